This design comes from an exercise in tuning for a short achievable clock period and few clock cycles on the open sky130 flow, not from production work. At most, simulation tests tie the RTL to the original design; equivalence was not proved. Order is by start time. A run may have started before the one above it ended, and the first run may already hold edits. Some runs may be left out. An edit can pass the tests and still lose a function that they never use. Function not checked in run 1: the RTL went through the layout flow alone.

==> flow/design.v <==
module MUX(input [31:0]a,input [31:0]b, input crl,output [31:0]c);
reg [31:0]temp;
always @(*)
begin 
 if(crl==0)
 temp=a;
 else
 temp=b;
end
assign c=temp;
endmodule
module MUXfour(input [31:0]a,input [31:0]b, input crl,output [4:0]c);
reg  [4:0] temp1;
reg  [4:0] temp2;
reg  [4:0] temp;
always @(*)
begin 
 temp1 [4:0] =a[20:16];
 temp2 [4:0] =b[15:11];
 if(crl==0)
 temp=temp1;
 else
 temp=temp2;
end
assign c=temp;
endmodule
module SHL2(input [31:0] a,input [31:0] pcn, output[31:0]b); 
reg [31:0] an;
always@(*)
begin
 an[25:0]=a[25:0];
 an[31:26]=pcn[31:26];
end
 assign b=an;
endmodule
module sixteentodou(input [31:0]a,output [31:0]b);
reg [31:0]ac;
integer i;
always @(a)
begin
ac[15:0]=a[15:0];
if (a[15]==0)
 for (i=16;i<=31;i=i+1)
  ac[i]=0;
else
 for (i=16;i<=31;i=i+1)
  ac[i]=1;
end
assign b=ac;
endmodule
module alu(
        input [31:0] a,         
        input [31:0] b,         
        input [5:0] aluc,     
        output [31:0] r,     
        output zero,
        output carry,
        output negative,
        output overflow);
    parameter Addu    =    4'b0000;     
    parameter Add    =    4'b0010;     
    parameter Subu    =    4'b0001;     
    parameter Sub    =    4'b0011;     
    parameter And    =    4'b0100;     
    parameter Or    =    4'b0101;     
    parameter Xor    =    4'b0110;     
    parameter Nor    =    4'b0111;     
    parameter Lui1    =    4'b1000;     
    parameter Lui2    =    4'b1001;     
    parameter Slt    =    4'b1011;     
    parameter Sltu    =    4'b1010;     
    parameter Sra    =    4'b1100;     
    parameter Sll    =    4'b1110;     
    parameter Srl    =    4'b1101;     
    parameter Divu   = 6'b010000;     
    parameter Multu   = 6'b010001;     
    parameter bits=31;
    parameter ENABLE=1,DISABLE=0;
    reg [32:0] result;
    wire signed [31:0] sa=a,sb=b;
    always@(*)begin
        case(aluc)
            Addu: begin
                result=a+b;
            end
            Subu: begin
                result=a-b;
            end
            Add: begin
                result=sa+sb;
            end
            Sub: begin
                result=sa-sb;
            end
            Sra: begin
                if(a==0) {result[31:0],result[32]}={b,1'b0};
                else {result[31:0],result[32]}=sb>>>(a-1);
            end
            Srl: begin
                if(a==0) {result[31:0],result[32]}={b,1'b0};
                else {result[31:0],result[32]}=b>>(a-1);
            end
            Sll: begin
                result=b<<a;
            end
            And: begin
                result=a&b;
            end
            Or: begin
                result=a|b;
            end
            Xor: begin
                result=a^b;
            end
            Nor: begin
                result=~(a|b);
            end
            Sltu: begin
                result=a<b?1:0;
            end
            Slt: begin
                result=sa<sb?1:0;
            end
            Lui1,Lui2: result = {b[15:0], 16'b0};
            Divu:begin 
                 result=(b==0)?33'h0ffffffff:a/b;
            end 
            Multu:begin 
                 result=a*b;   
            end
            default:
                result=a+b;
        endcase
    end
    assign r=result[31:0];
    assign carry = result[32]; 
    assign zero=(a==b)?1:0;
    assign negative=result[31];
    assign overflow=result[32];
endmodule
module RF(
        input clk,
        input we,
        input [4:0] raddr1,
        input [4:0] raddr2,
        input [4:0] waddr,
        input [31:0] wdata,
        output [31:0] rdata1,
        output [31:0] rdata2
        );
    reg [31:0] data [0:31];
    reg [31:0] a1,a2;
    always@(posedge clk) 
    begin
            if(we) data[waddr]<=wdata;
    end
    always@(*)
    begin
    a1=data[raddr1];
    a2=data[raddr2];
    end
    assign rdata1=a1;
    assign rdata2=a2;
endmodule
module CU(input [31:0] c,output regdst,output jump,output regwr,output bne,output branch,output memtoreg,output [5:0]aluop,output memwr,output memrd,output alusrc);
    parameter    
                ADDU    =   6'b100001, 
                SUBU    =   6'b100011,
                ADD     =   6'b100000,
                SUB     =   6'b100010,
                AND     =   6'b100100,
                OR      =   6'b100101,
                XOR     =   6'b100110,
                NOR     =   6'b100111,
                SLT     =   6'b101010,
                SLTU    =   6'b101011,
                SRL     =   6'b000010,
                SRA     =   6'b000011,
                SLL     =   6'b000000,
                SLLV    =   6'b000100,
                SRLV    =   6'b000110,
                SRAV    =   6'b000111,
                JR      =   6'b001000,
                JALR    =   6'b001001,
                MULT    =    6'b011000,
                MULTU   =   6'b011001,
                DIV     =   6'b011010,
                DIVU    =   6'b011011,
                MFHI    =   6'b010000,
                MFLO    =   6'b010010,
                MTHI    =   6'b010001,
                MTLO    =   6'b010011,
                BREAK   =   6'b001101,
                SYSCALL =   6'b001100,
                TEQ     =   6'b110100,
                CLZ        =   6'b100000,
                MUL        =   6'b000010,
                BLTZ    =   5'b00000,
                BGEZ    =   5'b00001,
                ERET    =   6'b011000,   
                MFC0    =   5'b00000,    
                MTC0    =   5'b00100,
                ADDI    =   6'b001000,
                ADDIU   =   6'b001001,
                ANDI    =   6'b001100,
                ORI     =   6'b001101,
                XORI    =   6'b001110,
                LW      =   6'b100011,
                SW      =   6'b101011,
                BEQ     =   6'b000100,
                BNE     =   6'b000101,
                BLEZ    =   6'b000110,
                BGTZ    =   6'b000111,
                SLTI    =   6'b001010,
                SLTIU   =   6'b001011,
                LUI     =   6'b001111,
                J       =   6'b000010,
                JAL     =   6'b000011,
                LB      =   6'b100000, 
                LBU     =   6'b100100, 
                LH      =   6'b100001, 
                LHU     =   6'b100101, 
                SB      =   6'b101000, 
                SH      =   6'b101001, 
                SPECIAL =   6'b000000,
                SPECIAL2=    6'b011100,
                REGIMM  =   6'b000001,
                COP0    =   6'b010000; 
    parameter   _ADDU   =   4'b0000;     
    parameter   _ADD    =   4'b0010;     
    parameter   _SUBU   =   4'b0001;     
    parameter   _SUB    =   4'b0011;     
    parameter   _AND    =   4'b0100;     
    parameter   _OR     =   4'b0101;     
    parameter   _XOR    =   4'b0110;     
    parameter   _NOR    =   4'b0111;     
    parameter   _LUI    =   4'b1000;     
    parameter   _SLT    =   4'b1011;     
    parameter   _SLTU   =   4'b1010;     
    parameter   _SRA    =   4'b1100;     
    parameter   _SLL    =   4'b1110;     
    parameter   _SRL    =   4'b1101;     
    parameter   _DIVU   = 6'b010000;
    parameter   _MULTU   = 6'b010001;
    parameter    _SYSCALL=   4'b1000,
                _BREAK    =   4'b1001,
                _TEQ    =   4'b1101;
reg c1,c2,c3,c4,c5,c6,c8,c9,c14;
reg[5:0]c7;
reg [5:0]o;
reg [5:0]mo,suanshu;
   always @(*)
   begin
   suanshu=0;
   o[5:0]=c[31:26];
   mo[5:0]=c[5:0];
   if(o==0)
   begin
      o=mo;
      suanshu=1;
   end
   c14=0;
   c1=0;c2=0;c3=0;c4=0;c5=0;c6=0;c7=0;c8=0;c9=0;
if(suanshu==0)
begin
c14=0;
   case(o)
LW:begin c1=0; c3=1;c4=1;c5=1;c6=0;c8=1;c9=0;c2=0;c7=_ADD;end 
SW,SB,SH:begin c1=1; c3=0;c4=1;c5=0;c6=1;c8=1;c9=0;c2=0;c7=_ADD;end 
BEQ:begin c1=0; c3=0;c4=0;c5=0;c6=0;c8=1;c9=1;c2=0;c7=_SUB;end
BNE:begin c1=0; c3=0;c4=0;c5=0;c6=0;c8=1;c9=0;c2=0;c7=_SUB;c14=1;end
J:begin c1=0; c3=0;c4=1;c5=0;c6=0;c8=1;c9=0;c2=1;c7=_ADD;end
ADDI:begin c1=0; c3=1;c4=1;c5=0;c6=0;c8=0;c9=0;c2=0;c7=_ADD;end
ANDI:begin c1=0; c3=1;c4=1;c5=0;c6=0;c8=0;c9=0;c2=0;c7=_AND;end
ORI:begin c1=0; c3=1;c4=1;c5=0;c6=0;c8=0;c9=0;c2=0;c7=_OR;end
XORI:begin c1=0; c3=1;c4=1;c5=0;c6=0;c8=0;c9=0;c2=0;c7=_XOR;end
SLTI:begin c1=0; c3=1;c4=1;c5=0;c6=0;c8=0;c9=0;c2=0;c7=_SLT;end
SLTIU:begin c1=0; c3=1;c4=1;c5=0;c6=0;c8=0;c9=0;c2=0;c7=_SLTU;end
ADDIU:begin c1=0; c3=1;c4=1;c5=0;c6=0;c8=0;c9=0;c2=0;c7=_ADDU;end
   endcase
end
else
begin
c14=0;
   case(o)
ADD:begin c1=1; c3=1;c4=0;c5=0;c6=0;c8=0;c9=0;c2=0;c7=_ADD;end
ADDU:begin c1=1; c3=1;c4=0;c5=0;c6=0;c8=0;c9=0;c2=0;c7=_ADDU;end
SUB:begin c1=1; c3=1;c4=0;c5=0;c6=0;c8=0;c9=0;c2=0;c7=_SUB;end
AND:begin c1=1; c3=1;c4=0;c5=0;c6=0;c8=0;c9=0;c2=0;c7=_AND;end
OR:begin c1=1; c3=1;c4=0;c5=0;c6=0;c8=0;c9=0;c2=0;c7=_OR;end
SLT:begin c1=1; c3=1;c4=0;c5=0;c6=0;c8=0;c9=0;c2=0;c7=_SLT;end
XOR:begin c1=1; c3=1;c4=0;c5=0;c6=0;c8=0;c9=0;c2=0;c7=_XOR;end 
NOR:begin c1=1; c3=1;c4=0;c5=0;c6=0;c8=0;c9=0;c2=0;c7=_NOR;end
SLTU:begin c1=1; c3=1;c4=0;c5=0;c6=0;c8=0;c9=0;c2=0;c7=_SLTU;end
SUBU:begin c1=1; c3=1;c4=0;c5=0;c6=0;c8=0;c9=0;c2=0;c7=_SUBU;end
SRAV:begin c1=1; c3=1;c4=0;c5=0;c6=0;c8=0;c9=0;c2=0;c7=_SRA;end
SLLV:begin c1=1; c3=1;c4=0;c5=0;c6=0;c8=0;c9=0;c2=0;c7=_SLL;end
SRLV:begin c1=1; c3=1;c4=0;c5=0;c6=0;c8=0;c9=0;c2=0;c7=_SRL;end
DIVU:begin c1=1; c3=1;c4=0;c5=0;c6=0;c8=0;c9=0;c2=0;c7=_DIVU;end
MULTU:begin c1=1; c3=1;c4=0;c5=0;c6=0;c8=0;c9=0;c2=0;c7=_MULTU;end
   endcase
end
   end
assign regdst=c1;
assign jump=c2;
assign regwr=c3;
assign alusrc=c4;
assign memrd=c5;
assign memwr=c6;
assign aluop=c7;
assign memtoreg=c8;
assign branch=c9;
assign bne=c14;
endmodule
module pca(
    input clk, 
    input rst, 
    input [31:0] data_in,
    output [31:0] data_out
    );
    reg [31:0] data;
    always @(posedge clk) begin
        if(rst) data<=32'h00000000;         
        else begin
             data<=data_in;         
        end
    end
    assign data_out    =   data;
endmodule
module sc_cpu(
    input         clk,
    input         rst,
    output [31:0] imem_addr,
    input  [31:0] imem_rdata,
    output [31:0] dmem_addr,
    output [31:0] dmem_wdata,
    output        dmem_we,
    output [3:0]  dmem_be,
    input  [31:0] dmem_rdata
    );
wire [31:0] s1,s2,s3,s4,s5,s7,s9,s10,s11,s12,s13,s14,s15,s16;
wire [4:0] s6;
wire [5:0] c7;
wire c1,c2,c3,c4,c5,c6,c8,c9,c10,c11,c12,c13,c14,c15;
assign c11=c9&c10;
assign c12=~c10;
assign c13=c14&c12;
assign c15=c11|c13;
assign imem_addr=s1;
assign s4=imem_rdata;
assign dmem_addr=s14;
assign dmem_wdata=s10;
assign dmem_we=c6;
assign dmem_be=(s4[31:26]==6'b101000)?4'b0001:
               (s4[31:26]==6'b101001)?4'b0011:4'b1111;
assign s15=dmem_rdata;
pca pc1(.clk(clk),.rst(rst),.data_in(s2),.data_out(s1));
alu alu1(.a(32'd1),.b(s1),.r(s3),.aluc(6'd0));
alu alu2(.a(s3),.b(s5),.r(s9),.aluc(6'd0));
alu alu3(.a(s11),.b(s13),.aluc(c7),.r(s14),.zero(c10));
sixteentodou se1(.a(s4),.b(s5));
MUXfour mux1(.a(s4),.b(s4),.crl(c1),.c(s6));
MUX     mux2(.a(s10),.b(s5),.crl(c4),.c(s13));
MUX     mux3(.a(s14),.b(s15),.crl(c8),.c(s12));
MUX     mux4(.a(s3),.b(s9),.crl(c15),.c(s16));
MUX     mux5(.a(s16),.b(s7),.crl(c2),.c(s2));
SHL2    shl(.a(s4),.b(s7),.pcn(s3));
RF   rf(.we(c3),.raddr1(s4[25:21]),.raddr2(s4[20:16]),.waddr(s6),.wdata(s12),.rdata1(s11),.rdata2(s10),.clk(clk));
CU   cu(.c(s4),.regdst(c1),.jump(c2),.regwr(c3),.alusrc(c4),.memrd(c5),.memwr(c6),.aluop(c7),.memtoreg(c8),.branch(c9),.bne(c14));
endmodule
==> flow/run.sh <==
#!/bin/bash
# synth_recipe.tcl (not shown) runs the flow's synth.tcl, then flattens the netlist and writes it again
# the make line also repeats each setting of config.mk as NAME=value (left out here)
make -C /OpenROAD-flow-scripts/flow DESIGN_CONFIG=/design/flow/config.mk WORK_HOME=/design/flow/orfs CLKGATE_MAP_FILE= SYNTH_SCRIPT=/design/flow/synth_recipe.tcl finish
==> flow/config.mk <==
export PLATFORM = sky130hd
export DESIGN_NAME = sc_cpu
export DESIGN_NICKNAME = sc_cpu
export VERILOG_FILES = /design/flow/design.v
export SDC_FILE = /design/flow/constraint.sdc
export NUM_CORES = 4
export LEC_CHECK = 0
export CAP_MARGIN = 20
export CORE_MARGIN = 2
export CORE_UTILIZATION = 40
export SLEW_MARGIN = 20
==> flow/constraint.sdc <==
create_clock -name core_clock -period 135.0 [get_ports {clk}]
set_input_delay 27.0000 -clock core_clock [delete_from_list [all_inputs] [get_ports {clk}]]
set_output_delay 27.0000 -clock core_clock [all_outputs]
set_load 0.01 [all_outputs]
==> results of run 1 <==
[cells by family (layout without fill, tap and decap cells)]
family,count (synthesis),in the layout,share of synthesized area
AND/OR/NAND/NOR,3681,3681,0.1506
AO/OA/AOI/OAI,2694,2694,0.1606
buffers and inverters,1410,2346,0.05325
adder cells (fa/ha/maj),1257,1257,0.1669
multiplexers,1130,1130,0.1455
flip-flops,1056,1056,0.2783
XOR/XNOR,576,576,0.04473
other,1,27,0.00003325
[synth_stat cells, types with 90 or more instances]
cell      instances  area [µm²]
nand2_1        1137        4268
nor2_1         1049        3938
edfxtp_1       1024       30750
ha_1            845       10570
inv_1           782        2935
a21oi_1         582        2913
mux2i_1         551        5515
o21ai_0         539        2698
fa_1            412        8248
xnor2_1         405        3547
nor3_1          386        1932
mux4_2          346        7792
clkbuf_1        312        1171
nand3_1         307        1536
o21a_1          220        1652
mux2_2          195        2196
a21o_1          177        1329
xor2_1          171        1498
a22oi_1         146        1096
a31oi_1         130       813.3
buf_2           117       585.6
nor2b_1         110       688.2
o211ai_1        108       810.8
nand4_1          97       606.8
and3_1           95       594.3
nand2b_1         93       581.8
and2_1           92       575.6
buf_1            90       337.8
[how the worst max path moves through the flow]
stage | from | endpoint | slack (ns) | depth (start not counted)
floorplan | imem_rdata[16] | dmem_addr[0] | 0.07 | 415
global placement | imem_rdata[24] | dmem_addr[0] | 0.33 | 388
detailed placement | imem_rdata[22] | dmem_addr[0] | -1.13 | 382
CTS | imem_rdata[26] | dmem_addr[0] | 0.004 | 398
global route | imem_rdata[28] | dmem_addr[0] | -0.53 | 402
finish | imem_rdata[17] | dmem_addr[0] | 3.58 | 380
[critical path: cells and delay by family]
kind	cells	cell delay [ns]
buffers and inverters	39	6.60
AO/OA/AOI/OAI	210	42.62
adder cells (fa/ha/maj)	32	9.49
AND/OR/NAND/NOR	90	15.68
multiplexers	9	2.83
[final cells by class]
type	instances	area [µm²]	area share
clock buffers	100	2354	0.01799
repair buffers	1375	11120	0.08504
diodes	26	65.06	0.0004974
well taps	3724	4659	0.03562
inverters	799	3000	0.02294
flip-flops and latches	1056	31390	0.2400
multi-input cells	9339	77380	0.5916
clock inverters	72	832.0	0.006361
[state kept, by name, summed over array words and instances, names as in the netlist]
signal,flops
rf.data,1024
pc1.data,32
[what timing repair did]
item                                    CTS  global route
endpoints found under the setup margin    1             3
hold buffers                              0             0
cloned                                    0             2
pin swaps                                 3           102
resized for setup                        26           275
buffers inserted                          7            53
[stage by stage]
step | setup TNS [ns] | utilization | hold WS, ns | area, µm²
after CTS | 0 | 0.4615 | 0.6827 | 129200
after detailed placement | -1.131 | 0.4496 | 0.6735 | 125800
after global placement | 0 | 0.4495 | 0.6667 | 125800
after floorplan | 0 | - | 0.6573 | 112900
after global routing | -0.5303 | 0.4672 | 0.7439 | 130700
final | 0 | 0.4674 | 0.6886 | 130800
[layer usage]
metal / track usage / up-vias
li1: - / 45339
met3: 0.07877 / 1993
met1: 0.4635 / 53584
met5: 0 / -
met2: 0.6201 / 6955
met4: 0.3156 / 36
==> results.json, run 1 <==
{
  "clock_latency_ns": 0.74,
  "routed.top_layer": "met5",
  "final_common_cell": "buf_4",
  "first_global_vias": 105557,
  "core_area_mm2": 0.2799,
  "required_ns": 108.00,
  "critPathKind": "input pin to output port",
  "critical_path_peak_fanout": 36,
  "drt_iter0_drc": 12713,
  "tightestPinTransition_ns": 1.327,
  "most-common-layout-cells": "1,174 x buf_4, 1,131 x nand2_1, 1,024 x edfxtp_1, 991 x nor2_1, 841 x ha_1",
  "slowest_stage": "nand3_1",
  "num_vias": 107907,
  "ioPinCount": 167,
  "portBuffers": 165,
  "min-delay-start": "pc1.data[0]$_SDFF_PP0_",
  "die_x_um": 535.0,
  "reg2reg_to": "rf.data[30][0]$_DFFE_PP_",
  "holdPathStages": 3,
  "routedWlPerCell_um": 34.96,
  "ys_warn_count": 8,
  "syn_area_mm2": 0.1128,
  "cts_made_buffers": 92,
  "timing.reg2reg.setup_slack_ns": 56.75,
  "cts_sinks": 1056,
  "gp_congestion": 1.080,
  "cts_tree": "yes",
  "hold_path.class": "register to register",
  "rows": 194,
  "post-route-period-util": 0.9735,
  "dr.pass1.iters": 8,
  "maxSlewHeadroom": 0.1074,
  "synth_cell_types": 130,
  "syn_inst": 11805,
  "hold_viol": 0,
  "layout_min_cycle_time_ns": 131.42,
  "root_buffer": "clkbuf_16",
  "max_freq_mhz": 7.609,
  "n_fill_cell": 26281,
  "syn_avg_cell_area_um2": 9.553,
  "ys_seq_area_frac": 0.2783,
  "dp.cells": 16230,
  "cp_common_cell": "ha_1",
  "ctsLongestPathBuffers": 3,
  "ys.flop_type": "edfxtp_1",
  "die_y_um": 535.0,
  "antenna_left": 0,
  "drt-met1-wl_um": 207000,
  "reg2reg_depth": 383,
  "wl_met2_um": 257800,
  "slowest_delay_ns": 0.76,
  "grt_max_degree": 80,
  "instances_no_fill": 16491,
  "htree_levels": 3,
  "fin_nets": 13986,
  "r2r_start": "rf.data[27][0]$_DFFE_PP_",
  "synth-seq-cells": 1056,
  "crit_path_end_kind": "output port",
  "worst_slack_ns": 3.580,
  "synthArstFlopShare": 0,
  "startpoint_type": "input pin",
  "drv_cap": 0,
  "syn_to_final_growth_pct": 15.99,
  "wl_met3_um": 55330,
  "wirelength_um": 576600,
  "clock-skew-final_ns": 0.04306,
  "synth_edf_count": 1024,
  "arrival_ns": 104.42,
  "hpwl_um": 429200,
  "path_clk_slew_ns": 0.07,
  "slew_violations": 0,
  "gr-total-overflow": 0,
  "start_util": 0.4030,
  "antenna_found_initial": 50,
  "grt_pass1_wl_um": 800200,
  "hold_end": "pc1.data[0]$_SDFF_PP0_",
  "grt_usage": 0.3918,
  "dieArea_mm2": 0.2862,
  "drt-vias-per-instance": 6.543,
  "setup_viol": 0,
  "dp_worst_setup_slack_ns": -1.131,
  "drc": 0,
  "drive_gt1_frac": 0.1915,
  "outcome": "timing/DRC/antenna clean"
}
Power of run 1 is not shown: default switching activity piles up to over one toggle a cycle in this logic, so the estimate is an artifact.
==> run 2: changes to the inputs <==
--- a/flow/design.v
+++ b/flow/design.v
@@ -338,33 +338,161 @@
     output [3:0]  dmem_be,
     input  [31:0] dmem_rdata
     );
-wire [31:0] s1,s2,s3,s4,s5,s7,s9,s10,s11,s12,s13,s14,s15,s16;
-wire [4:0] s6;
-wire [5:0] c7;
-wire c1,c2,c3,c4,c5,c6,c8,c9,c10,c11,c12,c13,c14,c15;
-assign c11=c9&c10;
-assign c12=~c10;
-assign c13=c14&c12;
-assign c15=c11|c13;
-assign imem_addr=s1;
-assign s4=imem_rdata;
-assign dmem_addr=s14;
-assign dmem_wdata=s10;
-assign dmem_we=c6;
-assign dmem_be=(s4[31:26]==6'b101000)?4'b0001:
-               (s4[31:26]==6'b101001)?4'b0011:4'b1111;
-assign s15=dmem_rdata;
-pca pc1(.clk(clk),.rst(rst),.data_in(s2),.data_out(s1));
-alu alu1(.a(32'd1),.b(s1),.r(s3),.aluc(6'd0));
-alu alu2(.a(s3),.b(s5),.r(s9),.aluc(6'd0));
-alu alu3(.a(s11),.b(s13),.aluc(c7),.r(s14),.zero(c10));
-sixteentodou se1(.a(s4),.b(s5));
-MUXfour mux1(.a(s4),.b(s4),.crl(c1),.c(s6));
-MUX     mux2(.a(s10),.b(s5),.crl(c4),.c(s13));
-MUX     mux3(.a(s14),.b(s15),.crl(c8),.c(s12));
-MUX     mux4(.a(s3),.b(s9),.crl(c15),.c(s16));
-MUX     mux5(.a(s16),.b(s7),.crl(c2),.c(s2));
-SHL2    shl(.a(s4),.b(s7),.pcn(s3));
-RF   rf(.we(c3),.raddr1(s4[25:21]),.raddr2(s4[20:16]),.waddr(s6),.wdata(s12),.rdata1(s11),.rdata2(s10),.clk(clk));
-CU   cu(.c(s4),.regdst(c1),.jump(c2),.regwr(c3),.alusrc(c4),.memrd(c5),.memwr(c6),.aluop(c7),.memtoreg(c8),.branch(c9),.bne(c14));
+localparam K   = 8;              
+localparam NCH = (32 + K - 1) / K;
+reg        valid;                
+reg [31:0] ir;                   
+reg [31:0] pc1;                  
+reg [31:0] opa, opb;             
+reg [31:0] rf [0:31];
+wire [5:0]  op  = ir[31:26];
+wire [5:0]  fn  = ir[5:0];
+wire [31:0] imm = {{16{ir[15]}}, ir[15:0]};
+wire        rty = (op == 6'b000000);
+wire f_add  = rty & (fn == 6'b100000 | fn == 6'b100001);
+wire f_sub  = rty & (fn == 6'b100010 | fn == 6'b100011);
+wire f_and  = rty & (fn == 6'b100100);
+wire f_or   = rty & (fn == 6'b100101);
+wire f_xor  = rty & (fn == 6'b100110);
+wire f_nor  = rty & (fn == 6'b100111);
+wire f_slt  = rty & (fn == 6'b101010);
+wire f_sltu = rty & (fn == 6'b101011);
+wire f_sllv = rty & (fn == 6'b000100);
+wire f_srlv = rty & (fn == 6'b000110);
+wire f_srav = rty & (fn == 6'b000111);
+wire f_mul  = rty & (fn == 6'b011001);
+wire f_div  = rty & (fn == 6'b011011);
+wire i_add  = (op == 6'b001000 | op == 6'b001001);
+wire i_and  = (op == 6'b001100);
+wire i_or   = (op == 6'b001101);
+wire i_xor  = (op == 6'b001110);
+wire i_slt  = (op == 6'b001010);
+wire i_sltu = (op == 6'b001011);
+wire i_lw   = (op == 6'b100011);
+wire i_sw   = (op == 6'b101011);
+wire i_sb   = (op == 6'b101000);
+wire i_sh   = (op == 6'b101001);
+wire i_beq  = (op == 6'b000100);
+wire i_bne  = (op == 6'b000101);
+wire i_j    = (op == 6'b000010);
+wire r_wr = f_add | f_sub | f_and | f_or | f_xor | f_nor | f_slt | f_sltu |
+            f_sllv | f_srlv | f_srav | f_mul | f_div;
+wire i_wr = i_add | i_and | i_or | i_xor | i_slt | i_sltu | i_lw;
+wire [31:0] bsel = rty ? opb : imm;
+wire [31:0] sum  = opa + bsel;
+wire [31:0] dif  = opa - opb;
+wire        lt_s = {~opa[31], opa[30:0]} < {~bsel[31], bsel[30:0]};
+wire        lt_u = opa < bsel;
+wire        big  = |opa[31:5];
+wire [31:0] shl  = big ? 32'd0 : (opb << opa[4:0]);
+wire [31:0] shr  = big ? 32'd0 : (opb >> opa[4:0]);
+wire signed [31:0] sopb = opb;
+wire [31:0] sra0 = sopb >>> opa[4:0];
+wire [31:0] sra  = big ? {32{opb[31]}} : sra0;
+wire [31:0] prod = opa * opb;
+wire [31:0] quo;
+wire [31:0] alu =
+      ({32{f_add | i_add}}   & sum)
+    | ({32{f_sub}}           & dif)
+    | ({32{f_and | i_and}}   & (opa & bsel))
+    | ({32{f_or  | i_or}}    & (opa | bsel))
+    | ({32{f_xor | i_xor}}   & (opa ^ bsel))
+    | ({32{f_nor}}           & ~(opa | bsel))
+    | ({32{f_slt | i_slt}}   & {31'd0, lt_s})
+    | ({32{f_sltu | i_sltu}} & {31'd0, lt_u})
+    | ({32{f_sllv}}          & shl)
+    | ({32{f_srlv}}          & shr)
+    | ({32{f_srav}}          & sra)
+    | ({32{f_mul}}           & prod)
+    | ({32{f_div}}           & quo);
+reg           dbusy;             
+reg [31:0]    drem;              
+reg [31:0]    dq;                
+reg [31:0]    dnum;              
+reg [2:0]     dch;               
+reg [31:0]    opb_d_r;           
+wire [31:0]   opb_d = dbusy ? opb_d_r : opb;
+reg [NCH-1:0] dz;                
+reg [2:0]     dtop;              
+reg [31:0]    d_rem0;            
+reg [K-1:0]   d_bits;            
+reg [2:0]     d_c;               
+reg [31:0]    d_rem;             
+reg [K-1:0]   d_qb;              
+reg [32:0]    d_t, d_s;
+integer       c, i;
+always @* begin
+    for (c = 0; c < NCH; c = c + 1)
+        dz[c] = ({32'd0, opa} >> (c * K)) < {32'd0, opb};
+    dtop = 3'd0;
+    for (c = 0; c < NCH; c = c + 1)
+        if (!dz[c]) dtop = c;
+    if (dbusy) begin
+        d_c    = dch;
+        d_rem0 = drem;
+        d_bits = {64'd0, dnum} >> (dch * K);
+    end else begin
+        d_c    = dtop;
+        d_rem0 = {32'd0, opa} >> ((dtop + 1) * K);
+        d_bits = {64'd0, opa} >> (dtop * K);
+    end
+    d_rem = d_rem0;
+    for (i = K - 1; i >= 0; i = i - 1) begin
+        d_t = {d_rem, d_bits[i]};
+        d_s = d_t - {1'b0, opb_d};
+        d_qb[i] = ~d_s[32];
+        d_rem = d_s[32] ? d_t[31:0] : d_s[31:0];
+    end
+end
+wire [31:0] d_q    = ((dbusy ? dq : 32'd0) << K) | d_qb;
+wire        d_zero = (opb == 32'd0);
+wire        d_done = dbusy ? (dch == 3'd0) : (d_zero | dz[0] | (dtop == 3'd0));
+assign quo = dbusy ? d_q : d_zero ? 32'hFFFFFFFF : dz[0] ? 32'd0 : d_q;
+wire stall = valid & f_div & ~d_done;
+always @(posedge clk) begin
+    if (rst) begin
+        dbusy <= 1'b0;
+    end else if (stall) begin
+        dbusy   <= 1'b1;
+        drem    <= d_rem;
+        dq      <= d_q;
+        dch     <= d_c - 3'd1;
+        if (!dbusy) begin
+            dnum    <= opa;
+            opb_d_r <= opb;
+        end
+    end else begin
+        dbusy <= 1'b0;
+    end
+end
+wire        eq    = (opa == opb);
+wire        take  = valid & ((i_beq & eq) | (i_bne & ~eq));
+wire        jump  = valid & i_j;
+wire [31:0] npc   = jump ? {pc1[31:26], ir[25:0]} : take ? (pc1 + imm) : pc1;
+assign imem_addr = npc;
+assign dmem_addr  = opa + imm;
+assign dmem_wdata = opb;
+assign dmem_we    = valid & (i_sw | i_sb | i_sh);
+assign dmem_be    = i_sb ? 4'b0001 : i_sh ? 4'b0011 : 4'b1111;
+wire        wen   = valid & (r_wr | i_wr) & ~stall;
+wire [4:0]  wa    = rty ? ir[15:11] : ir[20:16];
+wire [31:0] wdata = i_lw ? dmem_rdata : alu;
+always @(posedge clk)
+    if (wen) rf[wa] <= wdata;
+wire [4:0] nrs = imem_rdata[25:21];
+wire [4:0] nrt = imem_rdata[20:16];
+always @(posedge clk) begin
+    if (rst) begin
+        valid <= 1'b0;
+        pc1   <= 32'd0;
+    end else if (!stall) begin
+        valid <= 1'b1;
+        pc1   <= npc + 32'd1;
+    end
+    if (!stall) begin
+        ir  <= imem_rdata;
+        opa <= (wen && wa == nrs) ? wdata : rf[nrs];
+        opb <= (wen && wa == nrt) ? wdata : rf[nrt];
+    end
+end
 endmodule
==> results.json, run 2 <==
{
  "outcome": "timing/DRC/antenna clean",
  "synth_edf_count": 1243,
  "final_common_cell": "edfxtp_1",
  "ys.flop_type": "edfxtp_1",
  "slowest_delay_ns": 0.86,
  "antenna_found_initial": 36,
  "synth_top_family_by_area": "multiplexers",
  "die_x_um": 512.6,
  "drt_iter0_drc": 9741,
  "ys_seq_area_frac": 0.3674,
  "cts_sinks": 1277,
  "first_global_vias": 78472,
  "gr-total-overflow": 0,
  "max_freq_mhz": 26.46,
  "tns_ns": 0,
  "wirelength_um": 403300,
  "clock_latency_ns": 0.83,
  "critical_path_peak_fanout": 40,
  "min-delay-start": "pc1[28]$_SDFFE_PP0N_",
  "gp_congestion": 1.034,
  "layout_min_cycle_time_ns": 37.79,
  "synth-simple-area-share": 0.09082,
  "drt-vias-per-instance": 6.251,
  "dieArea_mm2": 0.2627,
  "crit_path_end_kind": "register",
  "hpwl_um": 283500,
  "synthArstFlopShare": 0,
  "ioPinCount": 167,
  "synth-seq-cells": 1277,
  "largest_reg_flops": 1024,
  "synthAdderAreaFrac": 0.1604,
  "tightestPinTransition_ns": 1.332,
  "fin_nets": 10260,
  "ys_top_cells_by_area": "edfxtp_1 36%, mux4_2 14%, fa_1 8.1%",
  "cp-startpoint": "opb[2]$_DFFE_PN_",
  "cp_common_cell": "a21oi_1",
  "rsz0062_at_grt": "no",
  "rows": 186,
  "synthTopCellsByCount": "1,243 x edfxtp_1, 847 x inv_1, 815 x nand2_1",
  "top_register": "rf",
  "slew_violations": 0,
  "hold_viol": 0,
  "grt_max_degree": 122,
  "yosysMostFrequentCell": "edfxtp_1",
  "core_area_mm2": 0.2569,
  "num_vias": 78860,
  "syn_inst": 9028,
  "syn_avg_cell_area_um2": 11.46,
  "n_fill_cell": 23475,
  "htree_levels": 4,
  "arrival_ns": 38.29,
  "hold_buffers": 0,
  "post-route-period-util": 0.2799,
  "cts_tree": "yes",
  "antenna_left": 0,
  "cts_made_buffers": 137,
  "slowest_stage": "nor2b_2",
  "die_y_um": 512.6,
  "maxSlewHeadroom": 0.1028,
  "startpoint_type": "register",
  "synth_top_area_cell": "edfxtp_1",
  "path_clk_slew_ns": 0.07,
  "most-common-layout-cells": "1,243 x edfxtp_1, 845 x inv_1, 814 x nand2_1, 662 x mux4_2, 654 x ha_1",
  "cts_resized": 0,
  "hold_path.class": "register to register",
  "start_util": 0.4027,
  "clock-skew-final_ns": 0.05890,
  "syn_area_mm2": 0.1035,
  "synth_top_area_share": 0.3608,
  "root_buffer": "clkbuf_16",
  "required_ns": 135.50,
  "routedWlPerCell_um": 31.97,
  "synth_compound_area_frac": 0.1100,
  "synth_cell_types": 104,
  "grt_usage": 0.3023,
  "synthXorXnorAreaFrac": 0.03515,
  "portBuffers": 165,
  "r2r_start": "opb[2]$_DFFE_PN_",
  "dr.pass1.iters": 9,
  "ys_warn_count": 1,
  "syn_to_final_growth_pct": 10.54,
  "cts_setup_buffers": 0,
  "synth_mux_area_frac": 0.1871,
  "drc": 0,
  "setup_viol": 0,
  "critPathKind": "register to register",
  "drv_cap": 0,
  "ctsLongestPathBuffers": 3,
  "grt_pass1_wl_um": 572000,
  "drive_gt1_frac": 0.1635
}
## run 2: cell count changes in the layout (fill, tap and decap cells not counted), sizes merged, moves of 271 or more
cell   previous run  this run
nor3            391       120
nor2           1051       659
buf            1219       279
mux2i           554       141
nand2          1140       815
mux4            376       662
## run 2: logic make-up after synthesis
group	count (synthesis)
simple gates	2121
compound gates	1748
buf+inv	1339
flops	1277
fa+ha+maj	1074
mux	1058
xor+xnor	410
other cells	1
## run 2: path summary, 6_finish.rpt
kind | slack, ns | cells past startpoint | end
max | 97.21 | 139 | rf[11][0]$_DFFE_PP_
min reg2reg | 0.49 | 2 | pc1[28]$_SDFFE_PP0N_
min | 0.49 | 2 | pc1[28]$_SDFFE_PP0N_
max reg2reg | 97.21 | 139 | rf[11][0]$_DFFE_PP_
## run 2: final cells by class
class	count	area, µm²	share of cell area
repair buffers	433	3699	0.03234
well taps	3384	4234	0.03703
diodes	8	20.02	0.0001751
clock inverters	76	793.3	0.006937
multi-input cells	6412	60790	0.5316
clock buffers	166	3578	0.03129
flip-flops and latches	1277	38010	0.3324
inverters	859	3227	0.02822
## run 2: layer usage
layer	vias to the layer above	track usage	part of all wire
met2	4149	0.4718	0.45
met1	40353	0.4020	0.40
met4	10	0.1635	0.062
li1	33452	-	-
met3	896	0.05111	0.087
met5	-	0	0.00016
## run 2: worst max-delay path: cells and delay by family (launching register included)
| kind | cells | cell delay (ns) |
|---|---|---|
| buffers and inverters | 14 | 4.73 |
| and+or+nand+nor | 24 | 5.67 |
| muxes | 7 | 2.90 |
| xor gates and xnor gates | 2 | 0.65 |
| DFF | 1 | 0.32 |
| adders and majority gates | 10 | 3.48 |
| AOI/OAI and AO/OA | 82 | 19.49 |
## run 2: per-stage QoR
step	setup slack [ns]	cell area [µm²]	hold slack [ns]	util	instances
floorplan	102.28	103500	0.4494	-	9028
global placement	98.30	109900	0.4656	0.4278	12363
detailed placement	97.91	109900	0.4776	0.4279	12364
CTS	97.70	114300	0.4866	0.4449	12606
global route	94.19	114300	0.5124	0.4450	12611
finish	97.21	114400	0.4862	0.4451	12615
Testbench counts for the RTL of run 2, summed over its fixed seeds: cycles 17,415.
Power of run 2 is left out for the same reason.
==> run 3: changes to the inputs <==
--- a/flow/design.v
+++ b/flow/design.v
@@ -338,13 +338,210 @@
     output [3:0]  dmem_be,
     input  [31:0] dmem_rdata
     );
-localparam K   = 8;              
-localparam NCH = (32 + K - 1) / K;
-reg        valid;                
-reg [31:0] ir;                   
-reg [31:0] pc1;                  
-reg [31:0] opa, opb;             
-reg [31:0] rf [0:31];
+localparam K = 7;                
+reg          valid;              
+reg [31:0]   ir;                 
+reg [31:0]   opa, opb;           
+reg [31:0]   aeq, ane;           
+reg [1023:0] rf;                 
+reg          mwe;                
+reg          mld;                
+reg [4:0]    mrt;                
+reg [31:0]   ma;                 
+reg [31:0]   mwd;                
+reg [3:0]    mbe;                
+reg        dpend;                
+reg [4:0]  pd;                   
+reg [31:0] drem;                 
+reg [31:0] dq;                   
+reg [31:0] dnum;                 
+reg [31:0] dden;                 
+reg [2:0]  dch;                  
+genvar g;
+generate for (g = 0; g < 4; g = g + 1) begin : g_npc
+    cpu_npc u_npc(.a(opa), .b(opb), .aeq(aeq[g*8 +: 8]), .ane(ane[g*8 +: 8]),
+        .npc(imem_addr[g*8 +: 8]));
+end endgenerate
+assign dmem_addr  = ma;
+assign dmem_wdata = mwd;
+assign dmem_we    = mwe;
+assign dmem_be    = mbe;
+wire [5:0]  op  = ir[31:26];
+wire [5:0]  fn  = ir[5:0];
+wire        rty = (op == 6'b000000);
+wire f_div  = rty & (fn == 6'b011011);
+wire i_lw   = (op == 6'b100011);
+wire i_sw   = (op == 6'b101011);
+wire i_sb   = (op == 6'b101000);
+wire i_sh   = (op == 6'b101001);
+wire        regwr;
+wire [31:0] alu;
+wire        d_zero, d_small;
+wire [2:0]  d_top;
+wire [31:0] d_rem0;
+cpu_divstart #(.K(K)) u_dst(.a(opa), .b(opb), .zero(d_zero), .lt(d_small),
+    .top(d_top), .rem0(d_rem0));
+cpu_alu u_alu(.ir(ir), .opa(opa), .opb(opb), .quo({32{d_zero}}), .regwr(regwr), .r(alu));
+wire        ddisp = valid & f_div & ~d_zero & ~d_small;    
+wire [4:0]  wa    = rty ? ir[15:11] : ir[20:16];
+wire        wen   = valid & regwr & ~i_lw & ~ddisp;
+wire [31:0] addr;
+cpu_agen u_agen(.a(opa), .imm(ir[15:0]), .addr(addr));
+always @(posedge clk) begin
+    if (rst) begin
+        mwe <= 1'b0;
+        mld <= 1'b0;
+    end else begin
+        mwe <= valid & (i_sw | i_sb | i_sh);
+        mld <= valid & i_lw;
+    end
+    mrt <= ir[20:16];
+    ma  <= addr;
+    mwd <= opb;
+    mbe <= i_sb ? 4'b0001 : i_sh ? 4'b0011 : 4'b1111;
+end
+wire [63:0]  dbits = {32'd0, dnum} >> (dch * K);
+wire [31:0]  e_rem;
+wire [K-1:0] e_qb;
+cpu_divsteps #(.K(K)) u_steps(.rem0(drem), .bits(dbits[K-1:0]), .den(dden), .rem(e_rem), .qb(e_qb));
+wire [63:0]  e_qs  = {32'd0, dq} << K;
+wire [31:0]  e_q   = e_qs[31:0] | {{(32-K){1'b0}}, e_qb};
+wire         dwr   = dpend & (dch == 3'd0);
+always @(posedge clk) begin
+    if (rst)
+        dpend <= 1'b0;
+    else if (ddisp)
+        dpend <= 1'b1;
+    else if (dwr)
+        dpend <= 1'b0;
+    if (ddisp) begin
+        dnum <= opa;
+        dden <= opb;
+        drem <= d_rem0;
+        dq   <= 32'd0;
+        dch  <= d_top;
+        pd   <= wa;
+    end else begin
+        drem <= e_rem;
+        dq   <= e_q;
+        dch  <= dch - 3'd1;
+    end
+end
+reg [1023:0] rfx;                
+integer      j;
+always @* begin
+    for (j = 0; j < 32; j = j + 1)
+        if (mld && mrt == j && !(wen && wa == j))
+            rfx[j*32 +: 32] = dmem_rdata;
+        else if (wen && wa == j)
+            rfx[j*32 +: 32] = alu;
+        else if (dwr && pd == j)
+            rfx[j*32 +: 32] = e_q;
+        else
+            rfx[j*32 +: 32] = rf[j*32 +: 32];
+end
+always @(posedge clk)
+    rf <= rfx;
+wire [31:0] opa_n, opb_n, aeq_n, ane_n;
+cpu_rfread u_rda(.sel(imem_rdata[25:21]), .rfv(rfx), .q(opa_n));
+cpu_rfread u_rdb(.sel(imem_rdata[20:16]), .rfv(rfx), .q(opb_n));
+cpu_pre u_pre(.ins(imem_rdata), .pc1(imem_addr + 32'd1), .aeq(aeq_n), .ane(ane_n));
+wire [4:0]  nrs    = imem_rdata[25:21];
+wire [4:0]  nrt    = imem_rdata[20:16];
+wire        dbusy  = (dpend & ~dwr) | ddisp;
+wire [4:0]  dreg   = ddisp ? wa : pd;
+wire        dwait  = dbusy & ((nrs == dreg) | (nrt == dreg) | (imem_rdata[15:11] == dreg) |
+                              (imem_rdata[31:26] == 6'b000000 & imem_rdata[5:0] == 6'b011011));
+wire [5:0]  nop    = imem_rdata[31:26];
+wire        nrdt   = (nop == 6'b000000) | (nop == 6'b000100) | (nop == 6'b000101) |
+                     (nop == 6'b101011) | (nop == 6'b101000) | (nop == 6'b101001);
+wire        lwait  = valid & i_lw & ((nrs == ir[20:16]) | (nrdt & nrt == ir[20:16]));
+wire        replay = dwait | lwait;
+always @(posedge clk) begin
+    if (rst) begin
+        valid <= 1'b0;
+        aeq   <= 32'd0;
+        ane   <= 32'd0;
+    end else if (replay) begin
+        valid <= 1'b0;
+        aeq   <= imem_addr;
+        ane   <= imem_addr;
+    end else begin
+        valid <= 1'b1;
+        aeq   <= aeq_n;
+        ane   <= ane_n;
+    end
+    ir  <= imem_rdata;
+    opa <= opa_n;
+    opb <= opb_n;
+end
+endmodule
+module cpu_npc(
+    input  [31:0] a,
+    input  [31:0] b,
+    input  [7:0]  aeq,
+    input  [7:0]  ane,
+    output [7:0]  npc
+    );
+assign npc = (a == b) ? aeq : ane;
+endmodule
+module cpu_agen(
+    input  [31:0] a,
+    input  [15:0] imm,
+    output [31:0] addr
+    );
+assign addr = a + {{16{imm[15]}}, imm};
+endmodule
+module cpu_pre(
+    input  [31:0] ins,
+    input  [31:0] pc1,
+    output [31:0] aeq,
+    output [31:0] ane
+    );
+wire [5:0]  op   = ins[31:26];
+wire [31:0] imm  = {{16{ins[15]}}, ins[15:0]};
+wire [31:0] nt   = (op == 6'b000010) ? {pc1[31:26], ins[25:0]} : pc1;
+wire [31:0] bt   = pc1 + imm;
+assign aeq  = (op == 6'b000100) ? bt : nt;
+assign ane  = (op == 6'b000101) ? bt : nt;
+endmodule
+module cpu_rfread(
+    input  [4:0]    sel,
+    input  [1023:0] rfv,
+    output [31:0]   q
+    );
+wire [31:0] hot;
+cpu_dec5 u_dec(.sel(sel), .hot(hot));
+genvar b, x;
+generate for (b = 0; b < 32; b = b + 1) begin : g_bit
+    wire [31:0] col;
+    for (x = 0; x < 32; x = x + 1) begin : g_reg
+        assign col[x] = rfv[x*32 + b];
+    end
+    cpu_andor32 u_ao(.en(hot), .d(col), .q(q[b]));
+end endgenerate
+endmodule
+module cpu_dec5(
+    input  [4:0]  sel,
+    output [31:0] hot
+    );
+assign hot = 32'd1 << sel;
+endmodule
+module cpu_andor32(
+    input  [31:0] en,
+    input  [31:0] d,
+    output        q
+    );
+assign q = |(en & d);
+endmodule
+module cpu_alu(
+    input  [31:0] ir,
+    input  [31:0] opa,
+    input  [31:0] opb,
+    input  [31:0] quo,
+    output        regwr,
+    output [31:0] r
+    );
 wire [5:0]  op  = ir[31:26];
 wire [5:0]  fn  = ir[5:0];
 wire [31:0] imm = {{16{ir[15]}}, ir[15:0]};
@@ -369,29 +566,22 @@
 wire i_slt  = (op == 6'b001010);
 wire i_sltu = (op == 6'b001011);
 wire i_lw   = (op == 6'b100011);
-wire i_sw   = (op == 6'b101011);
-wire i_sb   = (op == 6'b101000);
-wire i_sh   = (op == 6'b101001);
-wire i_beq  = (op == 6'b000100);
-wire i_bne  = (op == 6'b000101);
-wire i_j    = (op == 6'b000010);
-wire r_wr = f_add | f_sub | f_and | f_or | f_xor | f_nor | f_slt | f_sltu |
-            f_sllv | f_srlv | f_srav | f_mul | f_div;
-wire i_wr = i_add | i_and | i_or | i_xor | i_slt | i_sltu | i_lw;
+assign regwr = f_add | f_sub | f_and | f_or | f_xor | f_nor | f_slt | f_sltu |
+               f_sllv | f_srlv | f_srav | f_mul | f_div |
+               i_add | i_and | i_or | i_xor | i_slt | i_sltu | i_lw;
 wire [31:0] bsel = rty ? opb : imm;
 wire [31:0] sum  = opa + bsel;
 wire [31:0] dif  = opa - opb;
 wire        lt_s = {~opa[31], opa[30:0]} < {~bsel[31], bsel[30:0]};
 wire        lt_u = opa < bsel;
 wire        big  = |opa[31:5];
+wire signed [31:0] sopb = opb;
 wire [31:0] shl  = big ? 32'd0 : (opb << opa[4:0]);
 wire [31:0] shr  = big ? 32'd0 : (opb >> opa[4:0]);
-wire signed [31:0] sopb = opb;
 wire [31:0] sra0 = sopb >>> opa[4:0];
 wire [31:0] sra  = big ? {32{opb[31]}} : sra0;
 wire [31:0] prod = opa * opb;
-wire [31:0] quo;
-wire [31:0] alu =
+assign r =
       ({32{f_add | i_add}}   & sum)
     | ({32{f_sub}}           & dif)
     | ({32{f_and | i_and}}   & (opa & bsel))
@@ -405,94 +595,55 @@
     | ({32{f_srav}}          & sra)
     | ({32{f_mul}}           & prod)
     | ({32{f_div}}           & quo);
-reg           dbusy;             
-reg [31:0]    drem;              
-reg [31:0]    dq;                
-reg [31:0]    dnum;              
-reg [2:0]     dch;               
-reg [31:0]    opb_d_r;           
-wire [31:0]   opb_d = dbusy ? opb_d_r : opb;
-reg [NCH-1:0] dz;                
-reg [2:0]     dtop;              
-reg [31:0]    d_rem0;            
-reg [K-1:0]   d_bits;            
-reg [2:0]     d_c;               
-reg [31:0]    d_rem;             
-reg [K-1:0]   d_qb;              
-reg [32:0]    d_t, d_s;
-integer       c, i;
+endmodule
+module cpu_divstart #(parameter K = 8) (
+    input  [31:0] a,
+    input  [31:0] b,
+    output        zero,
+    output        lt,
+    output [2:0]  top,
+    output [31:0] rem0
+    );
+localparam NCH = (32 + K - 1) / K;
+reg [NCH-1:0] z;                 
+reg [2:0]     t;
+reg [63:0]    sh;
+integer       c;
 always @* begin
-    for (c = 0; c < NCH; c = c + 1)
-        dz[c] = ({32'd0, opa} >> (c * K)) < {32'd0, opb};
-    dtop = 3'd0;
-    for (c = 0; c < NCH; c = c + 1)
-        if (!dz[c]) dtop = c;
-    if (dbusy) begin
-        d_c    = dch;
-        d_rem0 = drem;
-        d_bits = {64'd0, dnum} >> (dch * K);
-    end else begin
-        d_c    = dtop;
-        d_rem0 = {32'd0, opa} >> ((dtop + 1) * K);
-        d_bits = {64'd0, opa} >> (dtop * K);
-    end
-    d_rem = d_rem0;
-    for (i = K - 1; i >= 0; i = i - 1) begin
-        d_t = {d_rem, d_bits[i]};
-        d_s = d_t - {1'b0, opb_d};
-        d_qb[i] = ~d_s[32];
-        d_rem = d_s[32] ? d_t[31:0] : d_s[31:0];
-    end
-end
-wire [31:0] d_q    = ((dbusy ? dq : 32'd0) << K) | d_qb;
-wire        d_zero = (opb == 32'd0);
-wire        d_done = dbusy ? (dch == 3'd0) : (d_zero | dz[0] | (dtop == 3'd0));
-assign quo = dbusy ? d_q : d_zero ? 32'hFFFFFFFF : dz[0] ? 32'd0 : d_q;
-wire stall = valid & f_div & ~d_done;
-always @(posedge clk) begin
-    if (rst) begin
-        dbusy <= 1'b0;
-    end else if (stall) begin
-        dbusy   <= 1'b1;
-        drem    <= d_rem;
-        dq      <= d_q;
-        dch     <= d_c - 3'd1;
-        if (!dbusy) begin
-            dnum    <= opa;
-            opb_d_r <= opb;
-        end
-    end else begin
-        dbusy <= 1'b0;
+    for (c = 0; c < NCH; c = c + 1) begin
+        sh   = {32'd0, a} >> (c * K);
+        z[c] = sh[32:0] < {1'b0, b};
     end
+    t = 3'd0;
+    for (c = 0; c < NCH; c = c + 1)
+        if (!z[c]) t = c[2:0];
+    sh = {32'd0, a} >> ((t + 1) * K);
 end
-wire        eq    = (opa == opb);
-wire        take  = valid & ((i_beq & eq) | (i_bne & ~eq));
-wire        jump  = valid & i_j;
-wire [31:0] npc   = jump ? {pc1[31:26], ir[25:0]} : take ? (pc1 + imm) : pc1;
-assign imem_addr = npc;
-assign dmem_addr  = opa + imm;
-assign dmem_wdata = opb;
-assign dmem_we    = valid & (i_sw | i_sb | i_sh);
-assign dmem_be    = i_sb ? 4'b0001 : i_sh ? 4'b0011 : 4'b1111;
-wire        wen   = valid & (r_wr | i_wr) & ~stall;
-wire [4:0]  wa    = rty ? ir[15:11] : ir[20:16];
-wire [31:0] wdata = i_lw ? dmem_rdata : alu;
-always @(posedge clk)
-    if (wen) rf[wa] <= wdata;
-wire [4:0] nrs = imem_rdata[25:21];
-wire [4:0] nrt = imem_rdata[20:16];
-always @(posedge clk) begin
-    if (rst) begin
-        valid <= 1'b0;
-        pc1   <= 32'd0;
-    end else if (!stall) begin
-        valid <= 1'b1;
-        pc1   <= npc + 32'd1;
-    end
-    if (!stall) begin
-        ir  <= imem_rdata;
-        opa <= (wen && wa == nrs) ? wdata : rf[nrs];
-        opb <= (wen && wa == nrt) ? wdata : rf[nrt];
+assign zero  = (b == 32'd0);
+assign lt    = z[0];
+assign top   = t;
+assign rem0  = sh[31:0];
+endmodule
+module cpu_divsteps #(parameter K = 8) (
+    input  [31:0]  rem0,
+    input  [K-1:0] bits,
+    input  [31:0]  den,
+    output [31:0]  rem,
+    output [K-1:0] qb
+    );
+reg [31:0]  r;
+reg [K-1:0] q;
+reg [32:0]  t, s;
+integer     i;
+always @* begin
+    r = rem0;
+    for (i = K - 1; i >= 0; i = i - 1) begin
+        t    = {r, bits[i]};
+        s    = t - {1'b0, den};
+        q[i] = ~s[32];
+        r    = s[32] ? t[31:0] : s[31:0];
     end
 end
+assign rem = r;
+assign qb  = q;
 endmodule
==> flow/flow/run.sh (new file) <==
#!/bin/bash
# The standard layout (standard.sh) with three changes to how it is made:
# - ORFS's timing repair is asked for 106 ns of setup slack, so it works on
#   every path longer than 29 ns (the constraints and clock period stay
#   the standard flow's);
# - repair may swap a cell for one of another footprint;
# - every port gets a buf_8 as its buffer.
set -o pipefail
bash standard.sh SETUP_SLACK_MARGIN=106 MATCH_CELL_FOOTPRINT=0 \
    "BUFFER_PORTS_ARGS=-buffer_cell sky130_fd_sc_hd__buf_8" finish > standard.log 2>&1
==> flow/standard.sh (new file) <==
#!/bin/bash
# synth_recipe.tcl (not shown) runs the flow's synth.tcl, then flattens the netlist and writes it again
# the make line also repeats each setting of config.mk as NAME=value (left out here)
make -C /OpenROAD-flow-scripts/flow DESIGN_CONFIG=/design/flow/config.mk WORK_HOME=/design/flow/orfs CLKGATE_MAP_FILE= SYNTH_SCRIPT=/design/flow/synth_recipe.tcl "${@:-finish}"
--- a/flow/config.mk
+++ b/flow/config.mk
@@ -5,7 +5,8 @@
 export SDC_FILE = /design/flow/constraint.sdc
 export NUM_CORES = 4
 export LEC_CHECK = 0
-export CAP_MARGIN = 20
+export CAP_MARGIN = 25
 export CORE_MARGIN = 2
 export CORE_UTILIZATION = 40
-export SLEW_MARGIN = 20
+export SLEW_MARGIN = 30
+export SYNTH_HIERARCHICAL = 1
removed: flow/run.sh
==> results.json, run 3 <==
{
  "outcome": "timing/DRC/antenna clean",
  "setup_viol": 0,
  "slowest_delay_ns": 0.55,
  "drt-vias-per-instance": 6.583,
  "grt_usage": 0.3716,
  "tns_ns": 0,
  "syn_avg_cell_area_um2": 8.065,
  "maxSlewHeadroom": 0.1560,
  "required_ns": 108.00,
  "critPathKind": "register to output port",
  "cp_top_family": "simple AND/OR/NAND/NOR gates",
  "clock-skew-final_ns": 0.09358,
  "routedWlPerCell_um": 31.66,
  "die_y_um": 565.4,
  "cts_tree": "yes",
  "grt_max_degree": 100,
  "wirelength_um": 621800,
  "root_buffer": "clkbuf_16",
  "die_x_um": 565.4,
  "largest_reg_flops": 1024,
  "slowest_stage": "dfxtp_4",
  "post-route-period-util": 0.2222,
  "crit_path_end_kind": "output port",
  "syn_inst": 15632,
  "syn_to_final_growth_pct": 12.45,
  "startpoint_type": "register",
  "grt_pass1_wl_um": 869000,
  "num_vias": 129276,
  "drive_gt1_frac": 0.1452,
  "htree_levels": 4,
  "gp_congestion": 1.052,
  "top_register": "rf",
  "critical_path_peak_fanout": 8,
  "portBuffers": 165,
  "rows": 206,
  "start_util": 0.4013,
  "ys_warn_count": 9,
  "antenna_found_initial": 42,
  "drc": 0,
  "crit_buf_inv": 2,
  "drv_cap": 0,
  "syn_area_mm2": 0.1261,
  "ctsLongestPathBuffers": 4,
  "cts_made_buffers": 169,
  "dr.pass1.iters": 10,
  "ioPinCount": 167,
  "multiInputGateArea_mm2": 0.09216,
  "crit_chain": "xor2_1 > nor4_1 > nand4_1 > nor2_4 > buf_12 > mux2_4 > buf_8",
  "dieArea_mm2": 0.3197,
  "path_clk_slew_ns": 0.06,
  "drt_iter0_drc": 19636,
  "antenna_left": 0,
  "seqCellArea_mm2": 0.02848,
  "tightestPinTransition_ns": 1.263,
  "max_freq_mhz": 33.34,
  "n_fill_cell": 30867,
  "core_area_mm2": 0.3142,
  "gr-total-overflow": 0,
  "slew_violations": 0,
  "arrival_ns": 2.99,
  "clock_latency_ns": 0.90,
  "hpwl_um": 412800,
  "fin_nets": 16449,
  "rsz0062_at_grt": "yes",
  "timing.reg2reg.setup_slack_ns": 107.61,
  "layout_min_cycle_time_ns": 29.99,
  "final_common_cell": "nand2_1",
  "first_global_vias": 118485,
  "cts_sinks": 1383,
  "most-common-layout-cells": "1,508 x nand2_1, 1,416 x nor2_1, 1,263 x dfxtp_1, 1,052 x mux2i_1, 1,015 x o21ai_0",
  "hold_path.class": "register to register",
  "hold_viol": 0
}
==> run 3: final cells by class <==
| class | instances | area share |
|---|---|---|
| multi-input combinational | 12377 | 0.6500 |
| antenna | 21 | 0.0003707 |
| clock inverter | 68 | 0.006434 |
| inverter | 681 | 0.01808 |
| tap | 4160 | 0.03671 |
| sequential | 1383 | 0.2009 |
| clock buffer | 238 | 0.03438 |
| timing repair buffer | 710 | 0.05311 |
==> run 3: layer usage <==
metal / wire, µm / vias to the layer above / GRT usage
met5: 423 / - / 0.003423
met4: 51100 / 34 / 0.2545
met3: 78480 / 2559 / 0.1150
met2: 253000 / 9106 / 0.5425
met1: 238800 / 61782 / 0.4660
li1: - / 55795 / -
==> run 3: final timing paths <==
kind              startpoint              to  cells after the start
max reg2reg   dch[0]$_DFF_P_  opa[0]$_DFF_P_                    120
max          opb[10]$_DFF_P_   imem_addr[17]                      7
min           ir[20]$_DFF_P_  mrt[4]$_DFF_P_                      0
min reg2reg   ir[20]$_DFF_P_  mrt[4]$_DFF_P_                      0
==> run 3: metrics by stage <==
step                      instance area (µm²)  utilization  std cells  hold WS (ns)  setup slack, ns
after global placement                 133400       0.4244      19167        0.4331           104.06
after global routing                   141700       0.4511      19621        0.4729           104.99
after CTS                              140700       0.4478      19551        0.4449           105.03
after floorplan                        126100            -      15636        0.3827           106.00
final                                  141800       0.4512      19638        0.4494           105.01
after detailed placement               133500       0.4248      19170        0.4283           104.00
==> run 3: timing repair <==
item / 4_1_cts / 5_1_grt
gates cloned: 9 / 5
resized for setup: 198 / 100
setup endpoints to repair: 105 / 113
hold buffers: 0 / 0
pin swaps: 20 / 40
setup buffers: 66 / 59
Testbench counts for the RTL of run 3, summed over its fixed seeds: cycles 17,379.
Power of run 3 is left out for the same reason.
==> run 4: changes to the inputs <==
--- a/flow/design.v
+++ b/flow/design.v
@@ -343,6 +343,7 @@
 reg [31:0]   ir;                 
 reg [31:0]   opa, opb;           
 reg [31:0]   aeq, ane;           
+reg [7:0]    eqg;                
 reg [1023:0] rf;                 
 reg          mwe;                
 reg          mld;                
@@ -359,7 +360,7 @@
 reg [2:0]  dch;                  
 genvar g;
 generate for (g = 0; g < 4; g = g + 1) begin : g_npc
-    cpu_npc u_npc(.a(opa), .b(opb), .aeq(aeq[g*8 +: 8]), .ane(ane[g*8 +: 8]),
+    cpu_npc u_npc(.eqg(eqg), .aeq(aeq[g*8 +: 8]), .ane(ane[g*8 +: 8]),
         .npc(imem_addr[g*8 +: 8]));
 end endgenerate
 assign dmem_addr  = ma;
@@ -445,6 +446,8 @@
 wire [31:0] opa_n, opb_n, aeq_n, ane_n;
 cpu_rfread u_rda(.sel(imem_rdata[25:21]), .rfv(rfx), .q(opa_n));
 cpu_rfread u_rdb(.sel(imem_rdata[20:16]), .rfv(rfx), .q(opb_n));
+wire [7:0]  eqg_n;
+cpu_eqg u_eqg(.a(opa_n), .b(opb_n), .eqg(eqg_n));
 cpu_pre u_pre(.ins(imem_rdata), .pc1(imem_addr + 32'd1), .aeq(aeq_n), .ane(ane_n));
 wire [4:0]  nrs    = imem_rdata[25:21];
 wire [4:0]  nrt    = imem_rdata[20:16];
@@ -474,16 +477,26 @@
     ir  <= imem_rdata;
     opa <= opa_n;
     opb <= opb_n;
+    eqg <= eqg_n;
 end
 endmodule
 module cpu_npc(
-    input  [31:0] a,
-    input  [31:0] b,
+    input  [7:0]  eqg,
     input  [7:0]  aeq,
     input  [7:0]  ane,
     output [7:0]  npc
     );
-assign npc = (a == b) ? aeq : ane;
+assign npc = (&eqg) ? aeq : ane;
+endmodule
+module cpu_eqg(
+    input  [31:0] a,
+    input  [31:0] b,
+    output [7:0]  eqg
+    );
+genvar k;
+generate for (k = 0; k < 8; k = k + 1) begin : g_k
+    assign eqg[k] = (a[k*4 +: 4] == b[k*4 +: 4]);
+end endgenerate
 endmodule
 module cpu_agen(
     input  [31:0] a,
@@ -510,13 +523,27 @@
     input  [1023:0] rfv,
     output [31:0]   q
     );
+genvar y, x;
+generate for (y = 0; y < 4; y = y + 1) begin : g_byte
+    wire [255:0] v;
+    for (x = 0; x < 32; x = x + 1) begin : g_reg
+        assign v[x*8 +: 8] = rfv[x*32 + y*8 +: 8];
+    end
+    cpu_rfread8 u_rd(.sel(sel), .rfv(v), .q(q[y*8 +: 8]));
+end endgenerate
+endmodule
+module cpu_rfread8(
+    input  [4:0]   sel,
+    input  [255:0] rfv,
+    output [7:0]   q
+    );
 wire [31:0] hot;
 cpu_dec5 u_dec(.sel(sel), .hot(hot));
 genvar b, x;
-generate for (b = 0; b < 32; b = b + 1) begin : g_bit
+generate for (b = 0; b < 8; b = b + 1) begin : g_bit
     wire [31:0] col;
     for (x = 0; x < 32; x = x + 1) begin : g_reg
-        assign col[x] = rfv[x*32 + b];
+        assign col[x] = rfv[x*8 + b];
     end
     cpu_andor32 u_ao(.en(hot), .d(col), .q(q[b]));
 end endgenerate
@@ -532,7 +559,17 @@
     input  [31:0] d,
     output        q
     );
-assign q = |(en & d);
+wire n0, n1;
+cpu_nor16 u_lo(.en(en[15:0]), .d(d[15:0]), .n(n0));
+cpu_nor16 u_hi(.en(en[31:16]), .d(d[31:16]), .n(n1));
+assign q = ~(n0 & n1);
+endmodule
+module cpu_nor16(
+    input  [15:0] en,
+    input  [15:0] d,
+    output        n
+    );
+assign n = ~|(en & d);
 endmodule
 module cpu_alu(
     input  [31:0] ir,
==> flow/flow/run.sh (replaced) <==
#!/bin/bash
# The standard layout (standard.sh) with three changes to how it is made:
# - ORFS's timing repair is asked for 108 ns of setup slack, so it works on
#   every path longer than 27 ns (the constraints and clock period stay
#   the standard flow's);
# - repair may swap a cell for one of another footprint;
# - every port gets a buf_8 as its buffer.
set -o pipefail
bash standard.sh SETUP_SLACK_MARGIN=108 MATCH_CELL_FOOTPRINT=0 \
    "BUFFER_PORTS_ARGS=-buffer_cell sky130_fd_sc_hd__buf_8" finish > standard.log 2>&1
==> results.json, run 4 <==
{
  "grt_usage": 0.3655,
  "rsz0062_at_grt": "yes",
  "gp_congestion": 1.070,
  "setup_viol": 0,
  "grt_pass1_wl_um": 891900,
  "drc": 0,
  "syn_to_final_growth_pct": 22.30,
  "routedWlPerCell_um": 32.12,
  "largest_reg_flops": 1024,
  "cts_tree": "yes",
  "crit_path_end_kind": "output port",
  "post-route-period-util": 0.2171,
  "antenna_left": 0,
  "max_freq_mhz": 34.13,
  "tightestPinTransition_ns": 1.144,
  "die_x_um": 574.9,
  "rows": 209,
  "arrival_ns": 2.30,
  "most-common-layout-cells": "1,498 x nand2_1, 1,311 x nor2_1, 1,232 x dfxtp_1, 1,037 x mux2i_1, 877 x a21oi_1",
  "gr-total-overflow": 0,
  "tns_ns": 0,
  "root_buffer": "clkbuf_16",
  "maxSlewHeadroom": 0.2339,
  "final_common_cell": "nand2_1",
  "cts_sinks": 1391,
  "final_util": 0.4917,
  "drv_cap": 0,
  "die_y_um": 574.9,
  "hold_viol": 0,
  "dieArea_mm2": 0.3305,
  "fin_nets": 16740,
  "cts_made_buffers": 172,
  "drt_iter0_drc": 17816,
  "portBuffers": 165,
  "syn_area_mm2": 0.1304,
  "htree_levels": 4,
  "ioPinCount": 167,
  "hold_path.class": "register to register",
  "clock-skew-final_ns": 0.1168,
  "num_vias": 130946,
  "core_area_mm2": 0.3243,
  "dr.pass1.iters": 9,
  "antenna_found_initial": 45,
  "required_ns": 108.00,
  "clock_latency_ns": 0.95,
  "ctsLongestPathBuffers": 4,
  "hpwl_um": 416100,
  "top_register": "rf",
  "layout_min_cycle_time_ns": 29.30,
  "critical_path_peak_fanout": 8,
  "startpoint_type": "register",
  "drive_gt1_frac": 0.2476,
  "wirelength_um": 646000,
  "first_global_vias": 121689,
  "outcome": "timing/DRC/antenna clean",
  "syn_avg_cell_area_um2": 8.347,
  "slew_violations": 0,
  "ys_warn_count": 9,
  "hold_buffers": 0,
  "grt_max_degree": 100,
  "start_util": 0.4020,
  "syn_inst": 15618,
  "critPathKind": "register to output port",
  "drt-vias-per-instance": 6.511,
  "path_clk_slew_ns": 0.06
}
==> run 4: repair_timing <==
action                     4_1_cts  5_1_grt
setup buffers                  318      145
cloned                          31       23
gates resized for setup        814      371
setup endpoints to repair      310      411
pin swaps                      250      291
==> run 4: stage by stage <==
stage               std cells  hold slack (ns)  cell area [µm²]  worst slack (ns)
floorplan               15622           0.3676           136800            106.05
global placement        19245           0.4907           142100            103.53
detailed placement      19247           0.4877           142200            103.13
CTS                     19907           0.5000           155600            105.66
global route            20092           0.4640           159400            105.67
finish                  20110           0.4559           159400            105.70
==> run 4: worst max-delay path: stages (launching register included) <==
cell	delay, ns
dfxtp_4	0.44
nand4_1	0.16
nor2_4	0.13
buf_12	0.16
mux2_4	0.37
buf_8	0.14
==> run 4: metal layers <==
metal / track usage / vias up / share of wire
met3: 0.1158 / 2319 / 0.13
met4: 0.2460 / 38 / 0.080
met5: 0.004448 / - / 0.00041
met2: 0.5220 / 8978 / 0.40
li1: - / 56732 / -
met1: 0.4680 / 62879 / 0.39
==> run 4: cell type report <==
class / count / area [µm²]
fill: 30194 / 164800
multi-input combinational: 12342 / 104900
sequential: 1391 / 28640
timing repair buffer: 1022 / 11830
tap: 4325 / 5411
clock buffer: 243 / 5035
inverter: 683 / 2591
clock inverter: 68 / 894.6
antenna: 35 / 87.58
timing repair inverter: 1 / 8.758
==> run 4: final timing paths <==
kind                            cells past startpoint             end           start  slack [ns]
worst max-delay path                                5   imem_addr[23]  eqg[7]$_DFF_P_      105.70
worst min-delay path                                1  dch[0]$_DFF_P_  dch[0]$_DFF_P_        0.46
worst max register to register                    122  eqg[0]$_DFF_P_  dch[0]$_DFF_P_      108.25
worst min register to register                      1  dch[0]$_DFF_P_  dch[0]$_DFF_P_        0.46
Testbench counts for the RTL of run 4, summed over its fixed seeds: cycles 17,379.
Power of run 4 is left out for the same reason.
==> run 5: changes to the inputs <==
--- a/flow/design.v
+++ b/flow/design.v
@@ -342,8 +342,8 @@
 reg          valid;              
 reg [31:0]   ir;                 
 reg [31:0]   opa, opb;           
-reg [31:0]   aeq, ane;           
-reg [7:0]    eqg;                
+reg [31:0]   aeqi, anei;         
+reg [3:0]    eqh;                
 reg [1023:0] rf;                 
 reg          mwe;                
 reg          mld;                
@@ -359,9 +359,9 @@
 reg [31:0] dden;                 
 reg [2:0]  dch;                  
 genvar g;
-generate for (g = 0; g < 4; g = g + 1) begin : g_npc
-    cpu_npc u_npc(.eqg(eqg), .aeq(aeq[g*8 +: 8]), .ane(ane[g*8 +: 8]),
-        .npc(imem_addr[g*8 +: 8]));
+generate for (g = 0; g < 8; g = g + 1) begin : g_npc
+    cpu_npc u_npc(.eqh(eqh), .aeqi(aeqi[g*4 +: 4]), .anei(anei[g*4 +: 4]),
+        .npc(imem_addr[g*4 +: 4]));
 end endgenerate
 assign dmem_addr  = ma;
 assign dmem_wdata = mwd;
@@ -446,9 +446,11 @@
 wire [31:0] opa_n, opb_n, aeq_n, ane_n;
 cpu_rfread u_rda(.sel(imem_rdata[25:21]), .rfv(rfx), .q(opa_n));
 cpu_rfread u_rdb(.sel(imem_rdata[20:16]), .rfv(rfx), .q(opb_n));
-wire [7:0]  eqg_n;
-cpu_eqg u_eqg(.a(opa_n), .b(opb_n), .eqg(eqg_n));
-cpu_pre u_pre(.ins(imem_rdata), .pc1(imem_addr + 32'd1), .aeq(aeq_n), .ane(ane_n));
+wire [3:0]  eqh_n;
+cpu_eqh u_eqh(.a(opa_n), .b(opb_n), .eqh(eqh_n));
+wire [31:0] pc1 = imem_addr + 32'd1;
+cpu_pre u_pre(.ins(imem_rdata), .pc1(pc1), .hip(pc1[31:16] + 16'd1), .him(pc1[31:16] - 16'd1),
+    .aeq(aeq_n), .ane(ane_n));
 wire [4:0]  nrs    = imem_rdata[25:21];
 wire [4:0]  nrt    = imem_rdata[20:16];
 wire        dbusy  = (dpend & ~dwr) | ddisp;
@@ -463,39 +465,39 @@
 always @(posedge clk) begin
     if (rst) begin
         valid <= 1'b0;
-        aeq   <= 32'd0;
-        ane   <= 32'd0;
+        aeqi  <= ~32'd0;
+        anei  <= ~32'd0;
     end else if (replay) begin
         valid <= 1'b0;
-        aeq   <= imem_addr;
-        ane   <= imem_addr;
+        aeqi  <= ~imem_addr;
+        anei  <= ~imem_addr;
     end else begin
         valid <= 1'b1;
-        aeq   <= aeq_n;
-        ane   <= ane_n;
+        aeqi  <= ~aeq_n;
+        anei  <= ~ane_n;
     end
     ir  <= imem_rdata;
     opa <= opa_n;
     opb <= opb_n;
-    eqg <= eqg_n;
+    eqh <= eqh_n;
 end
 endmodule
 module cpu_npc(
-    input  [7:0]  eqg,
-    input  [7:0]  aeq,
-    input  [7:0]  ane,
-    output [7:0]  npc
+    input  [3:0]  eqh,
+    input  [3:0]  aeqi,
+    input  [3:0]  anei,
+    output [3:0]  npc
     );
-assign npc = (&eqg) ? aeq : ane;
+assign npc = ~((&eqh) ? aeqi : anei);
 endmodule
-module cpu_eqg(
+module cpu_eqh(
     input  [31:0] a,
     input  [31:0] b,
-    output [7:0]  eqg
+    output [3:0]  eqh
     );
 genvar k;
-generate for (k = 0; k < 8; k = k + 1) begin : g_k
-    assign eqg[k] = (a[k*4 +: 4] == b[k*4 +: 4]);
+generate for (k = 0; k < 4; k = k + 1) begin : g_k
+    assign eqh[k] = (a[k*8 +: 8] == b[k*8 +: 8]);
 end endgenerate
 endmodule
 module cpu_agen(
@@ -508,13 +510,16 @@
 module cpu_pre(
     input  [31:0] ins,
     input  [31:0] pc1,
+    input  [15:0] hip,
+    input  [15:0] him,
     output [31:0] aeq,
     output [31:0] ane
     );
 wire [5:0]  op   = ins[31:26];
-wire [31:0] imm  = {{16{ins[15]}}, ins[15:0]};
 wire [31:0] nt   = (op == 6'b000010) ? {pc1[31:26], ins[25:0]} : pc1;
-wire [31:0] bt   = pc1 + imm;
+wire [16:0] lo   = {1'b0, pc1[15:0]} + {1'b0, ins[15:0]};
+wire [15:0] hi   = ins[15] ? (lo[16] ? pc1[31:16] : him) : (lo[16] ? hip : pc1[31:16]);
+wire [31:0] bt   = {hi, lo[15:0]};
 assign aeq  = (op == 6'b000100) ? bt : nt;
 assign ane  = (op == 6'b000101) ? bt : nt;
 endmodule
==> results.json, run 5 <==
{
  "outcome": "timing/DRC/antenna clean",
  "ys_warn_count": 9,
  "htree_levels": 4,
  "grt_usage": 0.3703,
  "final_common_cell": "nor2_1",
  "ioPinCount": 167,
  "die_x_um": 573.3,
  "post-route-period-util": 0.2165,
  "dp.cells": 19125,
  "cts_sinks": 1387,
  "wl_met3_um": 86270,
  "dieArea_mm2": 0.3287,
  "drt_iter0_drc": 18359,
  "maxSlewHeadroom": 0.2389,
  "top_register": "rf",
  "syn_to_final_growth_pct": 20.10,
  "hpwl_um": 427600,
  "portBuffers": 165,
  "drive_gt1_frac": 0.2202,
  "rsz0062_at_grt": "yes",
  "gp_congestion": 1.070,
  "num_vias": 131973,
  "instances_no_fill": 19843,
  "path_clk_slew_ns": 0.06,
  "layout_min_cycle_time_ns": 29.23,
  "clock-skew-final_ns": 0.09894,
  "grt_pass1_wl_um": 899800,
  "largest_reg_flops": 1024,
  "clock_latency_ns": 0.94,
  "crit_path_end_kind": "output port",
  "wl_met2_um": 263300,
  "drc": 0,
  "hold_path.class": "register to register",
  "antenna_found_initial": 34,
  "routedWlPerCell_um": 32.98,
  "required_ns": 108.00,
  "final_area_mm2": 0.1557,
  "root_buffer": "clkbuf_16",
  "cts_tree": "yes",
  "hold_viol": 0,
  "setup_viol": 0,
  "fin_nets": 16475,
  "critPathKind": "register to output port",
  "critical_path_peak_fanout": 8,
  "drt-met1-wl_um": 255700,
  "syn_area_mm2": 0.1296,
  "max_freq_mhz": 34.21,
  "rows": 209,
  "core_area_mm2": 0.3232,
  "routed.top_layer": "met5",
  "startpoint_type": "register",
  "placed_cell_area_mm2": 0.1408,
  "first_global_vias": 122020,
  "arrival_ns": 2.23,
  "syn_avg_cell_area_um2": 8.357,
  "drv_cap": 0,
  "tightestPinTransition_ns": 1.131,
  "syn_inst": 15512,
  "dr.pass1.iters": 10,
  "antenna_left": 0,
  "most-common-layout-cells": "1,532 x nor2_1, 1,255 x nand2_1, 1,228 x dfxtp_1, 899 x mux2i_1, 847 x a21oi_1",
  "ctsLongestPathBuffers": 4,
  "cts_made_buffers": 172,
  "die_y_um": 573.3,
  "gr-total-overflow": 0,
  "tns_ns": 0,
  "grt_max_degree": 101,
  "drt-vias-per-instance": 6.651,
  "slew_violations": 0,
  "start_util": 0.4011,
  "wirelength_um": 654400
}
## run 5: path summary, 6_finish.rpt
check,cells after the start,slack (ns),to,from
max,3,105.77,imem_addr[19],eqh[0]$_DFF_P_
min,0,0.46,mrt[4]$_DFF_P_,ir[20]$_DFF_P_
max reg2reg,128,108.12,eqh[0]$_DFF_P_,dch[0]$_DFF_P_
min reg2reg,0,0.46,mrt[4]$_DFF_P_,ir[20]$_DFF_P_
## run 5: what timing repair did
item                                    4_1_cts  5_1_grt
cloned                                       28       32
hold buffers                                  0        0
resized for setup                           728      276
buffers inserted                            228       99
pin swaps                                   173      246
endpoints found under the setup margin      349      492
## run 5: area by class of cell
cell class                 instances  area (µm²)
multi-input combinational      12178      102300
fill                           30791      167500
antenna                           25       62.56
inverter                         720        2735
clock inverter                    58       777.0
sequential                      1387       28570
clock buffer                     248        5087
timing repair buffer             902       10710
tap                             4325        5411
## run 5: routing by layer
layer	track usage	vias up
met5	0.004210	-
met4	0.2321	16
met3	0.1193	2193
met2	0.5271	9002
met1	0.4804	64251
li1	-	56511
## run 5: worst max-delay path, cell delays in order (launching register included)
cell and delay (ns):
dfxtp_4 0.50, nand4_4 0.27, mux2i_4 0.36, buf_8 0.15
## run 5: through the flow
step	hold slack, ns	utilization	setup WS (ns)
floorplan	0.3290	-	105.96
global placement	0.4231	0.4352	101.50
detailed placement	0.4233	0.4355	101.10
CTS	0.4552	0.4716	105.77
global route	0.4679	0.4815	105.78
finish	0.4572	0.4817	105.77
Testbench counts for the RTL of run 5, summed over its fixed seeds: cycles 17,379.
Power of run 5 is left out for the same reason.
==> run 6: changes to the inputs <==
--- a/flow/design.v
+++ b/flow/design.v
@@ -338,7 +338,7 @@
     output [3:0]  dmem_be,
     input  [31:0] dmem_rdata
     );
-localparam K = 7;                
+localparam K = 8;                
 reg          valid;              
 reg [31:0]   ir;                 
 reg [31:0]   opa, opb;           
==> results.json, run 6 <==
{
  "grt_max_degree": 100,
  "post-route-period-util": 0.2163,
  "die_x_um": 575.9,
  "slowest_delay_ns": 0.38,
  "rows": 209,
  "cts_tree": "yes",
  "maxSlewHeadroom": 0.2628,
  "rsz0062_at_grt": "yes",
  "cp_top_family": "multiplexers",
  "path_clk_slew_ns": 0.07,
  "reg2reg_to": "eqh[0]$_DFF_P_",
  "antenna_left": 0,
  "whs_ns": 0.4326,
  "hpwl_um": 422700,
  "layout_min_cycle_time_ns": 29.19,
  "routedWlPerCell_um": 31.78,
  "crit_buf_inv": 2,
  "dr.pass1.iters": 9,
  "die_y_um": 575.9,
  "final_common_cell": "nor2_1",
  "startpoint_type": "register",
  "holdPathStages": 0,
  "drt_iter0_drc": 18121,
  "crit_chain": "buf_12 > nand4_4 > mux2i_4 > buf_8",
  "syn_area_mm2": 0.1308,
  "dieArea_mm2": 0.3317,
  "critPathKind": "register to output port",
  "busiest_layer": "met2",
  "grt_usage": 0.3642,
  "wirelength_um": 646400,
  "antenna_found_initial": 28,
  "n_fill_cell": 30434,
  "core_area_mm2": 0.3248,
  "hold_viol": 0,
  "first_global_vias": 122997,
  "cts_sinks": 1386,
  "tightestPinTransition_ns": 1.102,
  "ctsLongestPathBuffers": 4,
  "start_util": 0.4028,
  "cts_made_buffers": 172,
  "slowest_stage": "mux2i_4",
  "drv_cap": 0,
  "gp_congestion": 1.024,
  "hold_end": "mrt[1]$_DFF_P_",
  "slew_violations": 0,
  "most-common-layout-cells": "1,474 x nor2_1, 1,423 x nand2_1, 1,226 x dfxtp_1, 957 x mux2i_1, 876 x a21oi_1",
  "top_register": "rf",
  "max_freq_mhz": 34.25,
  "min-delay-start": "ir[17]$_DFF_P_",
  "portBuffers": 165,
  "largest_reg_flops": 1024,
  "hold_buffers": 0,
  "drt-vias-per-instance": 6.537,
  "required_ns": 108.00,
  "arrival_ns": 2.19,
  "hold_path.class": "register to register",
  "num_vias": 132946,
  "htree_levels": 4,
  "clock-skew-final_ns": 0.08635,
  "outcome": "timing/DRC/antenna clean",
  "reg2reg_depth": 135,
  "fin_nets": 17001,
  "gr-usage-met3": 0.1031,
  "worst_slack_ns": 105.81,
  "timing.reg2reg.setup_slack_ns": 107.81,
  "grt_pass1_wl_um": 894100,
  "grt_util_met2": 0.5353,
  "r2r_start": "dch[0]$_DFF_P_",
  "syn_inst": 15779,
  "grt_util_met1": 0.4725,
  "clock_latency_ns": 0.91,
  "critical_path_peak_fanout": 8,
  "syn_avg_cell_area_um2": 8.292,
  "drc": 0,
  "gr-total-overflow": 0,
  "ioPinCount": 167,
  "drive_gt1_frac": 0.2335,
  "ys_warn_count": 9,
  "root_buffer": "clkbuf_16",
  "syn_to_final_growth_pct": 22.05,
  "setup_viol": 0,
  "crit_path_end_kind": "output port",
  "tns_ns": 0,
  "dp_worst_setup_slack_ns": 97.74
}
run 6: cell type report:
class	count	area (µm²)	share of cell area
antenna	19	47.55	0.0002978
inverter	746	2932	0.01836
sequential	1386	28550	0.1788
tap	4325	5411	0.03389
multi-input combinational	12450	104000	0.6514
clock inverter	52	593.1	0.003714
timing repair buffer	1105	13050	0.08169
clock buffer	253	5052	0.03164
timing repair inverter	3	33.78	0.0002116
run 6: layer usage:
layer  wire length [µm]  vias up
li1                   -    57768
met3              81540     2144
met1             252500    64359
met5                108        -
met2             266100     8661
met4              46090       14
run 6: worst max-delay path by stage:
stage | from | endpoint | slack [ns] | cells after the start
2_1_floorplan | imem_rdata[0] | anei[30]$_SDFF_PP1_ | 105.96 | 12
3_3_place_gp | dch[0]$_DFF_P_ | eqh[0]$_DFF_P_ | 97.89 | 143
3_5_place_dp | dch[0]$_DFF_P_ | eqh[0]$_DFF_P_ | 97.74 | 138
4_1_cts | eqh[0]$_DFF_P_ | imem_addr[18] | 105.77 | 4
5_1_grt | eqh[0]$_DFF_P_ | imem_addr[18] | 105.77 | 4
6_report | eqh[0]$_DFF_P_ | imem_addr[16] | 105.81 | 4
run 6: what timing repair did:
action / in CTS / in global routing
pin swaps: 320 / 301
gates cloned: 52 / 31
setup buffers: 355 / 144
endpoints found under the setup margin: 348 / 469
resized for setup: 775 / 389
run 6: per-stage QoR:
stage	utilization	cells	instance area, µm²
after global routing	0.4916	20329	159700
final	0.4917	20339	159700
after detailed placement	0.4378	19428	142200
after floorplan	-	15787	136800
after global placement	0.4375	19423	142100
after CTS	0.4790	20140	155600
run 6: worst register-to-register path, delay by kind of cell, from the launching register on:
kind / cells / cell delay [ns]
XOR/XNOR: 6 / 1.24
multiplexers: 8 / 2.13
AO/OA/AOI/OAI: 66 / 13.19
buffers and inverters: 23 / 3.27
AND/OR/NAND/NOR: 23 / 4.23
adder cells (fa/ha/maj): 9 / 2.76
flip-flops: 1 / 0.35
Testbench counts for the RTL of run 6, summed over its fixed seeds: cycles 17,346.
Power of run 6 is left out for the same reason.
==> run 7: changes to the inputs <==
--- a/flow/design.v
+++ b/flow/design.v
@@ -343,7 +343,7 @@
 reg [31:0]   ir;                 
 reg [31:0]   opa, opb;           
 reg [31:0]   aeqi, anei;         
-reg [3:0]    eqh;                
+reg [1:0]    eqh;                
 reg [1023:0] rf;                 
 reg          mwe;                
 reg          mld;                
@@ -446,7 +446,7 @@
 wire [31:0] opa_n, opb_n, aeq_n, ane_n;
 cpu_rfread u_rda(.sel(imem_rdata[25:21]), .rfv(rfx), .q(opa_n));
 cpu_rfread u_rdb(.sel(imem_rdata[20:16]), .rfv(rfx), .q(opb_n));
-wire [3:0]  eqh_n;
+wire [1:0]  eqh_n;
 cpu_eqh u_eqh(.a(opa_n), .b(opb_n), .eqh(eqh_n));
 wire [31:0] pc1 = imem_addr + 32'd1;
 cpu_pre u_pre(.ins(imem_rdata), .pc1(pc1), .hip(pc1[31:16] + 16'd1), .him(pc1[31:16] - 16'd1),
@@ -483,7 +483,7 @@
 end
 endmodule
 module cpu_npc(
-    input  [3:0]  eqh,
+    input  [1:0]  eqh,
     input  [3:0]  aeqi,
     input  [3:0]  anei,
     output [3:0]  npc
@@ -493,12 +493,10 @@
 module cpu_eqh(
     input  [31:0] a,
     input  [31:0] b,
-    output [3:0]  eqh
+    output [1:0]  eqh
     );
-genvar k;
-generate for (k = 0; k < 4; k = k + 1) begin : g_k
-    assign eqh[k] = (a[k*8 +: 8] == b[k*8 +: 8]);
-end endgenerate
+assign eqh[0] = (a[15:0] == b[15:0]);
+assign eqh[1] = (a[31:16] == b[31:16]);
 endmodule
 module cpu_agen(
     input  [31:0] a,
==> results.json, run 7 <==
{
  "ctsLongestPathBuffers": 4,
  "gr-total-overflow": 0,
  "cts_made_buffers": 172,
  "tns_ns": 0,
  "drive_gt1_frac": 0.2408,
  "drc": 0,
  "setup_viol": 0,
  "slew_violations": 0,
  "required_ns": 108.00,
  "cts_tree": "yes",
  "first_global_vias": 124795,
  "drt_iter0_drc": 19828,
  "wl_met3_um": 87330,
  "clock-skew-final_ns": 0.1125,
  "fin_nets": 17072,
  "core_area_mm2": 0.3269,
  "hold_viol": 0,
  "largest_reg_flops": 1024,
  "most-common-layout-cells": "1,474 x nor2_1, 1,427 x nand2_1, 1,225 x dfxtp_1, 929 x mux2i_1, 845 x a21oi_1",
  "grt_max_degree": 99,
  "top_register": "rf",
  "post-route-period-util": 0.2157,
  "ys_warn_count": 9,
  "arrival_ns": 2.13,
  "outcome": "timing/DRC/antenna clean",
  "tightestPinTransition_ns": 1.098,
  "crit_path_end_kind": "output port",
  "die_y_um": 576.9,
  "max_freq_mhz": 34.33,
  "startpoint_type": "register",
  "syn_avg_cell_area_um2": 8.309,
  "portBuffers": 165,
  "drv_cap": 0,
  "ioPinCount": 167,
  "hold_path.class": "register to register",
  "path_clk_slew_ns": 0.06,
  "cts_sinks": 1384,
  "final_common_cell": "nor2_1",
  "routed.top_layer": "met5",
  "hpwl_um": 440800,
  "n_fill_cell": 30580,
  "routedWlPerCell_um": 33.56,
  "dr.pass1.iters": 13,
  "maxSlewHeadroom": 0.2606,
  "antenna_found_initial": 45,
  "antenna_left": 0,
  "multiInputGateArea_mm2": 0.1052,
  "wirelength_um": 686500,
  "syn_inst": 15799,
  "drt-vias-per-instance": 6.636,
  "grt_usage": 0.3864,
  "seqCellArea_mm2": 0.02853,
  "syn_area_mm2": 0.1313,
  "hold_buffers": 0,
  "critPathKind": "register to output port",
  "die_x_um": 576.9,
  "start_util": 0.4016,
  "wl_met2_um": 274800,
  "rsz0062_at_grt": "yes",
  "syn_to_final_growth_pct": 22.86,
  "root_buffer": "clkbuf_16",
  "grt_pass1_wl_um": 939500,
  "rows": 210,
  "layout_min_cycle_time_ns": 29.13,
  "slowest_delay_ns": 0.35,
  "critical_path_peak_fanout": 8,
  "clock_latency_ns": 0.96,
  "num_vias": 135740,
  "htree_levels": 4,
  "dieArea_mm2": 0.3328,
  "crit_chain": "buf_12 > nand2_8 > mux2i_4 > buf_8",
  "gp_congestion": 1.059,
  "slowest_stage": "dfxtp_4",
  "drt-met1-wl_um": 261300
}
run 7: critical path: cells and delay by family, from the launching register on:
| kind | cells | cell delay (ns) |
|---|---|---|
| multiplexers | 1 | 0.33 |
| buffers and inverters | 2 | 0.39 |
| AND/OR/NAND/NOR | 1 | 0.13 |
| flip-flops | 1 | 0.35 |
run 7: path summary, 6_finish.rpt:
path	startpoint	to	slack, ns	cells past startpoint
setup / recovery	eqh[0]$_DFF_P_	imem_addr[20]	105.88	4
hold / removal	opb[28]$_DFF_P_	mwd[28]$_DFF_P_	0.46	0
setup reg to reg	dch[0]$_DFF_P_	eqh[0]$_DFF_P_	107.48	136
hold reg to reg	opb[28]$_DFF_P_	mwd[28]$_DFF_P_	0.46	0
run 7: repair_timing:
| action | in CTS | in global routing |
|---|---|---|
| pin swaps | 290 | 327 |
| endpoints found under the setup margin | 333 | 334 |
| gates cloned | 54 | 35 |
| buffers inserted | 349 | 193 |
| resized for setup | 854 | 407 |
run 7: routing by layer:
layer / up-vias / GRT usage
met5: - / 0.005452
li1: 57992 / -
met1: 65585 / 0.4818
met4: 41 / 0.2819
met3: 2734 / 0.1286
met2: 9388 / 0.5530
run 7: area by class of cell:
type | instances | area share
diodes | 35 | 0.0005431
clock buffers | 235 | 0.02998
clock inverters | 77 | 0.005485
inverters | 739 | 0.01802
multi-input cells | 12464 | 0.6526
flip-flops and latches | 1384 | 0.1769
well taps | 4346 | 0.03372
repair buffers | 1172 | 0.08269
repair inverters | 2 | 0.0001396
run 7: through the flow:
stage / area, µm² / utilization / setup WS, ns / instances / hold WS, ns
floorplan: 137400 / - / 105.96 / 15807 / 0.3290
global placement: 142800 / 0.4368 / 99.78 / 19473 / 0.4489
detailed placement: 142900 / 0.4371 / 99.79 / 19475 / 0.4475
CTS: 156600 / 0.4792 / 105.90 / 20190 / 0.4604
global route: 161200 / 0.4932 / 105.87 / 20427 / 0.4684
finish: 161300 / 0.4934 / 105.88 / 20454 / 0.4644
Testbench counts for the RTL of run 7, summed over its fixed seeds: cycles 17,346.
Power of run 7 is left out for the same reason.
==> run 8: changes to the inputs <==
--- a/flow/design.v
+++ b/flow/design.v
@@ -343,7 +343,7 @@
 reg [31:0]   ir;                 
 reg [31:0]   opa, opb;           
 reg [31:0]   aeqi, anei;         
-reg [1:0]    eqh;                
+reg [1:0]    eqh, eqh2;          
 reg [1023:0] rf;                 
 reg          mwe;                
 reg          mld;                
@@ -360,7 +360,7 @@
 reg [2:0]  dch;                  
 genvar g;
 generate for (g = 0; g < 8; g = g + 1) begin : g_npc
-    cpu_npc u_npc(.eqh(eqh), .aeqi(aeqi[g*4 +: 4]), .anei(anei[g*4 +: 4]),
+    cpu_npc u_npc(.eqh(g < 4 ? eqh : eqh2), .aeqi(aeqi[g*4 +: 4]), .anei(anei[g*4 +: 4]),
         .npc(imem_addr[g*4 +: 4]));
 end endgenerate
 assign dmem_addr  = ma;
@@ -446,8 +446,9 @@
 wire [31:0] opa_n, opb_n, aeq_n, ane_n;
 cpu_rfread u_rda(.sel(imem_rdata[25:21]), .rfv(rfx), .q(opa_n));
 cpu_rfread u_rdb(.sel(imem_rdata[20:16]), .rfv(rfx), .q(opb_n));
-wire [1:0]  eqh_n;
+wire [1:0]  eqh_n, eqh2_n;
 cpu_eqh u_eqh(.a(opa_n), .b(opb_n), .eqh(eqh_n));
+cpu_eqh u_eqh2(.a(opa_n), .b(opb_n), .eqh(eqh2_n));
 wire [31:0] pc1 = imem_addr + 32'd1;
 cpu_pre u_pre(.ins(imem_rdata), .pc1(pc1), .hip(pc1[31:16] + 16'd1), .him(pc1[31:16] - 16'd1),
     .aeq(aeq_n), .ane(ane_n));
@@ -479,7 +480,8 @@
     ir  <= imem_rdata;
     opa <= opa_n;
     opb <= opb_n;
-    eqh <= eqh_n;
+    eqh  <= eqh_n;
+    eqh2 <= eqh2_n;
 end
 endmodule
 module cpu_npc(
@@ -495,8 +497,20 @@
     input  [31:0] b,
     output [1:0]  eqh
     );
-assign eqh[0] = (a[15:0] == b[15:0]);
-assign eqh[1] = (a[31:16] == b[31:16]);
+wire [3:0] eqb;
+genvar k;
+generate for (k = 0; k < 4; k = k + 1) begin : g_k
+    cpu_eq8 u_eq(.a(a[k*8 +: 8]), .b(b[k*8 +: 8]), .eq(eqb[k]));
+end endgenerate
+assign eqh[0] = eqb[0] & eqb[1];
+assign eqh[1] = eqb[2] & eqb[3];
+endmodule
+module cpu_eq8(
+    input  [7:0] a,
+    input  [7:0] b,
+    output       eq
+    );
+assign eq = (a == b);
 endmodule
 module cpu_agen(
     input  [31:0] a,
==> results.json, run 8 <==
{
  "cts_tree": "yes",
  "syn_inst": 15871,
  "clock-skew-final_ns": 0.1125,
  "crit_buf_inv": 2,
  "wirelength_um": 677200,
  "first_global_vias": 124407,
  "outcome": "timing/DRC/antenna clean",
  "routedWlPerCell_um": 33.17,
  "setup_viol": 0,
  "r2r_start": "dch[0]$_DFF_P_",
  "startpoint_type": "register",
  "maxSlewHeadroom": 0.2341,
  "portBuffers": 165,
  "drc": 0,
  "crit_path_end_kind": "output port",
  "num_vias": 135524,
  "drive_gt1_frac": 0.2404,
  "top_register": "rf",
  "antenna_left": 0,
  "die_x_um": 578.5,
  "min-delay-start": "ir[20]$_DFF_P_",
  "n_fill_cell": 30548,
  "crit_chain": "nand2_8 > mux2i_4 > buf_12 > buf_8",
  "worst_slack_ns": 105.99,
  "multiInputGateArea_mm2": 0.1060,
  "cp-startpoint": "eqh[1]$_DFF_P_",
  "drt-vias-per-instance": 6.639,
  "largest_reg_flops": 1024,
  "gr-total-overflow": 0,
  "grt_max_degree": 100,
  "cp_top_family": "flip-flops",
  "ctsLongestPathBuffers": 4,
  "hpwl_um": 434900,
  "slowest_delay_ns": 0.49,
  "grt_util_met1": 0.4852,
  "ys_warn_count": 9,
  "rsz0062_at_grt": "yes",
  "final_common_cell": "nor2_1",
  "rows": 210,
  "arrival_ns": 2.01,
  "core_area_mm2": 0.3279,
  "grt_util_met2": 0.5439,
  "syn_avg_cell_area_um2": 8.319,
  "seqCellArea_mm2": 0.02856,
  "clock_latency_ns": 0.94,
  "cts_made_buffers": 171,
  "gp_congestion": 1.083,
  "dieArea_mm2": 0.3347,
  "die_y_um": 578.5,
  "ioPinCount": 167,
  "tns_ns": 0,
  "critical_path_peak_fanout": 5,
  "grt_usage": 0.3821,
  "fin_nets": 17048,
  "htree_levels": 4,
  "required_ns": 108.00,
  "max_freq_mhz": 34.47,
  "drv_cap": 0,
  "hold_buffers": 0,
  "syn_to_final_growth_pct": 22.69,
  "slew_violations": 0,
  "grt_pass1_wl_um": 933700,
  "post-route-period-util": 0.2149,
  "syn_area_mm2": 0.1320,
  "placed_cell_area_mm2": 0.1435,
  "dp_worst_setup_slack_ns": 99.12,
  "tightestPinTransition_ns": 1.134,
  "hold_viol": 0,
  "most-common-layout-cells": "1,432 x nor2_1, 1,416 x nand2_1, 1,212 x dfxtp_1, 931 x mux2i_1, 854 x a21oi_1",
  "final_area_mm2": 0.1620,
  "drt_iter0_drc": 18450,
  "dr.pass1.iters": 7,
  "gr-usage-met3": 0.1204,
  "busiest_layer": "met2",
  "slowest_stage": "dfxtp_4",
  "path_clk_slew_ns": 0.06,
  "antenna_found_initial": 34,
  "root_buffer": "clkbuf_16",
  "cts_sinks": 1386,
  "critPathKind": "register to output port",
  "start_util": 0.4026,
  "hold_path.class": "register to register",
  "layout_min_cycle_time_ns": 29.01
}
## run 8: worst paths after layout
| kind | slack (ns) | depth (start not counted) | to |
|---|---|---|---|
| max | 105.99 | 4 | imem_addr[13] |
| min | 0.41 | 0 | mrt[4]$_DFF_P_ |
| max reg2reg | 107.61 | 139 | eqh2[0]$_DFF_P_ |
| min reg2reg | 0.41 | 0 | mrt[4]$_DFF_P_ |
## run 8: per-stage QoR
step / hold slack (ns) / utilization / instances
after detailed placement: 0.4014 / 0.4375 / 19512
final: 0.4080 / 0.4940 / 20412
after CTS: 0.4099 / 0.4821 / 20195
after global placement: 0.4078 / 0.4371 / 19508
after floorplan: 0.3290 / - / 15879
after global routing: 0.4286 / 0.4939 / 20397
## run 8: worst register-to-register path, delay by kind of cell, from the launching register on
| family | cells | cell delay [ns] |
|---|---|---|
| compound gates | 73 | 14.21 |
| fa+ha+maj | 9 | 2.66 |
| buf+inv | 25 | 3.31 |
| flops | 1 | 0.36 |
| mux | 8 | 2.52 |
| xor+xnor | 5 | 0.94 |
| simple gates | 19 | 3.34 |
## run 8: layout make-up
class,count,area share
Timing Repair inverter,4,0.0002163
Tap cell,4346,0.03357
Clock inverter,85,0.007068
Antenna cell,22,0.0003399
Inverter,735,0.01759
Timing Repair Buffer,1085,0.08123
Multi-Input combinational cell,12528,0.6541
Clock buffer,221,0.02957
Sequential cell,1386,0.1763
## run 8: routing by layer
layer,wire length (µm),up-vias
li1,-,58038
met1,258900,65601
met2,271300,9331
met3,87350,2530
met4,59440,24
met5,184,-
## run 8: what timing repair did
action	in CTS	in global routing
pin swaps	324	335
setup endpoints to repair	336	348
buffers inserted	304	164
gates cloned	73	30
gates resized for setup	891	320
Testbench counts for the RTL of run 8, summed over its fixed seeds: cycles 17,346.
Power of run 8 is left out for the same reason.
==> run 9: changes to the inputs <==
--- a/flow/design.v
+++ b/flow/design.v
@@ -343,7 +343,7 @@
 reg [31:0]   ir;                 
 reg [31:0]   opa, opb;           
 reg [31:0]   aeqi, anei;         
-reg [1:0]    eqh, eqh2;          
+reg [7:0]    eqh;                
 reg [1023:0] rf;                 
 reg          mwe;                
 reg          mld;                
@@ -360,7 +360,7 @@
 reg [2:0]  dch;                  
 genvar g;
 generate for (g = 0; g < 8; g = g + 1) begin : g_npc
-    cpu_npc u_npc(.eqh(g < 4 ? eqh : eqh2), .aeqi(aeqi[g*4 +: 4]), .anei(anei[g*4 +: 4]),
+    cpu_npc u_npc(.eqh(eqh[(g/2)*2 +: 2]), .aeqi(aeqi[g*4 +: 4]), .anei(anei[g*4 +: 4]),
         .npc(imem_addr[g*4 +: 4]));
 end endgenerate
 assign dmem_addr  = ma;
@@ -446,9 +446,10 @@
 wire [31:0] opa_n, opb_n, aeq_n, ane_n;
 cpu_rfread u_rda(.sel(imem_rdata[25:21]), .rfv(rfx), .q(opa_n));
 cpu_rfread u_rdb(.sel(imem_rdata[20:16]), .rfv(rfx), .q(opb_n));
-wire [1:0]  eqh_n, eqh2_n;
-cpu_eqh u_eqh(.a(opa_n), .b(opb_n), .eqh(eqh_n));
-cpu_eqh u_eqh2(.a(opa_n), .b(opb_n), .eqh(eqh2_n));
+wire [7:0]  eqh_n;
+generate for (g = 0; g < 4; g = g + 1) begin : g_eqh
+    cpu_eqh u_eqh(.a(opa_n), .b(opb_n), .eqh(eqh_n[g*2 +: 2]));
+end endgenerate
 wire [31:0] pc1 = imem_addr + 32'd1;
 cpu_pre u_pre(.ins(imem_rdata), .pc1(pc1), .hip(pc1[31:16] + 16'd1), .him(pc1[31:16] - 16'd1),
     .aeq(aeq_n), .ane(ane_n));
@@ -480,8 +481,7 @@
     ir  <= imem_rdata;
     opa <= opa_n;
     opb <= opb_n;
-    eqh  <= eqh_n;
-    eqh2 <= eqh2_n;
+    eqh <= eqh_n;
 end
 endmodule
 module cpu_npc(
==> results.json, run 9 <==
{
  "clock-skew-final_ns": 0.08445,
  "ys_warn_count": 9,
  "grt_max_degree": 100,
  "start_util": 0.4010,
  "first_global_vias": 125150,
  "ctsLongestPathBuffers": 4,
  "grt_usage": 0.3737,
  "dr.pass1.iters": 9,
  "slowest_delay_ns": 0.47,
  "wirelength_um": 662300,
  "outcome": "timing/DRC/antenna clean",
  "startpoint_type": "register",
  "critPathKind": "register to output port",
  "dieArea_mm2": 0.3349,
  "required_ns": 108.00,
  "crit_chain": "nand2_8 > buf_12 > mux2i_4 > buf_8",
  "maxSlewHeadroom": 0.2511,
  "syn_area_mm2": 0.1321,
  "slew_violations": 0,
  "portBuffers": 165,
  "cp_top_family": "flip-flops",
  "slowest_stage": "dfxtp_4",
  "rsz0062_at_grt": "yes",
  "critical_path_peak_fanout": 4,
  "syn_avg_cell_area_um2": 8.302,
  "tightestPinTransition_ns": 1.119,
  "die_y_um": 578.7,
  "path_clk_slew_ns": 0.06,
  "hold_path.class": "register to register",
  "hold_buffers": 0,
  "root_buffer": "clkbuf_16",
  "num_vias": 134713,
  "instances_no_fill": 20480,
  "largest_reg_flops": 1024,
  "htree_levels": 4,
  "final_common_cell": "nor2_1",
  "arrival_ns": 1.95,
  "post-route-period-util": 0.2144,
  "final_area_mm2": 0.1624,
  "core_area_mm2": 0.3295,
  "fin_nets": 17105,
  "drv_cap": 0,
  "dp.cells": 19581,
  "gr-total-overflow": 0,
  "crit_buf_inv": 2,
  "rows": 211,
  "cts_tree": "yes",
  "holdPathStages": 0,
  "drt-vias-per-instance": 6.578,
  "hold_end": "mrt[2]$_DFF_P_",
  "antenna_left": 0,
  "clock_latency_ns": 0.92,
  "drt_iter0_drc": 17626,
  "reg2reg_depth": 134,
  "die_x_um": 578.7,
  "layout_min_cycle_time_ns": 28.95,
  "most-common-layout-cells": "1,453 x nor2_1, 1,425 x nand2_1, 1,230 x dfxtp_1, 946 x mux2i_1, 879 x a21oi_1",
  "grt_pass1_wl_um": 919500,
  "cts_made_buffers": 174,
  "antenna_found_initial": 39,
  "gp_congestion": 1.031,
  "r2r_start": "dch[0]$_DFF_P_",
  "setup_viol": 0,
  "top_register": "rf",
  "timing.reg2reg.setup_slack_ns": 107.47,
  "syn_to_final_growth_pct": 22.96,
  "placed_cell_area_mm2": 0.1436,
  "reg2reg_to": "eqh[4]$_DFF_P_",
  "drive_gt1_frac": 0.2371,
  "drc": 0,
  "cts_sinks": 1390,
  "hold_viol": 0,
  "routedWlPerCell_um": 32.34,
  "syn_inst": 15912,
  "tns_ns": 0,
  "ioPinCount": 167,
  "min-delay-start": "ir[18]$_DFF_P_",
  "max_freq_mhz": 34.54,
  "crit_path_end_kind": "output port",
  "hpwl_um": 428400
}
[run 9: routing by layer]
layer  vias up  global-route usage  wire length, µm
li1      58164                   -                -
met5         -            0.005389              422
met4        32              0.2584            56740
met2      9110              0.5486           270600
met1     64834              0.4617           249200
met3      2573              0.1215            85460
[run 9: what timing repair did]
item,in CTS,in global routing
endpoints found under the setup margin,352,419
gates resized for setup,935,403
gates cloned,55,26
buffers inserted,351,139
pin swaps,346,410
[run 9: worst max path at each step]
stage	cells after the start	from	slack, ns	end
floorplan	12	imem_rdata[0]	105.96	anei[30]$_SDFF_PP1_
global placement	141	dch[0]$_DFF_P_	97.28	eqh[4]$_DFF_P_
detailed placement	141	dch[0]$_DFF_P_	97.09	eqh[2]$_DFF_P_
CTS	3	eqh[0]$_DFF_P_	105.99	imem_addr[4]
global route	3	eqh[0]$_DFF_P_	106.03	imem_addr[4]
finish	4	eqh[0]$_DFF_P_	106.05	imem_addr[7]
[run 9: per-stage QoR]
stage	hold WS (ns)	setup WS [ns]	util
after floorplan	0.3290	105.96	-
after global placement	0.4562	97.28	0.4353
after detailed placement	0.4484	97.09	0.4358
after CTS	0.4390	105.99	0.4803
after global routing	0.4473	106.03	0.4930
final	0.4320	106.05	0.4930
[run 9: area by class of cell]
cell class                 instances  area (µm²)
clock inverter                    53       768.2
antenna                           15       37.54
inverter                         742        2893
sequential                      1390       28640
timing repair inverter             2       20.02
timing repair buffer            1078       12780
multi-input combinational      12580      106800
clock buffer                     254        5047
fill                           30670      167000
tap                             4366        5463
[run 9: worst register-to-register path: cells and delay by family (launching register included)]
kind / cells / cell delay, ns
multiplexers: 12 / 3.23
XOR/XNOR: 6 / 1.19
AO/OA/AOI/OAI: 67 / 13.60
flip-flops: 1 / 0.36
adder cells (fa/ha/maj): 9 / 2.70
AND/OR/NAND/NOR: 18 / 3.39
buffers and inverters: 22 / 3.03
Testbench counts for the RTL of run 9, summed over its fixed seeds: cycles 17,346.
Power of run 9 is left out for the same reason.

==> what the ideal ports hide <==
No port has a modelled driver above. Below, the same layouts with a new extraction and two added sets of constraints. Step 1, drivers: a clkbuf_16 drives clk and a buf_2 each remaining input, both assumed. Step 2 times the ports against the registers' clock, not the clock port: input delays grow and output delays shrink by t, the midpoint of the rising clock arrivals with the driver on. Three values: ideal ports, drivers, drivers and shift; two values: the first two.
run | t (ns) | setup slack, ns | hold WS [ns] | worst data-port slew with drivers (ns) | pins driven straight from the clock port
run 1 | 0.782 | 3.580 / 3.547 / 3.547 | 0.689 / 0.689 / 0.689 | 0.07 | 1
run 2 | 0.875 | 97.210 / 97.210 / 97.210 | 0.486 / 0.486 / 0.486 | 0.10 | 1
run 3 | 0.962 | 105.008 / 104.896 / 104.799 | 0.449 / 0.449 / 0.449 | 0.16 | 1
run 4 | 0.994 | 105.697 / 105.592 / 104.991 | 0.456 / 0.456 / 0.456 | 0.74 | 1
run 5 | 0.985 | 105.772 / 105.678 / 105.033 | 0.457 / 0.457 / 0.457 | 0.48 | 1
run 6 | 0.984 | 105.805 / 105.685 / 104.964 | 0.433 / 0.433 / 0.433 | 0.62 | 1
run 7 | 1.022 | 105.875 / 105.502 / 104.481 | 0.464 / 0.464 / 0.464 | 0.74 | 1
run 8 | 0.998 | 105.991 / 105.833 / 104.835 | 0.408 / 0.408 / 0.408 | 0.67 | 1
run 9 | 0.989 | 106.051 / 105.817 / 104.828 | 0.432 / 0.432 / 0.432 | 0.71 | 1
After both steps setup and hold are still met in every run listed. The setup slack of run 7, which loses most, moves by -0.373 ns with the drivers and by -1.394 ns with both steps.
